Background: an optimization exercise with open tools, aiming at small area and a short achievable clock period. Do not read the settings as production practice.
At most, simulation tests tie the RTL to the original design; equivalence was not proved.
Runs are listed by start time; runs that overlapped did not see each other's results, and the first one shown may already differ from the original design.
Not every run is shown, and edits may drop behaviour that the tests do not exercise.
The RTL of run 2 was laid out without a check of its function.
No activity file was given, so power comes from the tool's default toggle rates.

--- config.mk ---
export PLATFORM = sky130hd
export DESIGN_NAME = riscv_pipe
export DESIGN_NICKNAME = riscv_pipe
export VERILOG_FILES = /design/flow/design.v
export SDC_FILE = /design/flow/constraint.sdc
export NUM_CORES = 4
export LEC_CHECK = 0
export CAP_MARGIN = 20
export CORE_MARGIN = 2
export CORE_UTILIZATION = 40
export SLEW_MARGIN = 20
--- constraint.sdc ---
create_clock -name core_clock -period 7.0 [get_ports {clk}]
set_input_delay 1.4000 -clock core_clock [delete_from_list [all_inputs] [get_ports {clk}]]
set_output_delay 1.4000 -clock core_clock [all_outputs]
set_load 0.01 [all_outputs]
--- design.v ---
module IF(
    input clk,
    input res,
    input PCSrc,
    input [31:0] Sum,
    input [31:0] imem_rdata,
    output reg [31:0] pc,
    output reg [31:0] instruction
);
    always@(posedge clk)
        if(res)
            pc <= 0;
        else if(PCSrc == 0)
            pc <= pc+4;
        else
            pc <= Sum;          
    always@(posedge clk)
        if(res)
            instruction <= 0;
        else
            instruction <= imem_rdata;    
endmodule
module ID(
    input        clk,
    input        res,
    input [31:0] oldinstruction,
    input [31:0] oldpc,
    input [31:0] writeData,
    input [5:0]  writeRegister,
    input        RegWrite,
    output reg [31:0] ReadData1,
    output reg [31:0] ReadData2,
    output reg [31:0] pc2,
    output reg [6:0]  imm,
    output reg [31:0] instruction2,
    output reg [1:0]  controlWB,   
    output reg [2:0]  controlMEM,      
    output reg [2:0]  controlEX       
);
    reg [31:0] mem [0:31];
    reg [31:0] imm_full;
    reg [7:0]  control;
    integer i;
    always@(*) begin
        case(oldinstruction[6:0])
            7'b0000011,
            7'b0001111,
            7'b0011011,
            7'b1100111,
            7'b1110011,
            7'b0010011: imm_full = { {20{oldinstruction[31]}}, oldinstruction[31:20]};
            7'b0100011: imm_full = { {20{oldinstruction[31]}}, oldinstruction[31:25], oldinstruction[11:7]};
            7'b1100011: imm_full = { {20{oldinstruction[31]}}, oldinstruction[7], oldinstruction[30:25], oldinstruction[11:8], 1'b0};
            7'b1101111: imm_full = { {12{oldinstruction[31]}}, oldinstruction[19:12], oldinstruction[20], oldinstruction[30:25], oldinstruction[11:8], 1'b0};
            7'b0010111,
            7'b0110111: imm_full = { oldinstruction[31:12], {12{1'b0}}};
            default:
                imm_full = 32'h0000_0000;
        endcase
        case(oldinstruction[6:0])   
            7'b0110011: control = 8'b10_0__0_0_0__1_0;   
            7'b0000011: control = 8'b00_1__0_1_0__1_1;   
            7'b0100011: control = 8'b00_1__0_0_1__0_0;   
            7'b1100011: control = 8'b01_0__1_0_0__0_0;   
            7'b0010011: control = 8'b11_1__0_0_0__1_0;   
            default:
                control = 8'b0_0_0_0_0_0_00;
        endcase
    end
    always@(posedge clk)begin
        if(res)begin
            ReadData2 <= 0;
            ReadData1 <= 0;
            for(i = 0; i < 32; i = i + 1)
                mem[i] <= 0;
            imm <= 0;
            pc2 <= 0;
            instruction2 <= 0;
            {controlEX, controlMEM, controlWB} <= 8'b0;
        end
        else
            begin
                if(RegWrite)
                        mem[writeRegister[4:0]] <= writeData;
                ReadData2 <= mem[oldinstruction[24:20]];
                ReadData1 <= mem[oldinstruction[19:15]];
                imm <= imm_full[6:0];
                pc2 <= oldpc;
                instruction2 <= oldinstruction;
                {controlEX, controlMEM, controlWB} <= control;
            end
    end
endmodule
module EX(
    input        clk,
    input        res,
    input [31:0] ReadData1IDEX,
    input [31:0] ReadData2IDEX,
    input [31:0] pc2IDEX,
    input [6:0]  immIDEX,
    input [31:0] instructionIDEX,
    input [1:0]  controlWBIDEX,       
    input [2:0]  controlMEMIDEX,      
    input [2:0]  controlEXIDEX,        
    input [5:0]  writeRegister,            
    input [31:0] writeData,              
    input [31:0] instruction_last,       
    input [31:0] ALUres,              
    output reg [31:0] Sum,
    output reg        Zero,
    output reg [31:0] ALUresult,
    output reg [31:0] ReadData_next,
    output reg [31:0] Instruction_next,
    output reg [1:0]  controlWB_next,       
    output reg [2:0]  controlMEM_next,       
    output reg        PCSrc,
    output reg [31:0] SumPC
);
    reg [2:0] alu_ctrl;
    reg [31:0] operand2;
    reg [31:0] operand1;
    reg [31:0] alu_out;
    always @(*) begin
        casex({controlEXIDEX[2:1] , instructionIDEX[31:25] , instructionIDEX[14:12]})
            12'b00_xxxxxxx_xxx: alu_ctrl = 3'b010;  
            12'b01_xxxxxxx_xxx: alu_ctrl = 3'b110;  
            12'b10_0000000_000: alu_ctrl = 3'b010;  
            12'b10_0100000_000: alu_ctrl = 3'b110;  
            12'b10_0000000_111: alu_ctrl = 3'b000;  
            12'b10_0000000_110: alu_ctrl = 3'b001;  
            12'b10_0000000_100: alu_ctrl = 3'b011;  
            12'b11_xxxxxxx_000: alu_ctrl = 3'b010;  
            12'b11_xxxxxxx_111: alu_ctrl = 3'b000;  
            12'b11_xxxxxxx_110: alu_ctrl = 3'b001;  
            12'b11_xxxxxxx_100: alu_ctrl = 3'b011;  
            default:
                alu_ctrl = 3'b000;
        endcase
        operand1 = ReadData1IDEX;
        operand2 = (controlEXIDEX[0] ? {25'b0, immIDEX} : ReadData2IDEX);   
        if(instruction_last[11:7]==instructionIDEX[19:15])       
            operand1 = ALUres;
        if(instruction_last[11:7]==instructionIDEX[24:20])       
            operand2 =  ALUres;
        if(writeRegister == {1'b0, instructionIDEX[19:15]})       
            operand1 = writeData;
        if(writeRegister == {1'b0, instructionIDEX[24:20]})       
            operand2 =  writeData;
        case(alu_ctrl)
            3'b010: alu_out = operand1 + operand2;
            3'b110: alu_out = operand1 - operand2;
            3'b000: alu_out = operand1 & operand2;
            3'b001: alu_out = operand1 | operand2;
            3'b011: alu_out = operand1 ^ operand2;
            default:
                alu_out = 32'hFFFF_FFFF;
        endcase
    end
    always@(posedge clk)begin
        if(res)begin
            Sum <= 0;
            ALUresult <= 0;
            Zero <= 0;
            PCSrc <= 0;
            controlWB_next <= 0;
            controlMEM_next <= 0;
            Instruction_next <= 0;
            ReadData_next <= 0;
            SumPC <= 0;
        end
        else begin
            Sum <= pc2IDEX + {25'b0, immIDEX};
            ALUresult <= alu_out;
            Zero <= ~(|alu_out);
            PCSrc <= controlMEMIDEX[2] & Zero;
            controlWB_next  <= controlWBIDEX;
            controlMEM_next <= controlMEMIDEX;
            Instruction_next <= instructionIDEX;
            ReadData_next <= ReadData2IDEX;
            SumPC <= Sum-12;
        end
    end
endmodule
module MEM(
    input             clk,
    input             res,
    input [31:0]      SumEXMEM,
    input             ZeroEXMEM,
    input [31:0]      ALUresultEXMEM,
    input [31:0]      ReadData_nextEXMEM,
    input [31:0]      Instruction_nextEXMEM,
    input [1:0]       controlWB_nextEXMEM,
    input [2:0]       controlMEM_nextEXMEM,
    input [31:0]      dmem_rdata,
    output            dmem_re,
    output            dmem_we,
    output reg [31:0] dout,
    output reg [31:0] instruction_last,
    output reg [31:0] ALUres,
    output reg [1:0]  controlWB_last
);
    assign dmem_re = controlMEM_nextEXMEM[1] & ~controlMEM_nextEXMEM[0];
    assign dmem_we = ~controlMEM_nextEXMEM[1] & controlMEM_nextEXMEM[0];
    always@(posedge clk)begin
        if(res)begin
            dout <= 0;
            ALUres <= 0;
            controlWB_last <= 0;
            instruction_last <= 0;
        end
        else begin
            casex({controlMEM_nextEXMEM[1],controlMEM_nextEXMEM[0]})  
                2'b10:  dout <= dmem_rdata;
                2'b01:  dout <= dout;
                default: dout <= 32'hFFFF_FFFF;
            endcase
            ALUres <= ALUresultEXMEM;
            controlWB_last <= controlWB_nextEXMEM;
            instruction_last <= Instruction_nextEXMEM;
        end
    end
endmodule
module WB(
    input            clk,
    input            res,
    input [31:0]     doutMEMW,
    input [31:0]     instruction_lastMEMW,
    input [31:0]     ALUresMEMW,
    input [1:0]      controlWB_lastMEMW,
    output reg       RegWrite,
    output reg[31:0] writeData,
    output reg [5:0] writeRegister
);
    always@(controlWB_lastMEMW or doutMEMW or instruction_lastMEMW or ALUresMEMW)begin
        RegWrite = controlWB_lastMEMW[1];
        if(controlWB_lastMEMW[0])
            writeData = doutMEMW;
        else begin
            writeData = ALUresMEMW;
            end
        writeRegister = {1'b0, instruction_lastMEMW[11:7]};
    end
endmodule
module riscv_pipe(
    input         clk,
    input         res,
    output [31:0] imem_addr,       
    input  [31:0] imem_rdata,      
    output [31:0] dmem_addr,       
    output [31:0] dmem_wdata,
    output        dmem_we,         
    output        dmem_re,         
    input  [31:0] dmem_rdata,      
    output        wb_we,           
    output [4:0]  wb_rd,
    output [31:0] wb_data
);
    wire [31:0] SumPC;
    wire [31:0] pc, instruction;
    wire [6:0]  imm;
    wire [31:0] writeData;
    wire [5:0]  writeRegister;
    wire        RegWrite;
    wire [31:0] ReadData1;
    wire [31:0] ReadData2;
    wire [31:0] pc2;
    wire [31:0] instruction2;
    wire [1:0]  controlWB;
    wire [2:0]  controlMEM;
    wire [2:0]  controlEX;
    wire [31:0] Summ;
    wire        Zero;
    wire [31:0] ALUresult;
    wire [31:0] ReadData_next;
    wire [31:0] Instruction_next;
    wire [1:0]  controlWB_next;
    wire [2:0]  controlMEM_next;
    wire [31:0] dout;
    wire [31:0] instruction_last;
    wire [31:0] ALUres;
    wire        PCSrc;
    wire [1:0]  controlWB_last;
    IF instr_fetch (
        .clk(clk), .res(res), .PCSrc(PCSrc), .Sum(SumPC), .imem_rdata(imem_rdata),
        .pc(pc), .instruction(instruction)
    );
    ID instr_decode(
        .clk(clk), .res(res),
        .oldinstruction(instruction), .oldpc(pc),
        .writeData(writeData), .writeRegister(writeRegister), .RegWrite(RegWrite),
        .ReadData1(ReadData1), .ReadData2(ReadData2), .pc2(pc2), .imm(imm),
        .instruction2(instruction2),
        .controlWB(controlWB), .controlMEM(controlMEM), .controlEX(controlEX)
    );
    EX execution(
        .clk(clk), .res(res),
        .ReadData1IDEX(ReadData1), .ReadData2IDEX(ReadData2), .pc2IDEX(pc2),
        .immIDEX(imm), .instructionIDEX(instruction2),
        .controlWBIDEX(controlWB), .controlMEMIDEX(controlMEM), .controlEXIDEX(controlEX),
        .writeRegister(writeRegister), .writeData(writeData),
        .instruction_last(instruction_last), .ALUres(ALUres),
        .Sum(Summ), .Zero(Zero), .ALUresult(ALUresult), .ReadData_next(ReadData_next),
        .Instruction_next(Instruction_next), .controlWB_next(controlWB_next),
        .controlMEM_next(controlMEM_next), .PCSrc(PCSrc), .SumPC(SumPC)
    );
    MEM memory_acces(
        .clk(clk), .res(res),
        .SumEXMEM(Summ), .ZeroEXMEM(Zero), .ALUresultEXMEM(ALUresult),
        .ReadData_nextEXMEM(ReadData_next), .Instruction_nextEXMEM(Instruction_next),
        .controlWB_nextEXMEM(controlWB_next), .controlMEM_nextEXMEM(controlMEM_next),
        .dmem_rdata(dmem_rdata), .dmem_re(dmem_re), .dmem_we(dmem_we),
        .dout(dout), .instruction_last(instruction_last), .ALUres(ALUres),
        .controlWB_last(controlWB_last)
    );
    WB WrteBack(
        .clk(clk), .res(res),
        .doutMEMW(dout), .instruction_lastMEMW(instruction_last), .ALUresMEMW(ALUres),
        .controlWB_lastMEMW(controlWB_last),
        .RegWrite(RegWrite), .writeData(writeData), .writeRegister(writeRegister)
    );
    assign imem_addr  = pc;
    assign dmem_addr  = ALUresult;
    assign dmem_wdata = ReadData_next;
    assign wb_we      = RegWrite;
    assign wb_rd      = writeRegister[4:0];
    assign wb_data    = writeData;
endmodule
--- run.sh ---
#!/bin/bash
# synth_recipe.tcl (not shown) runs the flow's synth.tcl, then flattens the netlist and writes it again
# the make line also repeats each setting of config.mk as NAME=value (left out here)
make -C /OpenROAD-flow-scripts/flow DESIGN_CONFIG=/design/flow/config.mk WORK_HOME=/design/flow/orfs CLKGATE_MAP_FILE= SYNTH_SCRIPT=/design/flow/synth_recipe.tcl finish
==> flow_summary.ini, run 1 <==
[grt]
grt_pass1_vias = 46941
grt_pass1_wl_mm = 336
grt_use_total_pct = 25.9
grt_overflow = 0
grt_max_degree = 184
antenna_found_initial = 7

[route]
avgViaCountPerCell = 6.00
dr.pass1.iters = 6
drt_iter0_drc = 6241
wire_per_inst_um = 29.8
route.detailed.drc = 0
vias = 47123
ant_nets = 0
routed_wl_mm = 234

[placement]
dpl.hpwl_mm = 141
port_buffers = 201
dp_cells = 7575
gp_congestion = 0.909

[layout]
fin_nets = 5577
nFillCells = 15394
final_cell_count_no_fill = 7851
regMostFlops = instr_decode.mem
syn_to_final_growth_pct = 14.0
drive_gt1_share_pct = 20.7
largest_reg_flops = 1024

[floorplan]
dieArea_mm2 = 0.179
ioPinCount = 202
core-area_mm2 = 0.174
start_util_pct = 40.4
die_x_um = 424
placementRows = 153
die_h_um = 424

[clock_network]
htreeDepth = 4
clkSlewWorstSetupHoldPaths_ns = 0.07
clk_path_buf_depth = 3
cts.sinks = 1432
clk_latency_ns = 0.81
post-cts-setup-buffers = 0
cts_tree = yes
cts-resized-gates = 0
cts_made_buffers = 152
cts_root_buf = clkbuf_16
cts_hold_buf = 0

[timing]
relSlewSlack_pct = 25.5
tightest_slew_ns = 1.12
max_freq_mhz = 169
finalCritPeriodShare_pct = 84.8
slew_viol_final = 0
finalHoldViolations = 0
rsz0062_at_grt = false
setup_tns_ns = 0
period_needed_ns = 5.93
setup_viol = 0
skew_ns = 0.0294

[power_and_ir_drop]
ir_worst_vdd_mv = 0.286
p_leak_uw = 0.0276
power.total_uw = 22000
power_density_mw_per_mm2 = 274

[synth]
synth_fp_nets = 5544
yosysMostFrequentCell = nor2_1
syn_avg_cell_area_um2 = 13.1
synthTopCellsByArea = edfxtp_1, mux4_2, dfxtp_1, nor2_1, clkbuf_1
synth_edf_count = 1024
async_flop_share_pct = 0
netlist.area_leader.share_pct = 43.7
synth_area_mm2 = 0.0704
seq_area_frac_synth_pct = 55.3
synth_seq_cells = 1432
syn_inst = 5371
yosys_warnings = 5
synth_area_leader_cell = edfxtp_1
synth-main-ff-cell = edfxtp_1
synthDistinctLibCells = 91
synthTopCellsByCount = nor2_1, edfxtp_1, mux4_2

[setup_path]
end_kind = register
r2r_end = execution.Zero$_SDFF_PP0_
worstPathArrival_ns = 6.65
r2r_slack_ns = 1.07
cp-startpoint = memory_acces.controlWB_last[0]$_SDFF_PP0_
critPathMaxFanout = 34
cp.required_ns = 7.71
start_kind = register
worst-r2r-cell-count = 20
rr_startpoint = memory_acces.controlWB_last[0]$_SDFF_PP0_
crit_end = execution.Zero$_SDFF_PP0_
crit_type = register to register

[flow_run]
max_cap_viol_count = 0

[min_path]
hp-class = register to register

[outcome]
status = complete, no violations
## routing by layer
metal	GRT usage, %	vias up	share of wire, %
met5	0	-	0.017
met4	9.71	6	3.9
met3	5.61	498	10
met2	41.5	2718	47
met1	34.6	24066	38
li1	-	19835	-
## kinds of logic (layout without fill, tap and decap cells)
group	after synthesis	after routing	synth area share, %
AND/OR/NAND/NOR	1944	1944	12.0
flip-flops	1432	1432	55.3
multiplexers	756	756	22.1
buffers and inverters	588	742	3.24
AO/OA/AOI/OAI	415	415	3.73
XOR/XNOR	129	129	1.64
adder cells (fa/ha/maj)	107	107	1.92
other	0	1	0
## cell type report
class,instances,area (um^2),share of cell area [%]
inverters,124,465,0.580
diodes,1,2.50,0.00312
clock inverters,54,566,0.705
clock buffers,221,4290,5.35
well taps,2325,2910,3.62
repair buffers,343,3270,4.07
multi-input cells,3351,29800,37.1
flip-flops and latches,1432,39000,48.5
## layout by cell type (no fill, tap or decap), types with 19 or more instances in the layout
| cell type | instances |
|---|---|
| dfxtp_1 | 396 |
| nand2b_2 | 30 |
| mux4_2 | 640 |
| nand3_1 | 53 |
| clkbuf_1 | 47 |
| inv_1 | 116 |
| mux2i_4 | 32 |
| nand2_2 | 28 |
| a21oi_1 | 118 |
| nor2_1 | 1372 |
| ha_1 | 105 |
| nor3_1 | 34 |
| clkbuf_16 | 154 |
| o21ai_0 | 83 |
| xnor2_1 | 76 |
| o22ai_1 | 32 |
| clkdlybuf4s50_1 | 200 |
| nand2_1 | 88 |
| a21o_1 | 43 |
| mux2i_1 | 81 |
| buf_4 | 128 |
| edfxtp_1 | 1024 |
| xor2_1 | 50 |
| nor2b_1 | 189 |
| and3_1 | 19 |
## worst max-delay path, stage by stage, from the launching register on
cell       delay, ns
dfxtp_4         0.66
mux2i_4         0.32
buf_4           0.39
inv_1           0.14
a21oi_2         0.30
nand3b_2        0.23
nor2b_1         0.28
and2_1          0.23
nor2_1          0.07
xnor2_1         0.15
ha_1            0.48
nand4_1         0.28
a2111oi_0       0.47
nor3b_1         0.17
and3_1          0.22
o41ai_1         0.49
o211ai_1        0.21
nor2_1          0.14
and4_1          0.20
nand4_1         0.14
nor4_1          0.26
## per-stage QoR
step,setup slack [ns],instance area (um^2),hold WS (ns),util [%]
finish,1.07,80300,0.421,46.0
global route,0.728,80300,0.439,46.0
CTS,1.13,80200,0.427,46.0
detailed placement,1.14,75400,0.411,43.2
global placement,1.28,75300,0.411,43.2
floorplan,1.63,70400,0.395,-
## report_power, final
| group | internal [uW] | switching (uW) |
|---|---|---|
| clock | 4500 | 3480 |
| sequential | 9460 | 331 |
| combinational | 1640 | 2600 |
## worst min path at each step
| stage | start | end | slack, ns | cells after the start |
|---|---|---|---|---|
| 2_1_floorplan | execution.Zero$_SDFF_PP0_ | execution.PCSrc$_SDFF_PP0_ | 0.40 | 2 |
| 3_3_place_gp | instr_decode.controlMEM[2]$_SDFF_PP0_ | execution.PCSrc$_SDFF_PP0_ | 0.41 | 2 |
| 3_5_place_dp | instr_decode.controlMEM[2]$_SDFF_PP0_ | execution.PCSrc$_SDFF_PP0_ | 0.41 | 2 |
| 4_1_cts | instr_decode.controlMEM[2]$_SDFF_PP0_ | execution.PCSrc$_SDFF_PP0_ | 0.43 | 2 |
| 5_1_grt | instr_decode.controlMEM[2]$_SDFF_PP0_ | execution.PCSrc$_SDFF_PP0_ | 0.44 | 2 |
| 6_report | instr_decode.controlMEM[2]$_SDFF_PP0_ | execution.PCSrc$_SDFF_PP0_ | 0.42 | 2 |
==> run 2: changes to the inputs <==
==> design.v (replaced) <==
module riscv_pipe(
    input         clk,
    input         res,
    output [31:0] imem_addr,
    input  [31:0] imem_rdata,
    output [31:0] dmem_addr,
    output [31:0] dmem_wdata,
    output        dmem_we,
    output        dmem_re,
    input  [31:0] dmem_rdata,
    output        wb_we,
    output [4:0]  wb_rd,
    output [31:0] wb_data
);
    reg [31:0] pc;           
    reg [31:0] ir;           
    reg [31:0] op1_x;        
    reg [31:0] op2_x;        
    reg [31:0] sd_x;         
    reg [4:0]  rd_x;
    reg        rw_x, ld_x, st_x, br_x;
    reg        sub_x, log_x;
    reg [1:0]  lop_x;        
    reg [31:0] t_x;          
    reg        tinc_x, tdec_x;
    reg [31:0] alu_m;        
    reg [31:0] sd_m;
    reg [4:0]  rd_m;
    reg        rw_m, ld_m, st_m;
    reg [31:0] t_m;          
    reg        pcsrc;
    reg [31:0] sumpc;
    reg [31:0] wd;           
    reg [4:0]  rd_w;
    reg        rw_w;
    reg [31:0] rf [0:31];
    always @(posedge clk)
        if (res)
            pc <= 32'd0;
        else
            pc <= pcsrc ? sumpc : pc + 32'd4;
    always @(posedge clk)
        if (res)
            {ir[24:15], ir[11:0]} <= 22'd0;
        else
            {ir[24:15], ir[11:0]} <= {imem_rdata[24:15], imem_rdata[11:0]};
    always @(posedge clk) begin
        ir[31:25] <= imem_rdata[31:25];
        ir[14:12] <= imem_rdata[14:12];
    end
    wire [6:0] opc = ir[6:0];
    wire [4:0] rs1 = ir[19:15];
    wire [4:0] rs2 = ir[24:20];
    wire [2:0] f3  = ir[14:12];
    wire [6:0] f7  = ir[31:25];
    wire is_r  = opc == 7'b0110011;
    wire is_i  = opc == 7'b0010011;
    wire is_ld = opc == 7'b0000011;
    wire is_st = opc == 7'b0100011;
    wire is_br = opc == 7'b1100011;
    reg [6:0] imm7;
    always @(*)
        case (opc)
            7'b0000011, 7'b0001111, 7'b0011011, 7'b1100111, 7'b1110011, 7'b0010011:
                imm7 = ir[26:20];
            7'b0100011: imm7 = {ir[26:25], ir[11:7]};
            7'b1100011, 7'b1101111: imm7 = {ir[26:25], ir[11:8], 1'b0};
            default:    imm7 = 7'd0;
        endcase
    reg a_sub, a_log;
    reg [1:0] a_lop;
    always @(*) begin
        a_sub = 1'b0; a_log = 1'b0; a_lop = 2'b00;
        if (is_br)
            a_sub = 1'b1;
        else if (is_r) begin
            if (f7 == 7'b0000000 && f3 == 3'b000) ;
            else if (f7 == 7'b0100000 && f3 == 3'b000) a_sub = 1'b1;
            else if (f7 == 7'b0000000 && f3 == 3'b110) begin a_log = 1'b1; a_lop = 2'b01; end
            else if (f7 == 7'b0000000 && f3 == 3'b100) begin a_log = 1'b1; a_lop = 2'b10; end
            else a_log = 1'b1;
        end else if (is_i) begin
            if (f3 == 3'b000) ;
            else if (f3 == 3'b110) begin a_log = 1'b1; a_lop = 2'b01; end
            else if (f3 == 3'b100) begin a_log = 1'b1; a_lop = 2'b10; end
            else a_log = 1'b1;
        end
    end
    wire [31:0] wd_next = ld_m ? dmem_rdata : alu_m;
    wire fwd1 = rd_m == rs1;
    wire fwd2 = rd_m == rs2;
    wire alusrc = is_i | is_ld | is_st;
    wire [31:0] rdata1 = rf[rs1];
    wire [31:0] rdata2 = rf[rs2];
    wire [31:0] opnd2  = fwd2 ? wd_next : alusrc ? {25'd0, imm7} : rdata2;
    wire [7:0] toff = {1'b0, imm7} - 8'd12;
    wire [8:0] tlo  = {1'b0, pc[7:0]} + {1'b0, toff};
    always @(posedge clk)
        if (res) begin
            rd_x <= 5'd0; rw_x <= 1'b0; ld_x <= 1'b0; st_x <= 1'b0; br_x <= 1'b0;
            log_x <= 1'b1; lop_x <= 2'b11;
        end else begin
            rd_x   <= ir[11:7];
            rw_x   <= is_r | is_i | is_ld;
            ld_x   <= is_ld;
            st_x   <= is_st;
            br_x   <= is_br;
            log_x  <= a_log;
            lop_x  <= a_lop;
        end
    always @(posedge clk) begin
        op1_x  <= fwd1 ? wd_next : rdata1;
        op2_x  <= a_sub ? ~opnd2 : opnd2;
        sd_x   <= rdata2;
        sub_x  <= a_sub;
        t_x    <= {pc[31:8], tlo[7:0]};
        tinc_x <= tlo[8] & ~toff[7];
        tdec_x <= ~tlo[8] & toff[7];
    end
    wire [32:0] sum33 = {op1_x, 1'b1} + {op2_x, sub_x};
    wire [31:0] sum = sum33[32:1];
    reg  [31:0] logic_r;
    always @(*)
        case (lop_x)
            2'b00:   logic_r = op1_x & op2_x;
            2'b01:   logic_r = op1_x | op2_x;
            2'b10:   logic_r = op1_x ^ op2_x;
            default: logic_r = 32'd0;
        endcase
    wire [31:0] alu = log_x ? logic_r : sum;
    always @(posedge clk)
        if (res) begin
            rd_m <= 5'd1; rw_m <= 1'b0; ld_m <= 1'b0; st_m <= 1'b0;
        end else begin
            rd_m  <= rd_x;
            rw_m  <= rw_x;
            ld_m  <= ld_x;
            st_m  <= st_x;
        end
    always @(posedge clk) begin
        alu_m <= alu;
        t_m   <= {t_x[31:8] + {{23{tdec_x}}, tdec_x | tinc_x}, t_x[7:0]};
        sd_m  <= sd_x;
    end
    always @(posedge clk)
        if (res)
            pcsrc <= 1'b0;
        else
            pcsrc <= br_x & ~|alu_m;
    always @(posedge clk)
        sumpc <= t_m;
    always @(posedge clk)
        if (res)
            rw_w <= 1'b0;
        else
            rw_w <= rw_m;
    always @(posedge clk) begin
        wd   <= wd_next;
        rd_w <= rd_m;
    end
    wire [31:0] wdr = res ? 32'd0 : wd;
    genvar g;
    generate
        for (g = 0; g < 32; g = g + 1) begin : regs
            wire we = res | (rw_w & (rd_w == g));
            always @(posedge clk)
                if (we)
                    rf[g] <= wdr;
        end
    endgenerate
    assign imem_addr  = pc;
    assign dmem_addr  = alu_m;
    assign dmem_wdata = sd_m;
    assign dmem_we    = st_m;
    assign dmem_re    = ld_m;
    assign wb_we      = rw_w;
    assign wb_rd      = rd_w;
    assign wb_data    = wd;
endmodule
==> run 2 against run 1 <==
  * Sequential share of layout area rose by 6.9 points
  * Power rose by 9.5%
  * Global-route usage rose by 8.9 points
  * Synthesized cell count fell by 11%
==> flow_summary.ini, run 2 <==
[timing]
finalCritPeriodShare_pct = 66.6
whs_ns = 0.311
period_needed_ns = 4.66
setup_ws_ns = 2.34
finalHoldViolations = 0
relSlewSlack_pct = 10.4
setup_viol = 0
max_freq_mhz = 215
skew_ns = 0.0403
slew_viol_final = 0
setup_tns_ns = 0
rsz0062_at_grt = false
tightest_slew_ns = 1.34

[route]
wire_per_inst_um = 38.6
drt_iter0_drc = 11104
dr.pass1.iters = 10
vias = 49183
ant_nets = 0
route.detailed.drc = 0
routed_wl_mm = 272
avgViaCountPerCell = 6.98

[synth]
synth_seq_cells = 1406
synth_area_mm2 = 0.0593
yosysMostFrequentCell = edfxtp_1
yosys_warnings = 2
netlist.area_leader.share_pct = 51.9
seq_area_frac_synth_pct = 64.8
synth-main-ff-cell = edfxtp_1
syn_inst = 4772
synth_fp_nets = 4939
synthDistinctLibCells = 79
synthTopCellsByCount = edfxtp_1, a22oi_1, nand2_1
synthTopCellsByArea = edfxtp_1, dfxtp_1, a22oi_1, nand2_1, ha_1
synth_area_leader_cell = edfxtp_1
synth_edf_count = 1024
async_flop_share_pct = 0
syn_avg_cell_area_um2 = 12.4

[floorplan]
die_x_um = 389
core-area_mm2 = 0.147
start_util_pct = 40.2
ioPinCount = 202
placementRows = 141
die_h_um = 389
dieArea_mm2 = 0.151

[min_path]
hp-class = register to register

[grt]
grt_max_degree = 61
antenna_found_initial = 24
grt_use_total_pct = 34.9
grt_pass1_vias = 46025
grt_overflow = 0
grt_pass1_wl_mm = 367

[clock_network]
htreeDepth = 4
cts.sinks = 1406
cts_hold_buf = 0
clk_path_buf_depth = 3
cts_root_buf = clkbuf_16
cts-resized-gates = 0
post-cts-setup-buffers = 0
cts_tree = yes
clkSlewWorstSetupHoldPaths_ns = 0.06
cts_made_buffers = 145
clk_latency_ns = 0.81

[setup_path]
worst-r2r-cell-count = 9
cpMaxStageDelayCell = dfxtp_1
path_cells = nand3b_1, nor2_4, buf_4, a22oi_1, nand2_1, nor3_1, a21oi_1, a22oi_1, xnor2_1
end_kind = register
r2r_slack_ns = 2.34
critPathMaxFanout = 25
max_stage_delay_ns = 1.00
crit_end = op2_x[17]$_DFF_P_
crit_type = register to register
rr_startpoint = ir[22]$_SDFF_PP0_
worstPathArrival_ns = 5.33
start_kind = register
cpMostUsedCell = a22oi_1
r2r_end = op2_x[17]$_DFF_P_
cp-startpoint = ir[22]$_SDFF_PP0_
cp.required_ns = 7.67

[layout]
syn_to_final_growth_pct = 16.9
final_cell_mix = edfxtp_1, a22oi_1, nand2_1
regMostFlops = rf
largest_reg_flops = 1024
final_common_cell = edfxtp_1
fin_nets = 5136
drive_gt1_share_pct = 11.3

[placement]
dpl.hpwl_mm = 158
port_buffers = 201
gp_congestion = 0.986
dp_slack_ns = 2.72

[power_and_ir_drop]
power_density_mw_per_mm2 = 348
p_leak_uw = 0.0254
ir_worst_vdd_mv = 0.172

[flow_run]
max_cap_viol_count = 0

[outcome]
status = complete, no violations
[run 2: cell count changes after synthesis, moves of 54 or more]
cell / change
mux4_2: -640
buf_2: +61
nand2_1: +334
a21oi_1: +77
a22oi_1: +895
nand4_1: +96
clkbuf_1: -171
nand3_1: +96
nor2b_1: -108
nor4_1: +54
buf_1: -55
nor2_1: -1166
[run 2: power breakdown]
| group | internal, uW | switching, uW |
|---|---|---|
| combinational | 1390 | 2570 |
| clock | 4580 | 3420 |
| sequential | 10900 | 1260 |
[run 2: worst max-delay path: cells and delay by family, from the launching register on]
family / cells / cell delay (ns)
AND/OR/NAND/NOR: 4 / 1.62
buffers and inverters: 1 / 0.56
XOR/XNOR: 1 / 0.18
flip-flops: 1 / 1.00
AO/OA/AOI/OAI: 3 / 1.14
[run 2: kinds of logic after synthesis]
| kind of cell | count (synthesis) | synth area share, % |
|---|---|---|
| simple gates | 1290 | 10.6 |
| buf+inv | 395 | 2.72 |
| fa+ha+maj | 101 | 2.17 |
| mux | 114 | 2.04 |
| xor+xnor | 110 | 1.63 |
| flops | 1406 | 64.8 |
| compound gates | 1356 | 16.1 |
[run 2: worst min path at each step]
stage,to,from,depth (start not counted)
final,sumpc[5]$_DFF_P_,t_m[5]$_DFF_P_,0
after CTS,sumpc[5]$_DFF_P_,t_m[5]$_DFF_P_,0
after global placement,sumpc[5]$_DFF_P_,t_m[5]$_DFF_P_,0
after floorplan,sd_m[0]$_DFF_P_,sd_x[0]$_DFF_P_,0
after detailed placement,sd_m[29]$_DFF_P_,sd_x[29]$_DFF_P_,0
after global routing,t_m[2]$_DFF_P_,t_x[2]$_DFF_P_,0
[run 2: layer usage]
metal	share of wire [%]	routed length, um	vias up	track usage [%]
li1	-	-	18948	-
met1	34	93300	23453	43.7
met2	40	110000	5252	49.5
met3	17	46300	1510	14.6
met4	8.2	22200	20	21.8
met5	0.12	333	-	1.05
[run 2: layout make-up]
cell class	instances	area, um^2
Fill cell	13094	78200
Tap cell	1930	2410
Antenna cell	24	60.1
Clock buffer	190	4050
Timing Repair Buffer	348	3120
Multi-Input combinational cell	2971	20100
Inverter	97	367
Sequential cell	1406	38400
Clock inverter	78	810
[run 2: stage by stage]
stage	util [%]	std cells	cell area [um^2]	power, uW
after floorplan	-	4772	59300	13600
after detailed placement	43.6	6752	64300	16000
after global placement	43.6	6752	64300	15900
after global routing	47.0	7034	69300	24600
final	47.0	7044	69300	24100
after CTS	46.9	7020	69200	23800
==> run 3: changes to the inputs <==
--- a/design.v
+++ b/design.v
@@ -16,4 +16,4 @@
     reg [31:0] ir;           
-    reg [31:0] op1_x;        
-    reg [31:0] op2_x;        
+    reg [31:0] oh1, oh2;     
+    reg [31:0] p_x, g_x;     
     reg [31:0] sd_x;         
@@ -23,4 +23,4 @@
     reg [1:0]  lop_x;        
-    reg [31:0] t_x;          
-    reg        tinc_x, tdec_x;
+    reg [31:0] pc_x;         
+    reg [7:0]  toff_x;       
     reg [31:0] alu_m;        
@@ -36,2 +36,23 @@
     reg [31:0] rf [0:31];
+    function [31:0] ks_sum;
+        input [31:0] p, g;
+        input        cin;
+        reg   [31:0] gc, pc_, gn, pn;
+        integer      d, b;
+        begin
+            gc = {g[31:1], g[0] | (p[0] & cin)};
+            pc_ = p;
+            for (d = 1; d < 32; d = d * 2) begin
+                gn = gc;
+                pn = pc_;
+                for (b = d; b < 32; b = b + 1) begin
+                    gn[b] = gc[b] | (pc_[b] & gc[b-d]);
+                    pn[b] = pc_[b] & pc_[b-d];
+                end
+                gc = gn;
+                pc_ = pn;
+            end
+            ks_sum = p ^ {gc[30:0], cin};
+        end
+    endfunction
     always @(posedge clk)
@@ -40,3 +61,3 @@
         else
-            pc <= pcsrc ? sumpc : pc + 32'd4;
+            pc <= pcsrc ? sumpc : ks_sum(pc ^ 32'd4, pc & 32'd4, 1'b0);
     always @(posedge clk)
@@ -46,2 +67,10 @@
             {ir[24:15], ir[11:0]} <= {imem_rdata[24:15], imem_rdata[11:0]};
+    always @(posedge clk)
+        if (res) begin
+            oh1 <= 32'd0;
+            oh2 <= 32'd0;
+        end else begin
+            oh1 <= 32'd1 << imem_rdata[19:15];
+            oh2 <= 32'd1 << imem_rdata[24:20];
+        end
     always @(posedge clk) begin
@@ -92,7 +121,15 @@
     wire alusrc = is_i | is_ld | is_st;
-    wire [31:0] rdata1 = rf[rs1];
-    wire [31:0] rdata2 = rf[rs2];
+    reg [31:0] rdata1, rdata2;
+    integer i;
+    always @(*) begin
+        rdata1 = 32'd0;
+        rdata2 = 32'd0;
+        for (i = 0; i < 32; i = i + 1) begin
+            rdata1 = rdata1 | ({32{oh1[i]}} & rf[i]);
+            rdata2 = rdata2 | ({32{oh2[i]}} & rf[i]);
+        end
+    end
     wire [31:0] opnd2  = fwd2 ? wd_next : alusrc ? {25'd0, imm7} : rdata2;
-    wire [7:0] toff = {1'b0, imm7} - 8'd12;
-    wire [8:0] tlo  = {1'b0, pc[7:0]} + {1'b0, toff};
+    wire [31:0] opnd1  = fwd1 ? wd_next : rdata1;
+    wire [31:0] opnd2s = a_sub ? ~opnd2 : opnd2;
     always @(posedge clk)
@@ -111,12 +148,10 @@
     always @(posedge clk) begin
-        op1_x  <= fwd1 ? wd_next : rdata1;
-        op2_x  <= a_sub ? ~opnd2 : opnd2;
+        p_x    <= opnd1 ^ opnd2s;
+        g_x    <= opnd1 & opnd2s;
         sd_x   <= rdata2;
         sub_x  <= a_sub;
-        t_x    <= {pc[31:8], tlo[7:0]};
-        tinc_x <= tlo[8] & ~toff[7];
-        tdec_x <= ~tlo[8] & toff[7];
-    end
-    wire [32:0] sum33 = {op1_x, 1'b1} + {op2_x, sub_x};
-    wire [31:0] sum = sum33[32:1];
+        pc_x   <= pc;
+        toff_x <= {1'b0, imm7} - 8'd12;
+    end
+    wire [31:0] sum = ks_sum(p_x, g_x, sub_x);
     reg  [31:0] logic_r;
@@ -124,5 +159,5 @@
         case (lop_x)
-            2'b00:   logic_r = op1_x & op2_x;
-            2'b01:   logic_r = op1_x | op2_x;
-            2'b10:   logic_r = op1_x ^ op2_x;
+            2'b00:   logic_r = g_x;
+            2'b01:   logic_r = p_x | g_x;
+            2'b10:   logic_r = p_x;
             default: logic_r = 32'd0;
@@ -130,2 +165,3 @@
     wire [31:0] alu = log_x ? logic_r : sum;
+    wire [31:0] toff32 = {{24{toff_x[7]}}, toff_x};
     always @(posedge clk)
@@ -141,3 +177,3 @@
         alu_m <= alu;
-        t_m   <= {t_x[31:8] + {{23{tdec_x}}, tdec_x | tinc_x}, t_x[7:0]};
+        t_m   <= ks_sum(pc_x ^ toff32, pc_x & toff32, 1'b0);
         sd_m  <= sd_x;
@@ -160,3 +196,6 @@
     end
-    wire [31:0] wdr = res ? 32'd0 : wd;
+    reg res_q;
+    always @(posedge clk)
+        res_q <= res;
+    wire [31:0] wdr = res_q ? 32'd0 : wd;
     genvar g;
@@ -164,3 +203,3 @@
         for (g = 0; g < 32; g = g + 1) begin : regs
-            wire we = res | (rw_w & (rd_w == g));
+            wire we = res_q | (rw_w & (rd_w == g));
             always @(posedge clk)
==> flow/run.sh (new file) <==
#!/bin/bash
# The standard ORFS layout (standard.sh), with these make variables changed:
#  - the port buffers are buf_2 cells (the default pick is a slow delay buffer)
#  - repair may resize a cell into one of another footprint
#  - clock tree synthesis inserts no dummy loads
# make's output goes to flow_make.log; each ORFS step logs to orfs/logs/.
set -o pipefail
bash standard.sh MATCH_CELL_FOOTPRINT=0 \
    "BUFFER_PORTS_ARGS=-buffer_cell sky130_fd_sc_hd__buf_2" \
    "CTS_ARGS=-sink_clustering_enable -repair_clock_nets -dont_use_dummy_load" \
    finish > flow_make.log 2>&1
==> standard.sh (new file) <==
#!/bin/bash
# synth_recipe.tcl (not shown) runs the flow's synth.tcl, then flattens the netlist and writes it again
# the make line also repeats each setting of config.mk as NAME=value (left out here)
make -C /OpenROAD-flow-scripts/flow DESIGN_CONFIG=/design/flow/config.mk WORK_HOME=/design/flow/orfs CLKGATE_MAP_FILE= SYNTH_SCRIPT=/design/flow/synth_recipe.tcl "${@:-finish}"
--- a/config.mk
+++ b/config.mk
@@ -9,3 +9,5 @@
 export CORE_MARGIN = 2
-export CORE_UTILIZATION = 40
+export CORE_UTILIZATION = 50
+export SETUP_SLACK_MARGIN = 4.3
 export SLEW_MARGIN = 20
+export TNS_END_PERCENT = 5
removed: run.sh
==> run 3 against run 2 <==
  * Clock-buffer cell count shrank 40
  * Synthesized area shrank 1.4%
  * Register-to-register slack gained 1.6 ns
  * Wire length shrank 5.0%
  * Non-clock buffer count shrank 6
  * Worst hold slack lost 0.0020 ns
==> flow_summary.ini, run 3 <==
[setup_path]
cp-startpoint = oh1[24]$_SDFF_PP0_
worstPathArrival_ns = 3.70
crit_type = register to register
start_kind = register
cp.required_ns = 7.66
rr_startpoint = oh1[24]$_SDFF_PP0_
worst-r2r-cell-count = 7
critPathMaxFanout = 22
r2r_slack_ns = 3.96
crit_end = p_x[0]$_DFF_P_
r2r_end = p_x[0]$_DFF_P_
end_kind = register

[timing]
slew_viol_final = 0
max_freq_mhz = 329
period_needed_ns = 3.04
rsz0062_at_grt = true
relSlewSlack_pct = 19.2
setup_viol = 0
finalCritPeriodShare_pct = 43.4
setup_tns_ns = 0
tightest_slew_ns = 1.21
finalHoldViolations = 0
setup_ws_ns = 3.96
skew_ns = 0.0529

[layout]
final_common_cell = edfxtp_1
regMostFlops = rf
nFillCells = 9207
multi_input_area_mm2 = 0.0185
fin_nets = 4635
syn_to_final_growth_pct = 14.3
final_core_util_pct = 57.5
drive_gt1_share_pct = 17.7
final_cell_mix = edfxtp_1, a22oi_1, dfxtp_1
seq_area_mm2 = 0.0400
largest_reg_flops = 1024

[route]
avgViaCountPerCell = 7.78
route.detailed.drc = 0
drt_iter0_drc = 10941
ant_nets = 0
routed_wl_mm = 258
wire_per_inst_um = 42.8
dr.pass1.iters = 13
vias = 46924

[power_and_ir_drop]
power_density_mw_per_mm2 = 313
netSwitchingFraction_pct = 26.7
p_leak_uw = 0.0240
netSwitchingPower_uw = 5600
combPwrFrac_pct = 10.7
ir_worst_vdd_mv = 0.274
p_clk_share_pct = 32.6
seq_power_share_pct = 56.7
p_int_uw = 15300

[placement]
dpl.hpwl_mm = 132
gp_congestion = 0.960
dp_slack_ns = 3.85
port_buffers = 201

[synth]
synth_fp_nets = 4412
syn_avg_cell_area_um2 = 13.7
synth_seq_cells = 1477
yosys_warnings = 2
syn_inst = 4278
synthTopCellsByArea = edfxtp_1, dfxtp_1, a22oi_1, a221oi_1, a22o_1
yosysMostFrequentCell = edfxtp_1
synth_edf_count = 1024
async_flop_share_pct = 0
netlist.area_leader.share_pct = 52.6
synth_area_leader_cell = edfxtp_1
synth_area_mm2 = 0.0584
synthTopCellsByCount = edfxtp_1, a22oi_1, dfxtp_1
seq_area_frac_synth_pct = 68.1
synth-main-ff-cell = edfxtp_1
synthDistinctLibCells = 72

[floorplan]
dieArea_mm2 = 0.120
placementRows = 125
core-area_mm2 = 0.116
die_x_um = 346
die_h_um = 346
start_util_pct = 50.4
ioPinCount = 202

[grt]
grt_pass1_vias = 42945
antenna_found_initial = 16
grt_overflow = 0
grt_pass1_wl_mm = 346
grt_max_degree = 63
grt_use_total_pct = 41.8

[clock_network]
htreeDepth = 4
clk_path_buf_depth = 3
cts_hold_buf = 0
clkSlewWorstSetupHoldPaths_ns = 0.06
cts.sinks = 1477
cts_made_buffers = 150
clk_latency_ns = 0.80
cts_tree = yes
cts_root_buf = clkbuf_16

[outcome]
status = complete, no violations

[flow_run]
max_cap_viol_count = 0

[min_path]
hp-class = register to register
## run 3: cell types whose count changed in the layout (fill, tap and decap cells not counted), sizes merged, moves of 67 or more
| cell | before | now |
|---|---|---|
| a21oi | 196 | 129 |
| a221oi | 4 | 152 |
| a22o | 6 | 150 |
| a22oi | 910 | 780 |
| buf | 148 | 341 |
| clkdlybuf4s50 | 200 | 0 |
| dfxtp | 382 | 453 |
| inv | 109 | 24 |
| nand2 | 450 | 95 |
## run 3: metal layers
metal	routed length [um]	GRT usage, %
met5	562	0.360
met4	19300	22.9
met3	47800	20.7
met2	102000	57.9
met1	88600	53.2
## run 3: worst min path at each step
stage | endpoint | cells past startpoint | start | slack [ns]
floorplan | sd_m[0]$_DFF_P_ | 0 | sd_x[0]$_DFF_P_ | 0.31
global placement | sumpc[4]$_DFF_P_ | 0 | t_m[4]$_DFF_P_ | 0.31
detailed placement | sumpc[18]$_DFF_P_ | 0 | t_m[18]$_DFF_P_ | 0.31
CTS | sumpc[18]$_DFF_P_ | 0 | t_m[18]$_DFF_P_ | 0.30
global route | sumpc[18]$_DFF_P_ | 0 | t_m[18]$_DFF_P_ | 0.30
finish | sumpc[18]$_DFF_P_ | 0 | t_m[18]$_DFF_P_ | 0.31
## run 3: repair_timing
item | 4_1_cts | 5_1_grt
setup endpoints to repair | 165 | 171
buffers inserted | 7 | 22
endpoints found under the hold margin | 0 | 0
gates cloned | 1 | 0
resized for setup | 124 | 133
pin swaps | 13 | 29
## run 3: per-stage QoR
step / instances / total power (uW) / area [um^2] / hold WS, ns
final: 6034 / 20900 / 66800 / 0.309
after global routing: 6023 / 21400 / 66700 / 0.304
after CTS: 5999 / 20700 / 65900 / 0.301
after detailed placement: 5841 / 13900 / 61600 / 0.312
after global placement: 5841 / 13900 / 61600 / 0.310
after floorplan: 4278 / 12600 / 58400 / 0.310
## run 3: cells by family after synthesis
family	Yosys count	share of synthesized area, %
AOI/OAI and AO/OA	1406	18.1
xor gates and xnor gates	116	1.74
adders and majority gates	68	1.47
buffers and inverters	296	1.94
DFF	1477	68.1
muxes	40	0.752
and+or+nand+nor	875	7.88
## run 3: cell type report
cell class / instances / area share, %
Sequential cell: 1477 / 60.0
Multi-Input combinational cell: 2505 / 27.7
Clock buffer: 150 / 5.62
Timing Repair Buffer: 342 / 3.61
Tap cell: 1524 / 2.86
Inverter: 25 / 0.146
Antenna cell: 11 / 0.0412
## run 3: worst max-delay path: stages (launching register included)
cell,delay [ns]
dfxtp_2,0.57
buf_4,0.47
a22o_1,0.29
a221oi_1,0.32
nand4_1,0.14
nor3_1,0.64
a21oi_1,0.14
ha_1,0.32
## run 3: power groups by stage
stage	registers, uW	clock network, uW	logic, uW
floorplan	11600	0	1040
global placement	12000	0	1960
detailed placement	11900	0	1990
CTS	11800	6820	2050
global route	11900	7130	2320
finish	11900	6820	2230
==> run 4: changes to the inputs <==
--- a/design.v
+++ b/design.v
@@ -30,2 +30,3 @@
     reg [31:0] t_m;          
+    reg        tinc_m, tdec_m;
     reg        pcsrc;
@@ -165,3 +166,4 @@
     wire [31:0] alu = log_x ? logic_r : sum;
-    wire [31:0] toff32 = {{24{toff_x[7]}}, toff_x};
+    wire [31:0] toff16 = {16'd0, {8{toff_x[7]}}, toff_x};
+    wire [31:0] tlo    = ks_sum({16'd0, pc_x[15:0]} ^ toff16, {16'd0, pc_x[15:0]} & toff16, 1'b0);
     always @(posedge clk)
@@ -177,3 +179,5 @@
         alu_m <= alu;
-        t_m   <= ks_sum(pc_x ^ toff32, pc_x & toff32, 1'b0);
+        t_m    <= {pc_x[31:16], tlo[15:0]};
+        tinc_m <= tlo[16] & ~toff_x[7];
+        tdec_m <= ~tlo[16] & toff_x[7];
         sd_m  <= sd_x;
@@ -185,4 +189,10 @@
             pcsrc <= br_x & ~|alu_m;
-    always @(posedge clk)
-        sumpc <= t_m;
+    reg [15:0] thi;
+    integer j;
+    always @(*)
+        for (j = 0; j < 16; j = j + 1)
+            thi[j] = t_m[16+j] ^ ((tinc_m & (&(t_m[16+:16] | ~(16'hFFFF >> (16-j))))) |
+                                  (tdec_m & ~(|(t_m[16+:16] & (16'hFFFF >> (16-j))))));
+    always @(posedge clk)
+        sumpc <= {thi, t_m[15:0]};
     always @(posedge clk)
--- a/flow/run.sh
+++ b/flow/run.sh
@@ -4,3 +4,4 @@
 #  - repair may resize a cell into one of another footprint
-#  - clock tree synthesis inserts no dummy loads
+#  - clock tree synthesis inserts no dummy loads and clusters up to 24
+#    flip-flops within 60 um per leaf buffer
 # make's output goes to flow_make.log; each ORFS step logs to orfs/logs/.
@@ -9,3 +10,3 @@
     "BUFFER_PORTS_ARGS=-buffer_cell sky130_fd_sc_hd__buf_2" \
-    "CTS_ARGS=-sink_clustering_enable -repair_clock_nets -dont_use_dummy_load" \
+    "CTS_ARGS=-sink_clustering_enable -repair_clock_nets -dont_use_dummy_load -sink_clustering_size 24 -sink_clustering_max_diameter 60" \
     finish > flow_make.log 2>&1
--- a/config.mk
+++ b/config.mk
@@ -9,3 +9,4 @@
 export CORE_MARGIN = 2
-export CORE_UTILIZATION = 50
+export CORE_UTILIZATION = 45
+export PLACE_DENSITY = 0.55
 export SETUP_SLACK_MARGIN = 4.3
==> run 4 against run 3 <==
  * Critical path type unchanged
  * Sequential share of layout area grew 1.3 points
  * Power fell by 4.6%
  * Fmax up 3.7%
  * Via count is 3.5% lower
  * Largest power group unchanged
  * Core utilization is 6.4 points lower
  * Non-clock buffer count stayed put
==> flow_summary.ini, run 4 <==
[layout]
drive_gt1_share_pct = 16.6
largest_reg_flops = 1024
regMostFlops = rf
fin_nets = 4563
final_cell_mix = edfxtp_1, a22oi_1, dfxtp_1
final_area_mm2 = 0.0654
seq_area_mm2 = 0.0401
multi_input_area_mm2 = 0.0178
final_common_cell = edfxtp_1
syn_to_final_growth_pct = 12.7
nFillCells = 10858

[grt]
grt_use_total_pct = 38.0
grt_pass1_vias = 41735
busiest_layer = met2
grtUsageMet1_pct = 48.7
grt_max_degree = 70
grt_use_met3_pct = 19.4
grt_overflow = 0
grt_pass1_wl_mm = 344
antenna_found_initial = 9
met2_usage_pct = 53.1

[clock_network]
cts_made_buffers = 113
clk_path_buf_depth = 3
cts_tree = yes
clkSlewWorstSetupHoldPaths_ns = 0.09
cts_hold_buf = 0
clk_latency_ns = 0.77
htreeDepth = 3
cts.sinks = 1479
cts_root_buf = clkbuf_16

[power_and_ir_drop]
ir_worst_vdd_mv = 0.192
power_density_mw_per_mm2 = 305
p_leak_uw = 0.0232

[placement]
port_buffers = 201
place_area_mm2 = 0.0614
dp_slack_ns = 3.88
dpl.hpwl_mm = 137
gp_congestion = 0.939

[timing]
setup_viol = 0
finalCritPeriodShare_pct = 41.8
relSlewSlack_pct = 20.8
finalHoldViolations = 0
skew_ns = 0.0568
setup_tns_ns = 0
max_freq_mhz = 341
rsz0062_at_grt = true
setup_ws_ns = 4.07
period_needed_ns = 2.93
tightest_slew_ns = 1.19
slew_viol_final = 0

[setup_path]
path_cells = buf_4, a22o_1, a221oi_1, nand3_1, nor4_1, a21oi_1, ha_1
start_kind = register
worstPathArrival_ns = 3.57
critPathMaxFanout = 20
end_kind = register
max_stage_delay_ns = 0.59
worst-r2r-cell-count = 7
cp.required_ns = 7.64
crit_type = register to register
cpMaxStageDelayCell = nor4_1

[floorplan]
placementRows = 131
die_x_um = 363
core-area_mm2 = 0.128
ioPinCount = 202
dieArea_mm2 = 0.132
start_util_pct = 45.4
die_h_um = 363

[synth]
yosysMostFrequentCell = edfxtp_1
synthTopCellsByArea = edfxtp_1, dfxtp_1, a22oi_1, a22o_1, a221oi_1
synth_area_mm2 = 0.0580
synthTopCellsByCount = edfxtp_1, a22oi_1, dfxtp_1
synthAdderAreaFrac_pct = 1.16
async_flop_share_pct = 0
synth-simple-area-share_pct = 7.95
synthDistinctLibCells = 76
synth_area_leader_cell = edfxtp_1
syn_inst = 4254
synth_xor_area_share_pct = 1.84
netlist.area_leader.share_pct = 53.0
syn_avg_cell_area_um2 = 13.6
synth-main-ff-cell = edfxtp_1
synth_edf_count = 1024
synth_seq_cells = 1479
yosys_warnings = 2
synth-compound-area-share_pct = 17.5
seq_area_frac_synth_pct = 68.7
yosys-mux-area-fraction_pct = 0.811
synth_fp_nets = 4373
synth_top_family_by_area = compound AO/OA/AOI/OAI gates

[route]
route.detailed.drc = 0
wire_per_inst_um = 42.3
dr.pass1.iters = 11
avgViaCountPerCell = 7.41
vias = 45282
ant_nets = 0
routed_wl_mm = 259
drt_iter0_drc = 10843

[min_path]
min_path_cells = 0
hp-class = register to register

[outcome]
status = complete, no violations

[flow_run]
max_cap_viol_count = 0
-- run 4: path summary, 6_finish.rpt --
kind | start | endpoint | slack [ns]
hold reg to reg | t_m[15]$_DFF_P_ | sumpc[15]$_DFF_P_ | 0.28
setup reg to reg | oh1[17]$_SDFF_PP0_ | p_x[12]$_DFF_P_ | 4.07
setup / recovery | oh1[17]$_SDFF_PP0_ | p_x[12]$_DFF_P_ | 4.07
hold / removal | t_m[15]$_DFF_P_ | sumpc[15]$_DFF_P_ | 0.28
-- run 4: metrics by stage --
step	total power [uW]	std cells	util, %	hold WS, ns
2_1_floorplan	12700	4254	-	0.310
3_3_place_gp	14100	5970	48.1	0.310
3_5_place_dp	14100	5970	48.1	0.312
4_1_cts	19700	6089	50.6	0.276
5_1_grt	20500	6105	51.1	0.273
6_report	20000	6113	51.2	0.277
-- run 4: layout make-up --
cell class	instances	area share, %
sequential	1479	61.3
timing repair buffer	342	3.68
clock buffer	113	4.32
tap	1662	3.18
multi-input combinational	2465	27.3
inverter	43	0.247
antenna	9	0.0344
-- run 4: critical path: cells and delay by family, from the launching register on --
| kind | cells | cell delay [ns] |
|---|---|---|
| buffers and inverters | 1 | 0.46 |
| flip-flops | 1 | 0.57 |
| AND/OR/NAND/NOR | 2 | 0.74 |
| AO/OA/AOI/OAI | 3 | 0.73 |
| adder cells (fa/ha/maj) | 1 | 0.29 |
-- run 4: report_power, final --
group          switching [uW]  internal (uW)
registers                1050          10900
logic                    1560            718
clock network            2900           2820
-- run 4: per-layer routing --
metal  routed length, um  up-vias
li1                    -    17391
met1               91700    22030
met2              104000     4631
met3               45900     1214
met4               16700       16
met5                 240        -
-- run 4: logic make-up after synthesis --
family,count (synthesis)
DFF,1479
AOI/OAI and AO/OA,1362
and+or+nand+nor,885
buffers and inverters,310
xor gates and xnor gates,122
adders and majority gates,53
muxes,43
-- run 4: repair_timing --
item,CTS,global route
setup endpoints to repair,151,163
resized for setup,94,117
cloned,1,1
pin swaps,7,16
setup buffers,5,13
==> run 5: changes to the inputs <==
--- a/design.v
+++ b/design.v
@@ -36,2 +36,4 @@
     reg        rw_w;
+    reg [3:0]  weh_w;        
+    reg [7:0]  wel_w;        
     reg [31:0] rf [0:31];
@@ -198,9 +200,14 @@
     always @(posedge clk)
-        if (res)
-            rw_w <= 1'b0;
-        else
-            rw_w <= rw_m;
-    always @(posedge clk) begin
-        wd   <= wd_next;
-        rd_w <= rd_m;
+        if (res) begin
+            rw_w  <= 1'b0;
+            weh_w <= 4'd0;
+            wd    <= 32'd0;
+        end else begin
+            rw_w  <= rw_m;
+            weh_w <= rw_m ? 4'd1 << rd_m[4:3] : 4'd0;
+            wd    <= wd_next;
+        end
+    always @(posedge clk) begin
+        rd_w  <= rd_m;
+        wel_w <= 8'd1 << rd_m[2:0];
     end
@@ -209,3 +216,2 @@
         res_q <= res;
-    wire [31:0] wdr = res_q ? 32'd0 : wd;
     genvar g;
@@ -213,6 +219,6 @@
         for (g = 0; g < 32; g = g + 1) begin : regs
-            wire we = res_q | (rw_w & (rd_w == g));
+            wire we = res_q | (weh_w[g/8] & wel_w[g%8]);
             always @(posedge clk)
                 if (we)
-                    rf[g] <= wdr;
+                    rf[g] <= wd;
         end
==> run 5 against run 4 <==
  * Final cell count is 0.26% higher
  * Non-clock buffer count is 87 higher
  * Critical path depth stayed put
  * Setup slack better by 0.019 ns
  * Clock skew is 0.034 ns higher
  * Still clean on timing, DRC and antenna
  * Register-to-register slack better by 0.02 ns
  * Worst hold slack better by 0.025 ns
==> flow_summary.ini, run 5 <==
[outcome]
status = complete, no violations

[synth]
syn_avg_cell_area_um2 = 13.8
async_flop_share_pct = 0
syn_inst = 4193
netlist.area_leader.share_pct = 53.0
yosys_warnings = 2
yosysMostFrequentCell = edfxtp_1
synth_edf_count = 1024
synthDistinctLibCells = 71
synthTopCellsByArea = edfxtp_1, dfxtp_1, a22oi_1, a221oi_1, a22o_1
synth_seq_cells = 1491
synth_fp_nets = 4312
synth_area_mm2 = 0.0580
synth-main-ff-cell = edfxtp_1
synthTopCellsByCount = edfxtp_1, a22oi_1, dfxtp_1
seq_area_frac_synth_pct = 69.1
synth_area_leader_cell = edfxtp_1

[layout]
largest_reg_flops = 1024
final_common_cell = edfxtp_1
fin_nets = 4585
syn_to_final_growth_pct = 14.6
final_cell_count_no_fill = 6129
final_cell_mix = edfxtp_1, a22oi_1, dfxtp_1
regMostFlops = rf
drive_gt1_share_pct = 18.0
final_area_mm2 = 0.0665
nFillCells = 10722

[route]
drt_iter0_drc = 10199
avgViaCountPerCell = 7.50
route.detailed.drc = 0
wire_per_inst_um = 43.6
ant_nets = 0
routed_wl_mm = 267
dr.pass1.iters = 10
vias = 45952

[power_and_ir_drop]
combPwrFrac_pct = 12.7
netSwitchingPower_uw = 5710
p_leak_uw = 0.0238
ir_worst_vdd_mv = 0.182
p_int_uw = 14800
seq_power_share_pct = 58.9
p_clk_share_pct = 28.3
netSwitchingFraction_pct = 27.9
power_density_mw_per_mm2 = 308

[floorplan]
placementRows = 131
core-area_mm2 = 0.128
die_h_um = 363
die_x_um = 363
ioPinCount = 202
dieArea_mm2 = 0.132
start_util_pct = 45.4

[grt]
grt_use_total_pct = 39.0
grt_pass1_vias = 42126
met2_usage_pct = 55.5
grt_pass1_wl_mm = 351
antenna_found_initial = 16
grt_overflow = 0
grt_max_degree = 109
grtUsageMet1_pct = 49.1
grt_use_met3_pct = 17.7
busiest_layer = met2

[setup_path]
cpMaxStageDelayCell = nor4_2
cp.required_ns = 7.68
r2r_end = p_x[31]$_DFF_P_
path_cells = buf_4, a22o_1, a221oi_1, nand4_1, nor4_2, a21oi_1, ha_1
start_kind = register
max_stage_delay_ns = 0.71
worst-r2r-cell-count = 7
critPathMaxFanout = 22
end_kind = register
crit_type = register to register
rr_startpoint = oh1[26]$_SDFF_PP0_
worstPathArrival_ns = 3.59
r2r_slack_ns = 4.09

[placement]
gp_congestion = 0.943
dpl.hpwl_mm = 140
port_buffers = 201
dp_cells = 5917
place_area_mm2 = 0.0613

[timing]
setup_viol = 0
setup_tns_ns = 0
slew_viol_final = 0
finalHoldViolations = 0
period_needed_ns = 2.91
relSlewSlack_pct = 21.8
tightest_slew_ns = 1.17
skew_ns = 0.0906
rsz0062_at_grt = true
max_freq_mhz = 344
finalCritPeriodShare_pct = 41.6

[min_path]
hp-start = t_m[10]$_DFF_P_
min_path_cells = 0
hp-class = register to register
hold_path_end = sumpc[10]$_DFF_P_

[clock_network]
clk_path_buf_depth = 3
cts_tree = yes
cts_hold_buf = 0
cts_root_buf = clkbuf_16
htreeDepth = 3
cts_made_buffers = 115
clkSlewWorstSetupHoldPaths_ns = 0.09
cts.sinks = 1491
clk_latency_ns = 0.80

[flow_run]
max_cap_viol_count = 0
==> run 5: changes by cell type after synthesis, sizes merged, moves of 37 or more <==
| cell | before | now |
|---|---|---|
| a221oi | 131 | 216 |
| nor2b | 86 | 49 |
| a22o | 135 | 206 |
| nand2 | 120 | 82 |
| nand3 | 156 | 94 |
| a22oi | 790 | 635 |
| a21oi | 118 | 188 |
==> run 5: worst max path at each step <==
stage | startpoint | end | cells past startpoint
after floorplan | p_x[0]$_DFF_P_ | alu_m[24]$_DFF_P_ | 12
after global placement | p_x[0]$_DFF_P_ | alu_m[24]$_DFF_P_ | 12
after detailed placement | p_x[0]$_DFF_P_ | alu_m[24]$_DFF_P_ | 12
after CTS | oh1[23]$_SDFF_PP0_ | p_x[11]$_DFF_P_ | 8
after global routing | p_x[0]$_DFF_P_ | alu_m[20]$_DFF_P_ | 15
final | oh1[26]$_SDFF_PP0_ | p_x[31]$_DFF_P_ | 7
==> run 5: layer usage <==
metal,vias to the layer above,wire (um)
li1,17446,-
met1,22351,93200
met2,4782,107000
met3,1351,46800
met4,22,20300
met5,-,226
==> run 5: cells by family after synthesis <==
family | Yosys count | synth area share (%)
XOR/XNOR | 119 | 1.80
buffers and inverters | 300 | 1.95
AND/OR/NAND/NOR | 808 | 7.42
multiplexers | 42 | 0.735
adder cells (fa/ha/maj) | 53 | 1.16
AO/OA/AOI/OAI | 1380 | 17.8
flip-flops | 1491 | 69.1
==> run 5: critical path: cells and delay by family (launching register included) <==
kind,cells,cell delay [ns]
simple gates,2,0.89
compound gates,3,0.66
flops,1,0.55
buf+inv,1,0.45
fa+ha+maj,1,0.30
==> run 5: final cells by class <==
cell class                 instances  area (um^2)  area share (%)
antenna                            3         7.51          0.0113
clock buffer                     115         2880            4.33
inverter                          27          101           0.152
multi-input combinational       2402        17400            26.2
sequential                      1491        40400            60.7
tap                             1662         2080            3.13
timing repair buffer             429         3610            5.43
==> run 5: metrics by stage <==
stage                     util, %  hold slack [ns]  setup WS (ns)  total power [uW]
after floorplan                 -            0.310           4.33             12800
after global placement       48.0            0.310           3.68             14200
after detailed placement     48.0            0.312           3.61             14200
after CTS                    50.7            0.302           4.02             20000
after global routing         52.1            0.306           4.09             21000
final                        52.1            0.302           4.09             20500
==> run 5: repair_timing <==
item	in CTS	in global routing
gates cloned	1	14
endpoints found under the setup margin	154	173
pin swaps	1	32
gates resized for setup	117	236
setup buffers	20	58
==> run 5: power groups by stage <==
stage | Combinational [uW] | Clock, uW | Sequential, uW
floorplan | 900 | 0 | 11900
finish | 2610 | 5810 | 12100
detailed placement | 1960 | 0 | 12300
global route | 2710 | 6140 | 12100
global placement | 1940 | 0 | 12300
CTS | 2140 | 5830 | 12000
==> run 6: changes to the inputs <==
--- a/config.mk
+++ b/config.mk
@@ -13,2 +13,2 @@
 export SLEW_MARGIN = 20
-export TNS_END_PERCENT = 5
+export TNS_END_PERCENT = 100
==> run 6 against run 5 <==
  * Still clean
  * Non-clock buffer count is 120 higher
  * Setup slack better by 0.083 ns
  * Clock-buffer cell count stayed put
  * Die area stayed put
  * Clock skew is 0.0074 ns higher
  * Core utilization is 1.8 points higher
  * Via count is 3.7% higher
  * Final cell count is 2.1% higher
  * Worst hold slack worse by 0.00053 ns
  * Critical path depth is 1 lower
  * Critical path type unchanged
  * Largest cell class unchanged
  * Largest power group unchanged
==> flow_summary.ini, run 6 <==
[layout]
final_cell_mix = edfxtp_1, a22oi_1, dfxtp_1
syn_to_final_growth_pct = 18.5
largest_reg_flops = 1024
nFillCells = 10534
final_core_util_pct = 53.8
final_common_cell = edfxtp_1
seq_area_mm2 = 0.0405
final_cell_count_no_fill = 6260
regMostFlops = rf
drive_gt1_share_pct = 22.4
fin_nets = 4705
multi_input_area_mm2 = 0.0178

[timing]
tightest_slew_ns = 1.22
relSlewSlack_pct = 18.4
max_freq_mhz = 354
period_needed_ns = 2.83
whs_ns = 0.302
rsz0062_at_grt = true
setup_ws_ns = 4.17
slew_viol_final = 0
finalCritPeriodShare_pct = 40.4
setup_tns_ns = 0
finalHoldViolations = 0
setup_viol = 0
skew_ns = 0.0979

[clock_network]
cts_root_buf = clkbuf_16
clk_latency_ns = 0.80
cts_tree = yes
cts_hold_buf = 0
clkSlewWorstSetupHoldPaths_ns = 0.08
cts_made_buffers = 115
clk_path_buf_depth = 3
cts.sinks = 1491
htreeDepth = 3

[placement]
dp_cells = 5917
dpl.hpwl_mm = 140
dp_slack_ns = 3.61
port_buffers = 201
gp_congestion = 0.943

[floorplan]
start_util_pct = 45.4
core-area_mm2 = 0.128
die_x_um = 363
die_h_um = 363
dieArea_mm2 = 0.132
placementRows = 131
ioPinCount = 202

[synth]
synth_area_leader_cell = edfxtp_1
syn_avg_cell_area_um2 = 13.8
yosysMostFrequentCell = edfxtp_1
seq_area_frac_synth_pct = 69.1
synth_area_mm2 = 0.0580
synthDistinctLibCells = 71
synth-main-ff-cell = edfxtp_1
syn_inst = 4193
async_flop_share_pct = 0
synth_edf_count = 1024
synthTopCellsByArea = edfxtp_1, dfxtp_1, a22oi_1, a221oi_1, a22o_1
synth_seq_cells = 1491
yosys_warnings = 2
synthTopCellsByCount = edfxtp_1, a22oi_1, dfxtp_1
netlist.area_leader.share_pct = 53.0
synth_fp_nets = 4312

[setup_path]
cp-startpoint = oh1[3]$_SDFF_PP0_
r2r_end = p_x[17]$_DFF_P_
worst-r2r-cell-count = 6
worstPathArrival_ns = 3.48
path_cells = buf_6, a221oi_1, nand4_1, nor4_4, a21oi_1, ha_1
end_kind = register
rr_startpoint = oh1[3]$_SDFF_PP0_
crit_type = register to register
cp.required_ns = 7.65
critPathMaxFanout = 23
start_kind = register
max_stage_delay_ns = 0.73
cpMaxStageDelayCell = nor4_4
r2r_slack_ns = 4.17

[grt]
antenna_found_initial = 17
grt_pass1_vias = 43351
grt_pass1_wl_mm = 363
grt_max_degree = 109
grt_use_total_pct = 40.5
grt_overflow = 0

[min_path]
min_path_cells = 0
hp-class = register to register
hold_path_end = sumpc[10]$_DFF_P_
hp-start = t_m[10]$_DFF_P_

[flow_run]
max_cap_viol_count = 0

[power_and_ir_drop]
ir_worst_vdd_mv = 0.189
power_density_mw_per_mm2 = 301
p_leak_uw = 0.0249

[route]
wire_per_inst_um = 44.6
route.detailed.drc = 0
dr.pass1.iters = 14
avgViaCountPerCell = 7.61
route.met2.wl_mm = 109
top_layer = met5
drt_iter0_drc = 10681
vias = 47656
met1_length_mm = 94.7
routed_wl_mm = 279
wl_met3_mm = 50.9
ant_nets = 0

[outcome]
status = complete, no violations
==> run 6: cell types whose count changed in the layout (fill, tap and decap cells not counted), sizes merged <==
cell	change
clkbuf	+17
diode	+11
buf	+103
==> run 6: final cells by class <==
cell class	count	area share, %
timing repair buffer	549	7.83
antenna	14	0.0510
inverter	27	0.147
clock buffer	115	4.19
sequential	1491	58.9
tap	1662	3.02
multi-input combinational	2402	25.9
==> run 6: worst max-delay path by stage <==
stage,end,slack [ns],depth (start not counted)
floorplan,alu_m[24]$_DFF_P_,4.33,12
global placement,alu_m[24]$_DFF_P_,3.68,12
global route,alu_m[24]$_DFF_P_,4.12,14
finish,p_x[17]$_DFF_P_,4.17,6
detailed placement,alu_m[24]$_DFF_P_,3.61,12
CTS,wb_data[30],4.08,1
==> run 6: cells by family (layout without fill, tap and decap cells) <==
| kind of cell | count (synthesis) | count (layout) | synth area share [%] |
|---|---|---|---|
| buf+inv | 300 | 691 | 1.95 |
| other cells | 0 | 14 | 0 |
| compound gates | 1380 | 1380 | 17.8 |
| mux | 42 | 42 | 0.735 |
| flops | 1491 | 1491 | 69.1 |
| simple gates | 808 | 808 | 7.42 |
| xor+xnor | 119 | 119 | 1.80 |
| fa+ha+maj | 53 | 53 | 1.16 |
==> run 6: what timing repair did <==
| action | CTS | global route |
|---|---|---|
| gates cloned | 25 | 10 |
| endpoints found under the setup margin | 154 | 119 |
| setup buffers | 127 | 51 |
| resized for setup | 395 | 205 |
| pin swaps | 28 | 60 |
==> run 6: report_power, final <==
group / internal [uW] / total (uW) / switching (uW)
clock: 2870 / 5840 / 2980
sequential: 11000 / 12000 / 1010
combinational: 973 / 2830 / 1850
==> run 6: layer usage <==
metal / vias to the layer above / GRT usage, %
met5: - / 0.0726
met2: 5288 / 56.2
met4: 22 / 24.7
li1: 17731 / -
met1: 22991 / 50.3
met3: 1624 / 20.2
==> run 6: critical path: cells and delay by family, from the launching register on <==
kind            cells  cell delay (ns)
simple gates        2             0.94
flops               1             0.56
compound gates      2             0.52
buf+inv             1             0.37
fa+ha+maj           1             0.31
==> run 6: metrics by stage <==
| step | cell area, um^2 | power (uW) |
|---|---|---|
| 2_1_floorplan | 58000 | 12800 |
| 3_3_place_gp | 61300 | 14200 |
| 3_5_place_dp | 61300 | 14200 |
| 4_1_cts | 67200 | 20400 |
| 5_1_grt | 68700 | 21200 |
| 6_report | 68800 | 20700 |
==> run 7: changes to the inputs <==
--- a/design.v
+++ b/design.v
@@ -17,2 +17,3 @@
     reg [31:0] oh1, oh2;     
+    reg        fw1, fw2;     
     reg [31:0] p_x, g_x;     
@@ -60,2 +61,7 @@
     endfunction
+    wire [6:0] n_opc = imem_rdata[6:0];
+    wire n_st  = n_opc == 7'b0100011;
+    wire n_src = n_opc == 7'b0010011 || n_opc == 7'b0000011 || n_st;
+    wire nfw1  = rd_x != imem_rdata[19:15];
+    wire nfw2  = rd_x != imem_rdata[24:20];
     always @(posedge clk)
@@ -74,5 +80,9 @@
             oh2 <= 32'd0;
-        end else begin
-            oh1 <= 32'd1 << imem_rdata[19:15];
-            oh2 <= 32'd1 << imem_rdata[24:20];
+            fw1 <= 1'b0;
+            fw2 <= 1'b0;
+        end else begin
+            oh1 <= nfw1 ? 32'd1 << imem_rdata[19:15] : 32'd0;
+            oh2 <= (nfw2 & ~n_src) | n_st ? 32'd1 << imem_rdata[24:20] : 32'd0;
+            fw1 <= ~nfw1;
+            fw2 <= ~nfw2;
         end
@@ -121,4 +131,2 @@
     wire [31:0] wd_next = ld_m ? dmem_rdata : alu_m;
-    wire fwd1 = rd_m == rs1;
-    wire fwd2 = rd_m == rs2;
     wire alusrc = is_i | is_ld | is_st;
@@ -134,4 +142,5 @@
     end
-    wire [31:0] opnd2  = fwd2 ? wd_next : alusrc ? {25'd0, imm7} : rdata2;
-    wire [31:0] opnd1  = fwd1 ? wd_next : rdata1;
+    wire [31:0] opnd2  = (is_st ? 32'd0 : rdata2) | ({32{fw2}} & wd_next) |
+                         ({32{~fw2 & alusrc}} & {25'd0, imm7});
+    wire [31:0] opnd1  = rdata1 | ({32{fw1}} & wd_next);
     wire [31:0] opnd2s = a_sub ? ~opnd2 : opnd2;
--- a/config.mk
+++ b/config.mk
@@ -13,2 +13,2 @@
 export SLEW_MARGIN = 20
-export TNS_END_PERCENT = 100
+export TNS_END_PERCENT = 5
==> run 7 against run 6 <==
  * Still clean on timing, DRC and antenna
  * Via count decreased by 2.8%
  * Combinational power decreased by 28%
  * Wire length decreased by 2.6%
  * Critical endpoint is now p_x[12]$_DFF_P_
  * Largest cell class unchanged
==> flow_summary.ini, run 7 <==
[clock_network]
cts_root_buf = clkbuf_16
clk_path_buf_depth = 3
htreeDepth = 3
cts_hold_buf = 0
clkSlewWorstSetupHoldPaths_ns = 0.07
clk_latency_ns = 0.77
cts_made_buffers = 115
cts_tree = yes
cts.sinks = 1488

[route]
ant_nets = 0
routed_wl_mm = 272
wire_per_inst_um = 44.7
drt_iter0_drc = 11871
avgViaCountPerCell = 7.61
route.detailed.drc = 0
vias = 46309
dr.pass1.iters = 13

[synth]
synthTopCellsByArea = edfxtp_1, dfxtp_1, a22oi_1, nand4_1, clkbuf_1
async_flop_share_pct = 0
yosys_warnings = 2
synth_edf_count = 1024
netlist.area_leader.share_pct = 53.3
synth_seq_cells = 1488
synth_fp_nets = 4277
synth_area_leader_cell = edfxtp_1
synthDistinctLibCells = 75
synthTopCellsByCount = edfxtp_1, a22oi_1, dfxtp_1
yosysMostFrequentCell = edfxtp_1
syn_avg_cell_area_um2 = 13.9
synth_area_mm2 = 0.0576
synth-main-ff-cell = edfxtp_1
syn_inst = 4158
seq_area_frac_synth_pct = 69.5

[layout]
largest_reg_flops = 1024
syn_to_final_growth_pct = 14.2
final_common_cell = edfxtp_1
regMostFlops = rf
fin_nets = 4529
nFillCells = 10829
final_cell_mix = edfxtp_1, a22oi_1, dfxtp_1
drive_gt1_share_pct = 16.3

[setup_path]
cp.required_ns = 7.66
end_kind = register
start_kind = register
worstPathArrival_ns = 3.56
critPathMaxFanout = 32
crit_end = p_x[12]$_DFF_P_
r2r_slack_ns = 4.10
crit_type = register to register
r2r_end = p_x[12]$_DFF_P_
rr_startpoint = oh2[5]$_SDFF_PP0_
worst-r2r-cell-count = 7
cp-startpoint = oh2[5]$_SDFF_PP0_

[power_and_ir_drop]
netSwitchingFraction_pct = 26.7
power_density_mw_per_mm2 = 291
p_leak_uw = 0.0233
seq_power_share_pct = 59.0
combPwrFrac_pct = 10.6
p_int_uw = 14100
netSwitchingPower_uw = 5120
power.total_uw = 19200
ir_worst_vdd_mv = 0.228
p_clk_share_pct = 30.4

[floorplan]
die_h_um = 362
placementRows = 131
ioPinCount = 202
core-area_mm2 = 0.127
dieArea_mm2 = 0.131
die_x_um = 362
start_util_pct = 45.3

[timing]
max_freq_mhz = 345
relSlewSlack_pct = 20.6
whs_ns = 0.304
setup_tns_ns = 0
tightest_slew_ns = 1.19
rsz0062_at_grt = true
finalCritPeriodShare_pct = 41.4
skew_ns = 0.0966
setup_viol = 0
period_needed_ns = 2.90
finalHoldViolations = 0
slew_viol_final = 0
setup_ws_ns = 4.10

[outcome]
status = complete, no violations

[min_path]
hp-class = register to register

[placement]
dpl.hpwl_mm = 135
gp_congestion = 0.919
dp_slack_ns = 3.71
port_buffers = 201

[grt]
grt_pass1_wl_mm = 357
grt_overflow = 0
grt_pass1_vias = 42334
antenna_found_initial = 20
grt_max_degree = 78
grt_use_total_pct = 39.8

[flow_run]
max_cap_viol_count = 0
run 7: cell count changes after synthesis, moves of 8 or more:
cell      change
xnor2_1      +37
nor2_1        -8
a22o_1      -120
a21oi_1      -71
clkbuf_1     +22
o21ai_1      +14
xor2_1       -33
a22oi_1     +249
buf_1        -24
a221oi_1    -129
nand4_1      +35
run 7: worst min-delay path by stage:
stage	startpoint	slack (ns)	endpoint	depth (start not counted)
2_1_floorplan	sd_x[0]$_DFF_P_	0.31	sd_m[0]$_DFF_P_	0
3_3_place_gp	pc_x[29]$_DFF_P_	0.31	t_m[29]$_DFF_P_	0
3_5_place_dp	sd_x[12]$_DFF_P_	0.31	sd_m[12]$_DFF_P_	0
4_1_cts	sd_x[1]$_DFF_P_	0.30	sd_m[1]$_DFF_P_	0
5_1_grt	sd_x[1]$_DFF_P_	0.32	sd_m[1]$_DFF_P_	0
6_report	t_m[6]$_DFF_P_	0.30	sumpc[6]$_DFF_P_	0
run 7: power groups by stage:
stage | clock (uW) | sequential [uW] | combinational (uW)
after floorplan | 0 | 11300 | 661
after global placement | 0 | 11500 | 1550
after detailed placement | 0 | 11500 | 1560
after CTS | 5830 | 11300 | 1820
after global routing | 6150 | 11400 | 2070
final | 5840 | 11300 | 2030
run 7: critical path: stages (launching register included):
cell     delay (ns)
dfxtp_2        0.31
buf_4          0.30
a22oi_1        0.37
nand4_1        0.12
or4_1          0.83
a21oi_1        0.28
xnor2_1        0.14
ha_1           0.25
run 7: layout make-up:
cell class	count	area (um^2)	area share [%]
diodes	18	45.0	0.0684
clock buffers	115	2880	4.37
inverters	21	78.8	0.120
multi-input cells	2379	16900	25.7
flip-flops and latches	1488	40300	61.2
well taps	1662	2080	3.16
repair buffers	405	3550	5.39
run 7: per-layer routing:
metal	GRT usage [%]	vias to the layer above	part of all wire (%)
met5	0.111	-	0.12
met1	50.6	22477	35
met4	20.5	18	7.2
met3	20.9	1416	19
li1	-	17295	-
met2	54.9	5103	39
run 7: stage by stage:
step           utilization [%]  cell area (um^2)  instances
6_report                  51.7             65800       6088
5_1_grt                   51.7             65800       6070
4_1_cts                   50.9             64900       6039
3_5_place_dp              47.8             60900       5878
3_3_place_gp              47.8             60900       5878
2_1_floorplan                -             57700       4158
run 7: cell families after synthesis:
group / after synthesis / synth area share [%]
muxes: 40 / 0.712
adders and majority gates: 53 / 1.16
DFF: 1488 / 69.5
AOI/OAI and AO/OA: 1370 / 17.6
xor gates and xnor gates: 123 / 1.87
and+or+nand+nor: 793 / 7.34
buffers and inverters: 291 / 1.90
run 7: what timing repair did:
action                     CTS  global route
setup endpoints to repair  158           152
pin swaps                    1            10
cloned                      14             6
gates resized for setup    129           134
setup buffers               32            25
==> run 8: changes to the inputs <==
--- a/config.mk
+++ b/config.mk
@@ -11,3 +11,3 @@
 export PLACE_DENSITY = 0.55
-export SETUP_SLACK_MARGIN = 4.3
+export SETUP_SLACK_MARGIN = 4.15
 export SLEW_MARGIN = 20
==> run 8 against run 7 <==
  * Largest power group unchanged
  * Die area stayed put
  * Clock-buffer cell count is 2 lower
  * Critical path type unchanged
  * Via count is 1.9% lower
  * Setup slack worse by 0.40 ns
==> flow_summary.ini, run 8 <==
[route]
route.met2.wl_mm = 105
avgViaCountPerCell = 7.57
routed_wl_mm = 261
dr.pass1.iters = 9
vias = 45435
top_layer = met5
wire_per_inst_um = 43.4
met1_length_mm = 91.4
route.detailed.drc = 0
drt_iter0_drc = 10713
wl_met3_mm = 45.8
ant_nets = 0

[synth]
synth-main-ff-cell = edfxtp_1
synth_seq_cells = 1488
synth_fp_nets = 4277
async_flop_share_pct = 0
synth_area_mm2 = 0.0576
synthTopCellsByCount = edfxtp_1, a22oi_1, dfxtp_1
synth_edf_count = 1024
netlist.area_leader.share_pct = 53.3
seq_area_frac_synth_pct = 69.5
yosysMostFrequentCell = edfxtp_1
yosys_warnings = 2
synthTopCellsByArea = edfxtp_1, dfxtp_1, a22oi_1, nand4_1, clkbuf_1
synthDistinctLibCells = 75
syn_inst = 4158
synth_area_leader_cell = edfxtp_1
syn_avg_cell_area_um2 = 13.9

[clock_network]
cts_tree = yes
cts_root_buf = clkbuf_16
clk_latency_ns = 0.77
clk_path_buf_depth = 3
clkSlewWorstSetupHoldPaths_ns = 0.07
cts_made_buffers = 113
cts.sinks = 1488
cts_hold_buf = 0
htreeDepth = 3

[grt]
grt_use_total_pct = 38.8
antenna_found_initial = 19
grt_pass1_vias = 41330
grt_pass1_wl_mm = 348
grt_overflow = 0
grt_max_degree = 70

[floorplan]
start_util_pct = 45.3
ioPinCount = 202
core-area_mm2 = 0.127
dieArea_mm2 = 0.131
placementRows = 131
die_h_um = 362
die_x_um = 362

[min_path]
min_path_cells = 0
hp-class = register to register

[timing]
rsz0062_at_grt = true
max_freq_mhz = 303
whs_ns = 0.304
finalHoldViolations = 0
skew_ns = 0.0787
setup_tns_ns = 0
slew_viol_final = 0
finalCritPeriodShare_pct = 47.2
setup_viol = 0
period_needed_ns = 3.30
relSlewSlack_pct = 15.9
tightest_slew_ns = 1.25

[layout]
final_cell_mix = edfxtp_1, a22oi_1, dfxtp_1
final_core_util_pct = 50.3
multi_input_area_mm2 = 0.0167
regMostFlops = rf
fin_nets = 4453
final_common_cell = edfxtp_1
syn_to_final_growth_pct = 11.2
drive_gt1_share_pct = 13.8
nFillCells = 10816
seq_area_mm2 = 0.0402
largest_reg_flops = 1024

[power_and_ir_drop]
combPwrFrac_pct = 8.9
netSwitchingFraction_pct = 26.2
ir_worst_vdd_mv = 0.185
power.total_uw = 18800
p_clk_share_pct = 30.6
p_leak_uw = 0.0226
power_density_mw_per_mm2 = 293
netSwitchingPower_uw = 4910
seq_power_share_pct = 60.5
p_int_uw = 13800

[setup_path]
cp.required_ns = 7.60
critPathMaxFanout = 17
worst-r2r-cell-count = 7
crit_type = register to register
end_kind = register
worstPathArrival_ns = 3.90
start_kind = register

[placement]
gp_congestion = 0.934
dpl.hpwl_mm = 136
port_buffers = 201

[flow_run]
max_cap_viol_count = 0

[outcome]
status = complete, no violations
-- run 8: cell counts after synthesis --
Identical to the previous run, type by type.
-- run 8: metal layers --
metal | track usage (%) | vias up
met5 | 1.63 | -
met4 | 20.3 | 20
met3 | 17.0 | 1349
met2 | 54.7 | 5038
met1 | 50.1 | 21922
li1 | - | 17106
-- run 8: per-stage QoR --
step | area (um^2) | instances | worst slack (ns)
after detailed placement | 60800 | 5871 | 3.65
after CTS | 63900 | 5991 | 3.97
after global placement | 60800 | 5871 | 3.64
after global routing | 64100 | 5995 | 3.87
after floorplan | 57700 | 4158 | 4.12
final | 64100 | 6005 | 3.70
-- run 8: cell type report --
| type | instances | share of cell area (%) |
|---|---|---|
| flip-flops and latches | 1488 | 62.7 |
| multi-input cells | 2379 | 26.1 |
| clock buffers | 113 | 4.41 |
| repair buffers | 331 | 3.35 |
| well taps | 1662 | 3.24 |
| inverters | 21 | 0.123 |
| diodes | 11 | 0.0429 |
-- run 8: timing repair --
| item | in CTS | in global routing |
|---|---|---|
| hold endpoints to repair | 0 | 0 |
| cloned | 0 | 0 |
| buffers inserted | 7 | 2 |
| setup endpoints to repair | 80 | 105 |
| pin swaps | 0 | 2 |
| gates resized for setup | 49 | 27 |
-- run 8: path summary, 6_finish.rpt --
path                           start              end  slack, ns
hold reg to reg     pc_x[18]$_DFF_P_  t_m[18]$_DFF_P_       0.30
setup reg to reg  oh1[31]$_SDFF_PP0_   p_x[5]$_DFF_P_       3.70
setup / recovery  oh1[31]$_SDFF_PP0_   p_x[5]$_DFF_P_       3.70
hold / removal      pc_x[18]$_DFF_P_  t_m[18]$_DFF_P_       0.30
-- run 8: cell families after synthesis --
| group | Yosys count | share of synthesized area (%) |
|---|---|---|
| fa+ha+maj | 53 | 1.16 |
| mux | 40 | 0.712 |
| buf+inv | 291 | 1.90 |
| compound gates | 1370 | 17.6 |
| simple gates | 793 | 7.34 |
| flops | 1488 | 69.5 |
| xor+xnor | 123 | 1.87 |
-- run 8: power by group through the flow --
stage	sequential, uW	combinational, uW	clock, uW
3_5_place_dp	11500	1540	0
2_1_floorplan	11300	660	0
3_3_place_gp	11500	1530	0
5_1_grt	11400	1730	6080
4_1_cts	11300	1590	5760
6_report	11300	1680	5740
-- run 8: critical path, cell delays in order (launching register included) --
cell and delay (ns):
dfxtp_2 0.55, buf_4 0.39, a22o_1 0.26, a221oi_1 0.21, nand3_1 0.14, nor3_1 1.01
nand2_1 0.25, ha_1 0.34

[separate check: timing with driven ports]
No port has a modelled driver above. Below, the same layouts with a new extraction and two added sets of constraints.
Step 1 assumes that a clkbuf_16 drives the clock port and a buf_2 every other input.
Step 2, shift: input delay + t, output delay - t, t = (earliest + latest rising clock arrival at the registers) / 2. This alone moves slack from input paths to output paths.
Three values: ideal, step 1, step 2; two values: the first two.
| run | shift t [ns] | setup WS [ns] | hold WS [ns] | clock arrival spread, ns | worst data-port slew with drivers (ns) |
|---|---|---|---|---|---|
| run 1 | 0.873 | 1.067 / 1.067 / 1.067 | 0.421 / 0.421 / 0.421 | 0.044 / 0.044 | 0.08 |
| run 2 | 0.880 | 2.341 / 2.341 / 2.341 | 0.311 / 0.311 / 0.311 | 0.041 / 0.040 | 0.07 |
| run 3 | 0.848 | 3.963 / 3.963 / 3.766 | 0.309 / 0.309 / 0.309 | 0.058 / 0.058 | 0.12 |
| run 4 | 0.806 | 4.071 / 4.071 / 3.990 | 0.277 / 0.277 / 0.277 | 0.076 / 0.076 | 0.10 |
| run 5 | 0.824 | 4.090 / 4.069 / 3.754 | 0.302 / 0.302 / 0.302 | 0.103 / 0.103 | 0.07 |
| run 6 | 0.829 | 4.173 / 4.113 / 3.763 | 0.302 / 0.302 / 0.302 | 0.105 / 0.105 | 0.07 |
| run 7 | 0.817 | 4.102 / 4.021 / 3.676 | 0.304 / 0.304 / 0.304 | 0.113 / 0.113 | 0.12 |
| run 8 | 0.810 | 3.698 / 3.698 / 3.549 | 0.304 / 0.304 / 0.304 | 0.097 / 0.097 | 0.13 |
After both steps every run listed still meets setup and hold. For run 7, which loses most, drivers alone change the setup slack by -0.081 ns; drivers and shift together by -0.426 ns.
